What follows belongs to an exercise in optimizing a design on an open flow for a short achievable clock period and few clock cycles; a production flow would make more cautious choices.
At most, simulation tests tie the RTL to the original design; equivalence was not proved.
Order is by start time. A run may have started before the one above it ended, and the first run may already hold edits.
Some runs may be left out. An edit can pass the tests and still lose a function that they never use.
No functional check of the RTL was part of runs 2 and 4.
Power figures rest on the tool's default switching activity, not on a simulated workload.

==> design/flow/design.v <==
module ALU (
    input [1:0] ctrl,
    input [7:0] in_1,
    input [7:0] in_2,
    output reg [7:0] out,
    output zero
);
    assign zero = (out == 0);
    always @(*) begin
        case (ctrl)
            0: out = in_1 & in_2;
            1: out = in_1 | in_2;
            2: out = in_1 + in_2;
            3: out = in_1 - in_2;
        endcase
    end
endmodule
module Mux2 (
    input select,
    input [7:0] in_1,
    input [7:0] in_2,
    output reg [7:0] out
);
    always @(*) begin
        case (select)
            0: out = in_1;
            1: out = in_2;
        endcase
    end
endmodule
module Mux4 (
    input [1:0] select,
    input [7:0] in_1,
    input [7:0] in_2,
    input [7:0] in_3,
    input [7:0] in_4,
    output reg [7:0] out
);
    always @(*) begin
        case (select)
            2'b00: out = in_1;
            2'b01: out = in_2;
            2'b10: out = in_3;
            2'b11: out = in_4;
        endcase
    end
endmodule
module Decoder (
    input [31:0] inst,
    output reg reg_write_enable,
    output reg [4:0] reg_read_addr_1,
    output reg [4:0] reg_read_addr_2,
    output reg [4:0] reg_write_addr,
    output reg data_write_enable,
    output reg [4:0] data_read_addr,
    output reg [4:0] data_write_addr,
    output reg [1:0] alu_ctrl,
    output reg reg_write_select,
    output reg branch,
    output reg [4:0] branch_offset
);
    always @(inst) begin
        casex ({inst[31:25], inst[14:12], inst[6:0]})
            17'bXXXXXXX_011_0000011: begin  
                reg_write_enable = 1'b1;
                reg_read_addr_1 = 5'b00000;
                reg_read_addr_2 = 5'b00000;
                reg_write_addr = inst[11:7];
                data_write_enable = 1'b0;
                data_read_addr = inst[19:15] + inst[24:20];
                data_write_addr = 5'b00000;
                alu_ctrl = 2'b00;
                reg_write_select = 1'b0;
                branch = 1'b0;
                branch_offset = 5'b00000;
            end
            17'bXXXXXXX_011_0100011: begin  
                reg_write_enable = 1'b0;
                reg_read_addr_1 = inst[24:20];
                reg_read_addr_2 = 5'b00000;  
                reg_write_addr = 5'b00000;
                data_write_enable = 1'b1;
                data_read_addr = 5'b00000;
                data_write_addr = inst[19:15] + inst[11:7];
                alu_ctrl = 2'b00;
                reg_write_select = 1'b0;
                branch = 1'b0;
                branch_offset = 5'b00000;
            end
            17'b0000000_111_0110011: begin  
                reg_write_enable = 1'b1;
                reg_read_addr_1 = inst[19:15];
                reg_read_addr_2 = inst[24:20];
                reg_write_addr = inst[11:7];
                data_write_enable = 1'b0;
                data_read_addr = 5'b00000;
                data_write_addr = 5'b00000;
                alu_ctrl = 2'b00;
                reg_write_select = 1'b1;
                branch = 1'b0;
                branch_offset = 5'b00000;
            end
            17'b0000000_110_0110011: begin  
                reg_write_enable = 1'b1;
                reg_read_addr_1 = inst[19:15];
                reg_read_addr_2 = inst[24:20];
                reg_write_addr = inst[11:7];
                data_write_enable = 1'b0;
                data_read_addr = 5'b00000;
                data_write_addr = 5'b00000;
                alu_ctrl = 2'b01;
                reg_write_select = 1'b1;
                branch = 1'b0;
                branch_offset = 5'b00000;
            end
            17'b0000000_000_0110011: begin  
                reg_write_enable = 1'b1;
                reg_read_addr_1 = inst[19:15];
                reg_read_addr_2 = inst[24:20];
                reg_write_addr = inst[11:7];
                data_write_enable = 1'b0;
                data_read_addr = 5'b00000;
                data_write_addr = 5'b00000;
                alu_ctrl = 2'b10;
                reg_write_select = 1'b1;
                branch = 1'b0;
                branch_offset = 5'b00000;
            end
            17'b0100000_000_0110011: begin  
                reg_write_enable = 1'b1;
                reg_read_addr_1 = inst[19:15];
                reg_read_addr_2 = inst[24:20];
                reg_write_addr = inst[11:7];
                data_write_enable = 1'b0;
                data_read_addr = 5'b00000;
                data_write_addr = 5'b00000;
                alu_ctrl = 2'b11;
                reg_write_select = 1'b1;
                branch = 1'b0;
                branch_offset = 5'b00000;
            end
            17'bXXXXXXX_000_1100011: begin  
                reg_write_enable = 1'b0;
                reg_read_addr_1 = inst[19:15];
                reg_read_addr_2 = inst[24:20];
                reg_write_addr = 5'b00000;
                data_write_enable = 1'b0;
                data_read_addr = 5'b00000;
                data_write_addr = 5'b00000;
                alu_ctrl = 2'b11;
                reg_write_select = 1'b0;
                branch = 1'b1;
                branch_offset = {inst[25], inst[11:8]} >> 1;
            end
            default: begin
                reg_write_enable = 1'b0;
                reg_read_addr_1 = 5'b00000;
                reg_read_addr_2 = 5'b00000;
                reg_write_addr = 5'b00000;
                data_write_enable = 1'b0;
                data_read_addr = 5'b00000;
                data_write_addr = 5'b00000;
                alu_ctrl = 2'b00;
                reg_write_select = 1'b0;
                branch = 1'b0;
                branch_offset = 5'b00000;
            end
        endcase
    end
endmodule
module DataHazardCtrl (
    input clk,
    input ex_mem_reg_write_enable,
    input [4:0] ex_mem_reg_write_addr,
    input mem_wb_reg_write_enable,
    input [4:0] mem_wb_reg_write_addr,
    input wb_reg_write_enable,
    input [4:0] wb_reg_write_addr,
    input [4:0] id_ex_reg_read_addr_1,
    input [4:0] id_ex_reg_read_addr_2,
    input id_ex_reg_write_enable,
    input id_ex_reg_write_select,
    input [4:0] id_ex_reg_write_addr,
    input [31:0] if_id_inst,
    output reg [1:0] forward_1,
    output reg [1:0] forward_2,
    output reg stall
);
    always @(*) begin
        if (ex_mem_reg_write_enable
            && (ex_mem_reg_write_addr != 0)
            && (ex_mem_reg_write_addr == id_ex_reg_read_addr_1)) begin
            forward_1 = 2'b01;
        end else if (mem_wb_reg_write_enable
            && (mem_wb_reg_write_addr != 0)
            && (mem_wb_reg_write_addr == id_ex_reg_read_addr_1)) begin
            forward_1 = 2'b10;
        end else if (wb_reg_write_enable
            && (wb_reg_write_addr != 0)
            && (wb_reg_write_addr == id_ex_reg_read_addr_1)) begin
            forward_1 = 2'b11;
        end else begin
            forward_1 = 2'b00;
        end
        if (ex_mem_reg_write_enable
            && (ex_mem_reg_write_addr != 0)
            && (ex_mem_reg_write_addr == id_ex_reg_read_addr_2)) begin
            forward_2 = 2'b01;
        end else if (mem_wb_reg_write_enable
            && (mem_wb_reg_write_addr != 0)
            && (mem_wb_reg_write_addr == id_ex_reg_read_addr_2)) begin
            forward_2 = 2'b10;
        end else if (wb_reg_write_enable
            && (wb_reg_write_addr != 0)
            && (wb_reg_write_addr == id_ex_reg_read_addr_2)) begin
            forward_2 = 2'b11;
        end else begin
            forward_2 = 2'b00;
        end
        if ((id_ex_reg_write_enable && !id_ex_reg_write_select)
            && ((id_ex_reg_write_addr == if_id_inst[19:15])
            || (id_ex_reg_write_addr == if_id_inst[24:20]))) begin
            stall = 1;
        end else begin
            stall = 0;
        end
    end
endmodule
module Register (
    input clk,
    input rst,
    input write_enable,
    input [4:0] read_addr_1,
    input [4:0] read_addr_2,
    input [4:0] write_addr,
    input [7:0] write_data,
    output [7:0] read_data_1,
    output [7:0] read_data_2
);
    reg [7:0] mem [0:31];
    integer i;
    assign read_data_1 = mem[read_addr_1];
    assign read_data_2 = mem[read_addr_2];
    always @(posedge clk) begin
        if (rst) begin
            for (i = 0; i < 32; i = i + 1) begin
                mem[i] <= 0;
            end
        end else if (write_enable && (write_addr != 0)) begin
            mem[write_addr] <= write_data;
        end
    end
endmodule
module PipelinedProcessor (
    input clk,
    input rst,
    output [4:0] imem_addr,
    input [31:0] imem_data,
    output [4:0] dmem_raddr,
    input [7:0] dmem_rdata,
    output dmem_we,
    output [4:0] dmem_waddr,
    output [7:0] dmem_wdata
);
    reg [4:0] pc;
    wire [31:0] inst;
    wire reg_write_enable;
    wire [4:0] reg_read_addr_1;
    wire [4:0] reg_read_addr_2;
    wire [4:0] reg_write_addr;
    wire data_write_enable;
    wire [4:0] data_read_addr;
    wire [4:0] data_write_addr;
    wire [1:0] alu_ctrl;
    wire reg_write_select;
    wire branch;
    wire [4:0] branch_offset;
    wire [7:0] reg_read_data_1;
    wire [7:0] reg_read_data_2;
    wire [7:0] data_read_data;
    wire [7:0] alu_out;
    wire [7:0] reg_write_mux_out;
    wire zero;
    reg [4:0] if_id_pc;
    reg [31:0] if_id_inst;
    reg [4:0] id_ex_pc;
    reg [4:0] id_ex_reg_read_addr_1;
    reg [4:0] id_ex_reg_read_addr_2;
    reg [7:0] id_ex_reg_read_data_1;
    reg [7:0] id_ex_reg_read_data_2;
    reg id_ex_reg_write_enable;
    reg [4:0] id_ex_reg_write_addr;
    reg id_ex_data_write_enable;
    reg [4:0] id_ex_data_read_addr;
    reg [4:0] id_ex_data_write_addr;
    reg [1:0] id_ex_alu_ctrl;
    reg id_ex_reg_write_select;
    reg id_ex_branch;
    reg [4:0] id_ex_branch_offset;
    reg [7:0] ex_mem_reg_read_data_1;
    reg ex_mem_reg_write_enable;
    reg [4:0] ex_mem_reg_write_addr;
    reg ex_mem_data_write_enable;
    reg [4:0] ex_mem_data_read_addr;
    reg [4:0] ex_mem_data_write_addr;
    reg ex_mem_reg_write_select;
    reg [7:0] ex_mem_alu_out;
    reg mem_wb_reg_write_enable;
    reg [4:0] mem_wb_reg_write_addr;
    reg mem_wb_reg_write_select;
    reg [7:0] mem_wb_alu_out;
    reg [7:0] mem_wb_data_read_data;
    reg [7:0] wb_reg_write_mux_out;
    reg wb_reg_write_enable;
    reg [4:0] wb_reg_write_addr;
    wire [1:0] forward_1;
    wire [1:0] forward_2;
    wire stall;
    wire [7:0] alu_in_1_mux_out;
    wire [7:0] alu_in_2_mux_out;
    Decoder decoder (
        .inst(if_id_inst),
        .reg_write_enable(reg_write_enable),
        .reg_read_addr_1(reg_read_addr_1),
        .reg_read_addr_2(reg_read_addr_2),
        .reg_write_addr(reg_write_addr),
        .data_write_enable(data_write_enable),
        .data_read_addr(data_read_addr),
        .data_write_addr(data_write_addr),
        .alu_ctrl(alu_ctrl),
        .reg_write_select(reg_write_select),
        .branch(branch),
        .branch_offset(branch_offset)
    );
    assign imem_addr = pc;
    assign inst = imem_data;
    Register register (
        .clk(clk),
        .rst(rst),
        .write_enable(mem_wb_reg_write_enable),
        .read_addr_1(reg_read_addr_1),
        .read_addr_2(reg_read_addr_2),
        .write_addr(mem_wb_reg_write_addr),
        .write_data(reg_write_mux_out),
        .read_data_1(reg_read_data_1),
        .read_data_2(reg_read_data_2)
    );
    assign dmem_we = ex_mem_data_write_enable;
    assign dmem_raddr = ex_mem_data_read_addr;
    assign dmem_waddr = ex_mem_data_write_addr;
    assign dmem_wdata = ex_mem_reg_read_data_1;
    assign data_read_data = dmem_rdata;
    Mux2 reg_write_mux (
        .select(mem_wb_reg_write_select),
        .in_1(mem_wb_data_read_data),
        .in_2(mem_wb_alu_out),
        .out(reg_write_mux_out)
    );
    Mux4 alu_in_1_mux (
        .select(forward_1),
        .in_1(id_ex_reg_read_data_1),
        .in_2(ex_mem_alu_out),
        .in_3(reg_write_mux_out),
        .in_4(wb_reg_write_mux_out),
        .out(alu_in_1_mux_out)
    );
    Mux4 alu_in_2_mux (
        .select(forward_2),
        .in_1(id_ex_reg_read_data_2),
        .in_2(ex_mem_alu_out),
        .in_3(reg_write_mux_out),
        .in_4(wb_reg_write_mux_out),
        .out(alu_in_2_mux_out)
    );
    ALU alu (
        .ctrl(id_ex_alu_ctrl),
        .in_1(alu_in_1_mux_out),
        .in_2(alu_in_2_mux_out),
        .out(alu_out),
        .zero(zero)
    );
    DataHazardCtrl data_hazard_ctrl (
        .clk(clk),
        .ex_mem_reg_write_enable(ex_mem_reg_write_enable),
        .ex_mem_reg_write_addr(ex_mem_reg_write_addr),
        .mem_wb_reg_write_enable(mem_wb_reg_write_enable),
        .mem_wb_reg_write_addr(mem_wb_reg_write_addr),
        .wb_reg_write_enable(wb_reg_write_enable),
        .wb_reg_write_addr(wb_reg_write_addr),
        .id_ex_reg_read_addr_1(id_ex_reg_read_addr_1),
        .id_ex_reg_read_addr_2(id_ex_reg_read_addr_2),
        .id_ex_reg_write_enable(id_ex_reg_write_enable),
        .id_ex_reg_write_select(id_ex_reg_write_select),
        .id_ex_reg_write_addr(id_ex_reg_write_addr),
        .if_id_inst(if_id_inst),
        .forward_1(forward_1),
        .forward_2(forward_2),
        .stall(stall)
    );
    always @(posedge clk) begin
        if (rst) begin
            pc <= 0;
            if_id_pc <= 0;
            if_id_inst <= 0;
            id_ex_pc <= 0;
            id_ex_reg_read_addr_1 <= 0;
            id_ex_reg_read_addr_2 <= 0;
            id_ex_reg_read_data_1 <= 0;
            id_ex_reg_read_data_2 <= 0;
            id_ex_reg_write_enable <= 0;
            id_ex_reg_write_addr <= 0;
            id_ex_data_write_enable <= 0;
            id_ex_data_read_addr <= 0;
            id_ex_data_write_addr <= 0;
            id_ex_alu_ctrl <= 0;
            id_ex_reg_write_select <= 0;
            id_ex_branch <= 0;
            id_ex_branch_offset <= 0;
            ex_mem_reg_read_data_1 <= 0;
            ex_mem_reg_write_enable <= 0;
            ex_mem_reg_write_addr <= 0;
            ex_mem_data_write_enable <= 0;
            ex_mem_data_read_addr <= 0;
            ex_mem_data_write_addr <= 0;
            ex_mem_reg_write_select <= 0;
            ex_mem_alu_out <= 0;
            mem_wb_reg_write_enable <= 0;
            mem_wb_reg_write_addr <= 0;
            mem_wb_reg_write_select <= 0;
            mem_wb_alu_out <= 0;
            mem_wb_data_read_data <= 0;
            wb_reg_write_mux_out <= 0;
            wb_reg_write_enable <= 0;
            wb_reg_write_addr <= 0;
        end else begin
            if (id_ex_branch & zero) begin
                pc <= id_ex_pc + id_ex_branch_offset * 2;
                if_id_pc <= 0;
                if_id_inst <= 0;
                id_ex_pc <= 0;
                id_ex_reg_read_addr_1 <= 0;
                id_ex_reg_read_addr_2 <= 0;
                id_ex_reg_read_data_1 <= 0;
                id_ex_reg_read_data_2 <= 0;
                id_ex_reg_write_enable <= 0;
                id_ex_reg_write_addr <= 0;
                id_ex_data_write_enable <= 0;
                id_ex_data_read_addr <= 0;
                id_ex_data_write_addr <= 0;
                id_ex_alu_ctrl <= 0;
                id_ex_reg_write_select <= 0;
                id_ex_branch <= 0;
                id_ex_branch_offset <= 0;
            end else if (stall) begin
                pc <= pc;
                if_id_pc <= if_id_pc;
                if_id_inst <= if_id_inst;
                id_ex_pc <= 0;
                id_ex_reg_read_addr_1 <= 0;
                id_ex_reg_read_addr_2 <= 0;
                id_ex_reg_read_data_1 <= 0;
                id_ex_reg_read_data_2 <= 0;
                id_ex_reg_write_enable <= 0;
                id_ex_reg_write_addr <= 0;
                id_ex_data_write_enable <= 0;
                id_ex_data_read_addr <= 0;
                id_ex_data_write_addr <= 0;
                id_ex_alu_ctrl <= 0;
                id_ex_reg_write_select <= 0;
                id_ex_branch <= 0;
                id_ex_branch_offset <= 0;
            end else begin
                pc <= pc + 1;
                if_id_pc <= pc;
                if_id_inst <= inst;
                id_ex_pc <= if_id_pc;
                id_ex_reg_read_addr_1 <= reg_read_addr_1;
                id_ex_reg_read_addr_2 <= reg_read_addr_2;
                id_ex_reg_read_data_1 <= reg_read_data_1;
                id_ex_reg_read_data_2 <= reg_read_data_2;
                id_ex_reg_write_enable <= reg_write_enable;
                id_ex_reg_write_addr <= reg_write_addr;
                id_ex_data_write_enable <= data_write_enable;
                id_ex_data_read_addr <= data_read_addr;
                id_ex_data_write_addr <= data_write_addr;
                id_ex_alu_ctrl <= alu_ctrl;
                id_ex_reg_write_select <= reg_write_select;
                id_ex_branch <= branch;
                id_ex_branch_offset <= branch_offset;
            end
            ex_mem_reg_read_data_1 <= alu_in_1_mux_out;  
            ex_mem_reg_write_enable <= id_ex_reg_write_enable;
            ex_mem_reg_write_addr <= id_ex_reg_write_addr;
            ex_mem_data_write_enable <= id_ex_data_write_enable;
            ex_mem_data_read_addr <= id_ex_data_read_addr;
            ex_mem_data_write_addr <= id_ex_data_write_addr;
            ex_mem_reg_write_select <= id_ex_reg_write_select;
            ex_mem_alu_out <= alu_out;
            mem_wb_reg_write_enable <= ex_mem_reg_write_enable;
            mem_wb_reg_write_addr <= ex_mem_reg_write_addr;
            mem_wb_reg_write_select <= ex_mem_reg_write_select;
            mem_wb_alu_out <= ex_mem_alu_out;
            mem_wb_data_read_data <= data_read_data;
            wb_reg_write_mux_out <= reg_write_mux_out;
            wb_reg_write_enable <= mem_wb_reg_write_enable;
            wb_reg_write_addr <= mem_wb_reg_write_addr;
        end
    end
endmodule
==> design/flow/run.sh <==
#!/bin/bash
# synth_recipe.tcl (not shown) runs the flow's synth.tcl, then flattens the netlist and writes it again
# the make line also repeats each setting of config.mk as NAME=value (left out here)
make -C /OpenROAD-flow-scripts/flow DESIGN_CONFIG=/design/flow/config.mk WORK_HOME=/design/flow/orfs CLKGATE_MAP_FILE= SYNTH_SCRIPT=/design/flow/synth_recipe.tcl finish
==> design/flow/config.mk <==
export PLATFORM = sky130hd
export DESIGN_NAME = PipelinedProcessor
export DESIGN_NICKNAME = PipelinedProcessor
export VERILOG_FILES = /design/flow/design.v
export SDC_FILE = /design/flow/constraint.sdc
export NUM_CORES = 4
export LEC_CHECK = 0
export CAP_MARGIN = 20
export CORE_MARGIN = 2
export CORE_UTILIZATION = 40
export SLEW_MARGIN = 20
==> design/flow/constraint.sdc <==
create_clock -name core_clock -period 5.5 [get_ports {clk}]
set_input_delay 1.1000 -clock core_clock [delete_from_list [all_inputs] [get_ports {clk}]]
set_output_delay 1.1000 -clock core_clock [all_outputs]
set_load 0.01 [all_outputs]
==> results of run 1 <==
## synthesized netlist by cell type (6+ instances only)
master                       n  area [µm²]
sky130_fd_sc_hd__a2111o_1    8        90.1
sky130_fd_sc_hd__and3_1     32         200
sky130_fd_sc_hd__nor3b_1     7        52.6
sky130_fd_sc_hd__o31a_1      8        70.1
sky130_fd_sc_hd__mux2_2     70         788
sky130_fd_sc_hd__a21o_1      7        52.6
sky130_fd_sc_hd__a31oi_1    45         282
sky130_fd_sc_hd__dfxtp_1   169        3380
sky130_fd_sc_hd__or3_1       6        37.5
sky130_fd_sc_hd__a221oi_1   17         149
sky130_fd_sc_hd__and2_1      6        37.5
sky130_fd_sc_hd__buf_2      18        90.1
sky130_fd_sc_hd__nor4b_1    10        87.6
sky130_fd_sc_hd__inv_1      26        97.6
sky130_fd_sc_hd__nor2_1    297        1110
sky130_fd_sc_hd__buf_1       8        30.0
sky130_fd_sc_hd__edfxtp_1  256        7690
sky130_fd_sc_hd__nor2b_1    67         419
sky130_fd_sc_hd__nand2b_1   36         225
sky130_fd_sc_hd__nor3_1     74         370
sky130_fd_sc_hd__mux4_2     16         360
sky130_fd_sc_hd__nand3_1    49         245
sky130_fd_sc_hd__a311oi_1   17         149
sky130_fd_sc_hd__nand4_1     9        56.3
sky130_fd_sc_hd__a22o_1     14         123
sky130_fd_sc_hd__a21oi_1    65         325
sky130_fd_sc_hd__xnor2_1    39         342
sky130_fd_sc_hd__xor2_1     25         219
sky130_fd_sc_hd__o31ai_1     9        67.6
sky130_fd_sc_hd__o221ai_1   10        87.6
sky130_fd_sc_hd__buf_4       9        67.6
sky130_fd_sc_hd__o21ai_0    67         335
sky130_fd_sc_hd__nand2_1   227         852
sky130_fd_sc_hd__nor4_1     48         300
sky130_fd_sc_hd__ha_1       22         275
sky130_fd_sc_hd__mux2i_1   155        1550
sky130_fd_sc_hd__clkbuf_1  134         503
## report_power, final
| group | switching, µW | internal, µW |
|---|---|---|
| Sequential | 87.7 | 3470 |
| Clock | 1290 | 1750 |
| Combinational | 329 | 226 |
## what timing repair did
| item | in CTS | in global routing |
|---|---|---|
| endpoints found under the setup margin | 0 | 98 |
| hold buffers | 0 | 0 |
| setup buffers | 0 | 0 |
| gates resized for setup | 0 | 10 |
## logic make-up (layout without fill, tap and decap cells)
| family | after synthesis | in the layout |
|---|---|---|
| and+or+nand+nor | 888 | 888 |
| DFF | 425 | 425 |
| AOI/OAI and AO/OA | 316 | 316 |
| muxes | 246 | 246 |
| buffers and inverters | 197 | 241 |
| xor gates and xnor gates | 64 | 64 |
| adders and majority gates | 29 | 29 |
| other | 1 | 8 |
## flip-flops by register name, summed over array words and instances (netlist names), 8 cells and up
name and count:
id_ex_reg_read_data_1 8, ex_mem_alu_out 8, mem_wb_alu_out 8, if_id_inst 32, ex_mem_reg_read_data_1 8, wb_reg_write_mux_out 8, id_ex_reg_read_data_2 8, register.mem 256
mem_wb_data_read_data 8
## per-layer routing
metal	routed length, µm	vias up	global-route usage [%]
met2	32100	683	39.6
li1	-	7875	-
met1	28100	8336	30.9
met5	15	-	0
met4	2830	2	10.0
met3	4790	152	3.51
## layout make-up
type / instances / area (µm²) / share of cell area [%]
flip-flops and latches: 425 / 11100 / 44.2
multi-input cells: 1551 / 10300 / 41.1
clock buffers: 65 / 1310 / 5.24
repair buffers: 133 / 1260 / 5.02
well taps: 696 / 871 / 3.48
clock inverters: 17 / 141 / 0.564
inverters: 26 / 97.6 / 0.390
## cell usage in the layout (no fill, tap or decap), types with 47 or more instances in the layout
master                            count
sky130_fd_sc_hd__clkbuf_16           47
sky130_fd_sc_hd__o21ai_0             66
sky130_fd_sc_hd__edfxtp_1           256
sky130_fd_sc_hd__nand3_1             49
sky130_fd_sc_hd__nor2b_1             67
sky130_fd_sc_hd__buf_4               61
sky130_fd_sc_hd__clkdlybuf4s50_1     64
sky130_fd_sc_hd__dfxtp_1            167
sky130_fd_sc_hd__nor2_1             296
sky130_fd_sc_hd__nor3_1              74
sky130_fd_sc_hd__nand2_1            225
sky130_fd_sc_hd__a21oi_1             64
sky130_fd_sc_hd__mux2i_1            147
sky130_fd_sc_hd__mux2_2              70
## worst max-delay path: stages, from the launching register on
cell and delay (ns):
sky130_fd_sc_hd__dfxtp_1 0.34, sky130_fd_sc_hd__or4_1 0.59, sky130_fd_sc_hd__o21a_1 0.24, sky130_fd_sc_hd__and3_1 0.27, sky130_fd_sc_hd__or3_1 0.39, sky130_fd_sc_hd__a31oi_4 0.23
sky130_fd_sc_hd__ha_1 0.20, sky130_fd_sc_hd__nand2_1 0.07, sky130_fd_sc_hd__o21ai_1 0.17, sky130_fd_sc_hd__xor2_1 0.16, sky130_fd_sc_hd__ha_1 0.30, sky130_fd_sc_hd__nand3_1 0.09
sky130_fd_sc_hd__a21oi_1 0.05, sky130_fd_sc_hd__a2111oi_2 0.34, sky130_fd_sc_hd__buf_4 0.17, sky130_fd_sc_hd__o21ai_0 0.07, sky130_fd_sc_hd__a21o_1 0.23, sky130_fd_sc_hd__o211ai_1 0.19
sky130_fd_sc_hd__o2bb2ai_1 0.20, sky130_fd_sc_hd__a21oi_4 0.10, sky130_fd_sc_hd__buf_12 0.17, sky130_fd_sc_hd__buf_12 0.16, sky130_fd_sc_hd__nor4_1 0.29
## worst paths after layout
kind / endpoint / depth (start not counted) / slack (ns) / start
min: ex_mem_data_write_enable / 1 / 0.44 / id_ex_data_write_enable
max: id_ex_reg_read_data_2[1] / 22 / 0.33 / wb_reg_write_addr[1]
max reg2reg: id_ex_reg_read_data_2[1] / 22 / 0.33 / wb_reg_write_addr[1]
min reg2reg: ex_mem_data_write_enable / 1 / 0.44 / id_ex_data_write_enable
## stage by stage
step / hold WS [ns] / cells / TNS, ns / area, µm²
6_report: 0.438 / 2913 / 0 / 25100
5_1_grt: 0.449 / 2913 / -0.0000893 / 25100
4_1_cts: 0.440 / 2912 / 0 / 25000
3_5_place_dp: 0.426 / 2830 / 0 / 23500
3_3_place_gp: 0.431 / 2830 / 0 / 23500
2_1_floorplan: 0.414 / 2173 / 0 / 21900
==> impl.org, run 1 <==
** Status
- The run finished with no timing, DRC or antenna violations.

** Route
- DR vias/cell :: 5.85
- Final routed DRC violation total :: 0
- For this block, the initial DRC count from the detailed router was 1,714.
- Number of search-and-repair iterations in the first detailed-routing pass :: 6
- Detailed Route WL :: 67,800 µm
- Remaining antenna violation count after routing :: 0
- After detailed routing, the average wire length per cell comes to 23.3 µm.
- The routed layout has 17.0k vias.

** Synthesis
- The most used flip-flop cell after synthesis is sky130_fd_sc_hd__edfxtp_1.
- The synthesized netlist occupies a cell area of 21,900 µm².
- Number of flops mapped to enable cells by yosys :: 256
- Number of warnings issued by yosys :: 7
- Gate Count Post-Synth :: 2,166
- By area, the combinational part of the netlist is dominated by simple AND/OR/NAND/NOR gates.
- The synthesized netlist devotes 1.76% of its cell area to adder and majority cells.
- The number of different library cells used by synthesis comes to 76.
- Flip-flop and latch count after synthesis :: 425
- Share of synthesized flip-flops with an asynchronous set or reset :: 0%
- Avg Cell Area, Syn :: 10.1 µm²
- Fraction of synthesized area in multiplexers :: 12.6%
- After Yosys synthesis, and, or, nand and nor cells account for 19.1% of the synthesized area.
- Of the total synthesized cell area, the portion taken by XOR and XNOR cells is 2.56%.
- Fraction of the mapped netlist area in compound gates :: 9.75%
- Sequential share of the synthesized area :: 50.5%

** Timing
- For the finished layout, the period the worst path requires is 5.17 ns.
- The worst path uses 94.0% of the clock period.
- The number of hold violations in the final report came to 0.
- Tightest Pin Transition :: 1.21 ns
- Setup Viol. Count Final :: 0
- Measured against its own limit, the worst slew margin works out to 19.2%.
- Post-route setup slack :: 0.330 ns
- The final max-slew violation count is 0.
- Derived from the worst setup path, the maximum achievable clock frequency is 193 MHz.
- Post-route clock skew :: 0.0161 ns

** GRT
- Global routing finished with a remaining overflow of 0.
- Vias in the first global route :: 16.9k
- First-pass GRT wire length :: 103,000 µm
- Gr usage total :: 23.7%
- Entering global routing, the biggest net connects 99 pins.
- The initial antenna violation count is 1.

** Final layout
- The net count of the finished layout is 2,250.
- Cells fill 46.4% of the core in the end.
- Cells with a size suffix above 1 make up 11.9% of the layout.
- Fill cells in the final layout number 5,024.
- Antenna diode instance count :: 0
- Area growth from synthesis to final layout :: 14.3%

** Clock network
- Number of clock buffers inserted by TritonCTS :: 45
- Maximum clock path buffer count :: 3
- CTS tree :: built
- Maximum level of the CTS H-tree :: 2
- Buffer cell driving the clock tree root :: sky130_fd_sc_hd__clkbuf_16
- Source-to-sink clock delay at the later pin of the worst-skew pair :: 0.59 ns
- Clock-pin slew reported for the worst setup and hold paths after clock tree synthesis :: 0.06 ns
- The tree built by TritonCTS fans out to 425 sinks.

** Place
- Estimated wirelength of the detail-placed design :: 45,500 µm
- Gp weighted congestion :: 0.905
- Input and output buffers added on the ports amount to 65.
- Worst setup timing slack at the placement stage :: 0.190 ns

** Floorplan
- The floorplan step set the die width to 238 µm.
- Die ar. :: 56,700 µm²
- The core region is 54,000 µm².
- Row generation in the floorplan step produced 85 rows.
- Initial cell density of the core :: 40.6%
- Number of primary I/O pins :: 66
- Chip height :: 238 µm

** Critical path
- The worst setup path is captured at a flip-flop.
- By startpoint and endpoint, the worst setup path is classified as flip-flop to flip-flop.
- Data required time at the worst endpoint :: 5.96 ns
- STA puts the critical path data arrival time at 5.63 ns.
- In this run the worst path has a maximum fanout of 28.
- STA classifies the critical path startpoint as a flip-flop.

** Run
- Max-capacitance violation count :: 0

** Power and ir drop
- P per Cell Area :: 286 nW/µm²
- Across the VDD grid, the largest voltage drop is 0.000235 V.
- Static leakage :: 0.00904 µW
- Power comes to 7160 µW.

** Min path
- The worst hold path belongs to the class flip-flop to flip-flop.
Testbench counts, summed over its fixed seeds: cycles 26,351.
==> inputs of run 2 (changes only) <==
==> design/flow/design.v (replaced) <==
module ALU (
    input [1:0] ctrl,
    input [7:0] in_1,
    input [7:0] in_2,
    output reg [7:0] out,
    output zero
);
    assign zero = (out == 0);
    always @(*) begin
        case (ctrl)
            0: out = in_1 & in_2;
            1: out = in_1 | in_2;
            2: out = in_1 + in_2;
            3: out = in_1 - in_2;
        endcase
    end
endmodule
module Mux2 (
    input select,
    input [7:0] in_1,
    input [7:0] in_2,
    output reg [7:0] out
);
    always @(*) begin
        case (select)
            0: out = in_1;
            1: out = in_2;
        endcase
    end
endmodule
module Mux4 (
    input [1:0] select,
    input [7:0] in_1,
    input [7:0] in_2,
    input [7:0] in_3,
    input [7:0] in_4,
    output reg [7:0] out
);
    always @(*) begin
        case (select)
            2'b00: out = in_1;
            2'b01: out = in_2;
            2'b10: out = in_3;
            2'b11: out = in_4;
        endcase
    end
endmodule
module Decoder (
    input [31:0] inst,
    output reg reg_write_enable,
    output reg [4:0] reg_read_addr_1,
    output reg [4:0] reg_read_addr_2,
    output reg [4:0] reg_write_addr,
    output reg data_write_enable,
    output reg [4:0] data_read_addr,
    output reg [4:0] data_write_addr,
    output reg [1:0] alu_ctrl,
    output reg reg_write_select,
    output reg branch,
    output reg [4:0] branch_offset
);
    always @(inst) begin
        casex ({inst[31:25], inst[14:12], inst[6:0]})
            17'bXXXXXXX_011_0000011: begin  
                reg_write_enable = 1'b1;
                reg_read_addr_1 = 5'b00000;
                reg_read_addr_2 = 5'b00000;
                reg_write_addr = inst[11:7];
                data_write_enable = 1'b0;
                data_read_addr = inst[19:15] + inst[24:20];
                data_write_addr = 5'b00000;
                alu_ctrl = 2'b00;
                reg_write_select = 1'b0;
                branch = 1'b0;
                branch_offset = 5'b00000;
            end
            17'bXXXXXXX_011_0100011: begin  
                reg_write_enable = 1'b0;
                reg_read_addr_1 = inst[24:20];
                reg_read_addr_2 = 5'b00000;  
                reg_write_addr = 5'b00000;
                data_write_enable = 1'b1;
                data_read_addr = 5'b00000;
                data_write_addr = inst[19:15] + inst[11:7];
                alu_ctrl = 2'b00;
                reg_write_select = 1'b0;
                branch = 1'b0;
                branch_offset = 5'b00000;
            end
            17'b0000000_111_0110011: begin  
                reg_write_enable = 1'b1;
                reg_read_addr_1 = inst[19:15];
                reg_read_addr_2 = inst[24:20];
                reg_write_addr = inst[11:7];
                data_write_enable = 1'b0;
                data_read_addr = 5'b00000;
                data_write_addr = 5'b00000;
                alu_ctrl = 2'b00;
                reg_write_select = 1'b1;
                branch = 1'b0;
                branch_offset = 5'b00000;
            end
            17'b0000000_110_0110011: begin  
                reg_write_enable = 1'b1;
                reg_read_addr_1 = inst[19:15];
                reg_read_addr_2 = inst[24:20];
                reg_write_addr = inst[11:7];
                data_write_enable = 1'b0;
                data_read_addr = 5'b00000;
                data_write_addr = 5'b00000;
                alu_ctrl = 2'b01;
                reg_write_select = 1'b1;
                branch = 1'b0;
                branch_offset = 5'b00000;
            end
            17'b0000000_000_0110011: begin  
                reg_write_enable = 1'b1;
                reg_read_addr_1 = inst[19:15];
                reg_read_addr_2 = inst[24:20];
                reg_write_addr = inst[11:7];
                data_write_enable = 1'b0;
                data_read_addr = 5'b00000;
                data_write_addr = 5'b00000;
                alu_ctrl = 2'b10;
                reg_write_select = 1'b1;
                branch = 1'b0;
                branch_offset = 5'b00000;
            end
            17'b0100000_000_0110011: begin  
                reg_write_enable = 1'b1;
                reg_read_addr_1 = inst[19:15];
                reg_read_addr_2 = inst[24:20];
                reg_write_addr = inst[11:7];
                data_write_enable = 1'b0;
                data_read_addr = 5'b00000;
                data_write_addr = 5'b00000;
                alu_ctrl = 2'b11;
                reg_write_select = 1'b1;
                branch = 1'b0;
                branch_offset = 5'b00000;
            end
            17'bXXXXXXX_000_1100011: begin  
                reg_write_enable = 1'b0;
                reg_read_addr_1 = inst[19:15];
                reg_read_addr_2 = inst[24:20];
                reg_write_addr = 5'b00000;
                data_write_enable = 1'b0;
                data_read_addr = 5'b00000;
                data_write_addr = 5'b00000;
                alu_ctrl = 2'b11;
                reg_write_select = 1'b0;
                branch = 1'b1;
                branch_offset = {inst[25], inst[11:8]} >> 1;
            end
            default: begin
                reg_write_enable = 1'b0;
                reg_read_addr_1 = 5'b00000;
                reg_read_addr_2 = 5'b00000;
                reg_write_addr = 5'b00000;
                data_write_enable = 1'b0;
                data_read_addr = 5'b00000;
                data_write_addr = 5'b00000;
                alu_ctrl = 2'b00;
                reg_write_select = 1'b0;
                branch = 1'b0;
                branch_offset = 5'b00000;
            end
        endcase
    end
endmodule
module DataHazardCtrl (
    input clk,
    input ex_mem_reg_write_enable,
    input [4:0] ex_mem_reg_write_addr,
    input mem_wb_reg_write_enable,
    input [4:0] mem_wb_reg_write_addr,
    input wb_reg_write_enable,
    input [4:0] wb_reg_write_addr,
    input [4:0] id_ex_reg_read_addr_1,
    input [4:0] id_ex_reg_read_addr_2,
    input id_ex_reg_write_enable,
    input id_ex_reg_write_select,
    input [4:0] id_ex_reg_write_addr,
    input [31:0] if_id_inst,
    output reg [1:0] forward_1,
    output reg [1:0] forward_2,
    output reg stall
);
    always @(*) begin
        if (ex_mem_reg_write_enable
            && (ex_mem_reg_write_addr != 0)
            && (ex_mem_reg_write_addr == id_ex_reg_read_addr_1)) begin
            forward_1 = 2'b01;
        end else if (mem_wb_reg_write_enable
            && (mem_wb_reg_write_addr != 0)
            && (mem_wb_reg_write_addr == id_ex_reg_read_addr_1)) begin
            forward_1 = 2'b10;
        end else if (wb_reg_write_enable
            && (wb_reg_write_addr != 0)
            && (wb_reg_write_addr == id_ex_reg_read_addr_1)) begin
            forward_1 = 2'b11;
        end else begin
            forward_1 = 2'b00;
        end
        if (ex_mem_reg_write_enable
            && (ex_mem_reg_write_addr != 0)
            && (ex_mem_reg_write_addr == id_ex_reg_read_addr_2)) begin
            forward_2 = 2'b01;
        end else if (mem_wb_reg_write_enable
            && (mem_wb_reg_write_addr != 0)
            && (mem_wb_reg_write_addr == id_ex_reg_read_addr_2)) begin
            forward_2 = 2'b10;
        end else if (wb_reg_write_enable
            && (wb_reg_write_addr != 0)
            && (wb_reg_write_addr == id_ex_reg_read_addr_2)) begin
            forward_2 = 2'b11;
        end else begin
            forward_2 = 2'b00;
        end
        if ((id_ex_reg_write_enable && !id_ex_reg_write_select)
            && ((id_ex_reg_write_addr == if_id_inst[19:15])
            || (id_ex_reg_write_addr == if_id_inst[24:20]))) begin
            stall = 1;
        end else begin
            stall = 0;
        end
    end
endmodule
module Register (
    input clk,
    input rst,
    input write_enable,
    input [4:0] read_addr_1,
    input [4:0] read_addr_2,
    input [4:0] write_addr,
    input [7:0] write_data,
    output [7:0] read_data_1,
    output [7:0] read_data_2
);
    reg [7:0] mem [0:31];
    integer i;
    assign read_data_1 = mem[read_addr_1];
    assign read_data_2 = mem[read_addr_2];
    always @(posedge clk) begin
        if (rst) begin
            for (i = 0; i < 32; i = i + 1) begin
                mem[i] <= 0;
            end
        end else if (write_enable && (write_addr != 0)) begin
            mem[write_addr] <= write_data;
        end
    end
endmodule
module PipelinedProcessor (
    input clk,
    input rst,
    output [4:0] imem_addr,
    input [31:0] imem_data,
    output [4:0] dmem_raddr,
    input [7:0] dmem_rdata,
    output dmem_we,
    output [4:0] dmem_waddr,
    output [7:0] dmem_wdata
);
    reg [4:0] pc;
    assign imem_addr = pc;
    reg        d_valid;
    reg [4:0]  d_pc;
    reg [31:0] d_inst;
    reg        e_valid;
    reg        e_wr;         
    reg [4:0]  e_rd;
    reg        e_ld;
    reg        e_sd;
    reg        e_beq;
    reg        e_pred;       
    reg [1:0]  e_op;         
    reg [7:0]  e_a, e_b;
    reg        e_fwd_a, e_fwd_b;
    reg        e_ld_fwd;     
    reg [4:0]  e_ld_addr;
    reg [4:0]  e_st_addr;
    reg [4:0]  e_target;
    reg        w_wr;
    reg [4:0]  w_rd;
    reg [7:0]  r;            
    reg        w_st;
    reg [4:0]  w_st_addr;
    reg [7:0]  w_st_data;
    reg [7:0] rf [1:31];
    wire [6:0] op  = d_inst[6:0];
    wire [2:0] f3  = d_inst[14:12];
    wire [6:0] f7  = d_inst[31:25];
    wire [4:0] rd  = d_inst[11:7];
    wire [4:0] rs1 = d_inst[19:15];
    wire [4:0] rs2 = d_inst[24:20];
    wire is_ld  = (f3 == 3'b011) && (op == 7'b0000011);
    wire is_sd  = (f3 == 3'b011) && (op == 7'b0100011);
    wire is_beq = (f3 == 3'b000) && (op == 7'b1100011);
    wire is_rr  = (op == 7'b0110011) &&
                  (((f7 == 7'b0000000) && ((f3 == 3'b111) || (f3 == 3'b110) || (f3 == 3'b000))) ||
                   ((f7 == 7'b0100000) && (f3 == 3'b000)));
    wire [1:0] alu_op = (f3 == 3'b111) ? 2'd0 :
                        (f3 == 3'b110) ? 2'd1 :
                        f7[5] ? 2'd3 : 2'd2;
    wire d_wr = (is_ld || is_rr) && (rd != 5'd0);
    wire [4:0] ld_addr = rs1 + rs2;
    wire [4:0] st_addr = rs1 + rd;
    wire [4:0] target = d_pc + {d_inst[25], d_inst[11:9], 1'b0};
    wire uncond = is_beq && (rs1 == rs2);
    wire d_redirect = d_valid && uncond;
    wire [7:0] rf_a = (rs1 == 5'd0) ? 8'd0 : rf[rs1];
    wire [7:0] rf_b = (rs2 == 5'd0) ? 8'd0 : rf[rs2];
    wire [7:0] rd_a = (w_wr && (w_rd == rs1)) ? r : rf_a;
    wire [7:0] rd_b = (w_wr && (w_rd == rs2)) ? r : rf_b;
    wire fwd_a = e_valid && e_wr && (e_rd == rs1);
    wire fwd_b = e_valid && e_wr && (e_rd == rs2);
    wire ld_fwd = e_valid && e_sd && (e_st_addr == ld_addr);
    wire [7:0] a = e_fwd_a ? r : e_a;
    wire [7:0] b = e_fwd_b ? r : e_b;
    reg [7:0] alu;
    always @(*) begin
        case (e_op)
            2'd0: alu = a & b;
            2'd1: alu = a | b;
            2'd2: alu = a + b;
            default: alu = a - b;
        endcase
    end
    wire [7:0] ld_data = e_ld_fwd ? w_st_data : dmem_rdata;
    wire eq = (a == b);
    wire e_redirect = e_valid && e_beq && !e_pred && eq;
    assign dmem_raddr = e_ld_addr;
    assign dmem_we = w_st;
    assign dmem_waddr = w_st_addr;
    assign dmem_wdata = w_st_data;
    integer i;
    always @(posedge clk) begin
        if (rst) begin
            pc <= 5'd0;
            d_valid <= 1'b0;
            e_valid <= 1'b0;
            w_wr <= 1'b0;
            w_st <= 1'b0;
            for (i = 1; i < 32; i = i + 1) rf[i] <= 8'd0;
        end else begin
            if (e_redirect) begin
                pc <= e_target;
                d_valid <= 1'b0;
                e_valid <= 1'b0;
            end else if (d_redirect) begin
                pc <= target;
                d_valid <= 1'b0;
                e_valid <= 1'b1;
            end else begin
                pc <= pc + 5'd1;
                d_valid <= 1'b1;
                e_valid <= d_valid;
            end
            w_wr <= e_valid && e_wr;
            w_st <= e_valid && e_sd;
            if (e_valid && e_wr) begin
                w_rd <= e_rd;
                r <= e_ld ? ld_data : alu;
            end
            if (e_valid && e_sd) begin
                w_st_addr <= e_st_addr;
                w_st_data <= b;
            end
            if (w_wr) rf[w_rd] <= r;
        end
        d_pc <= pc;
        d_inst <= imem_data;
        e_wr <= d_wr;
        e_rd <= rd;
        e_ld <= is_ld;
        e_sd <= is_sd;
        e_beq <= is_beq;
        e_pred <= uncond;
        e_op <= alu_op;
        e_a <= rd_a;
        e_b <= rd_b;
        e_fwd_a <= fwd_a;
        e_fwd_b <= fwd_b;
        e_ld_fwd <= ld_fwd;
        e_ld_addr <= ld_addr;
        e_st_addr <= st_addr;
        e_target <= target;
    end
endmodule
--- a/design/flow/config.mk
+++ b/design/flow/config.mk
@@ -7,2 +7,3 @@
 export LEC_CHECK = 0
+export ABC_CLOCK_PERIOD_IN_PS = 1500
 export CAP_MARGIN = 20
@@ -10,2 +11,4 @@
 export CORE_UTILIZATION = 40
+export SETUP_SLACK_MARGIN = 3.7
 export SLEW_MARGIN = 20
+export TNS_END_PERCENT = 100
==> run 2 against run 1 <==
Still clean on timing, DRC and antenna. Maximum frequency increased by 92%. Sequential share of layout area decreased by 3.5 points. Via count decreased by 23%. Synthesized cell count decreased by 35%. Register-to-register slack improved by 2.5 ns. Worst hold slack got worse by 0.071 ns. Total power decreased by 2.7%. Global-route usage increased by 0.19 points. Routed wire length decreased by 11%. Non-clock buffer count increased by 144. Largest cell class unchanged. Largest power group unchanged.
==> impl.org, run 2 <==
** Status
- Status :: finished clean

** Route
- Final routed DRC violation total :: 0
- Drt wl/cell :: 26.5 µm
- The first TritonRoute pass finished after 7 iterations.
- Number of vias after detailed routing :: 13.2k
- Wires add up to 60,400 µm.
- The count of nets left with antenna violations once routing finished came out at 0.
- DR vias/cell :: 5.77
- The first routing iteration left 1,276 violations.

** Critical path
- The worst register-to-register path has a setup slack of 2.81 ns.
- Arrival time at the worst endpoint :: 3.11 ns
- Capturing point of the worst reg2reg path :: r[6]
- Reg2reg start :: r[1]
- The worst setup path is captured at a flip-flop.
- Crit path launch :: r[1]
- At the worst endpoint, the required time is 5.92 ns.
- Measured in cells, the most critical reg-to-reg path has a length of 10.
- Category of the critical setup timing path :: flip-flop to flip-flop
- STA classifies the critical path startpoint as a flip-flop.
- Maximum fanout encountered on the critical timing path :: 4

** Timing
- Setup Viol. Count Final :: 0
- In this run the tightest slew margin relative to its limit is 38.9%.
- Post-route clock skew :: 0.0285 ns
- Achievable clock frequency :: 372 MHz
- At the pin with the least slew margin, the transition time is 0.917 ns.
- Hold Vio Cnt, Final :: 0
- After routing, the total negative slack on setup checks comes to 0 ns.
- Setup repair after global routing could not meet its margin everywhere.
- The final max-slew violation count was 0.
- Of the available clock period, the critical path in the final layout requires 48.9%.
- The worst path needs 2.69 ns of the cycle, external delays included.

** Power and ir drop
- The clock network accounts for 38.7% of the total power.
- IR drop worst, VDD :: 0.000199 V
- Switching portion of total power :: 25.4%
- P_int :: 5200 µW
- The design draws 6960 µW.
- Power share of the sequential group :: 46.4%
- Power spread over the standard cell area amounts to 273 nW/µm².
- Static leakage :: 0.00961 µW
- The share of total power dissipated in combinational logic is 14.9%.
- For this design the total switching power over the nets is 1770 µW.

** Clock network
- Clock tree synthesis found a total of 374 sinks.
- The clock passes through at most 3 buffers.
- Number of clock buffers inserted by TritonCTS :: 40
- Maximum level of the CTS H-tree :: 2
- The cell sitting at the root of the clock tree is a sky130_fd_sc_hd__clkbuf_16.
- The later pin in the worst-skew pair is clocked with a latency of 0.58 ns.
- CTS tree :: built
- After clock tree synthesis, the clock-pin slew on the worst setup and hold paths is 0.07 ns.

** Synthesis
- For this run, the number of Yosys warnings is 1.
- For this run, the leading register cell type out of synthesis is sky130_fd_sc_hd__edfxtp_1.
- Sequential share of the synthesized area :: 53.7%
- sky130_fd_sc_hd__edfxtp_1 is the most common cell in the netlist.
- Number of library cell types mapped by synthesis :: 64
- Counting instances in the post-synthesis netlist gives the leading cell types as 282 x sky130_fd_sc_hd__edfxtp_1, 251 x sky130_fd_sc_hd__and2_1, 115 x sky130_fd_sc_hd__mux4_2.
- In this run, synthesis inferred 282 flip-flops with an integrated enable.
- Of all flip-flops after synthesis, the portion carrying an async set or reset was 0%.
- Cell Area, Synth :: 19,200 µm²
- Ranked by total cell area, the synthesized netlist is headed by sky130_fd_sc_hd__edfxtp_1 44%, sky130_fd_sc_hd__mux4_2 14%, sky130_fd_sc_hd__dfxtp_1 9.6%.
- Avg Cell Area, Syn :: 13.6 µm²
- The synthesized design devotes to its leading area cell type 44.1% of total area.
- After synthesis the netlist holds a flip-flop and latch count of 374.
- Dominant cell type by area after synthesis :: sky130_fd_sc_hd__edfxtp_1
- After technology mapping, the gate count stands at 1,411.

** Floorplan
- The floorplan step defined a die boundary enclosing 49,700 µm².
- 66 I/O pins were placed.
- From bottom edge to top edge, the die measures 223 µm.
- Row Count :: 80
- The die is 223 µm wide.
- Initial cell density of the core :: 40.3%
- The core region is 47,500 µm².

** Run
- The tool flagged a number of max-cap violations equal to 0.

** GRT
- Sum of overflow across all layers after global routing :: 0
- First-pass GRT wire length :: 87,300 µm
- The initial antenna violation count was 0.
- Vias in the first global route :: 13.1k
- Gr usage total :: 23.9%
- Entering global routing, the biggest net connects 37 pins.

** Min path
- Hold wc startpoint :: d_pc[0]
- The worst hold path was traced through 0 stages.
- The path with the worst hold slack has its endpoint at e_target[0].
- In this run the worst hold path is classified as flip-flop to flip-flop.

** Place
- Gp weighted congestion :: 0.856
- During placement, the flow inserted port buffers numbering 65.
- Estimated wirelength of the detail-placed design :: 35,700 µm
- Post-Place Cells :: 2,015

** Final layout
- Once layout is complete, the cells apart from fillers number 2,282.
- Most used cells in the layout excluding fill and tap cells :: 282 x sky130_fd_sc_hd__edfxtp_1, 196 x sky130_fd_sc_hd__and2_1, 117 x sky130_fd_sc_hd__mux4_2
- Cells with a size suffix above 1 make up 43.3% of the layout.
- The net count of the finished layout is 1,718.
- Antenna diode instance count :: 0
- Max FFs per register :: 256
- Area growth from synthesis to final layout :: 32.8%
- Register containing the most flip-flops in the final layout :: rf
- Fill cells in the final layout number 3,765.
- Leading registers by flop count :: rf: 256 flops, d_inst: 32 flops
- Commonest non-fill, non-tap cell in the layout :: sky130_fd_sc_hd__edfxtp_1
[run 2: cells by family after synthesis]
logic type | after synthesis | synth area share, %
XOR/XNOR | 44 | 2.01
adder cells (fa/ha/maj) | 40 | 2.80
flip-flops | 374 | 53.7
AO/OA/AOI/OAI | 137 | 4.60
buffers and inverters | 130 | 3.42
AND/OR/NAND/NOR | 478 | 14.2
multiplexers | 208 | 19.2
[run 2: area by class of cell]
| cell class | count | area (µm²) | share of cell area [%] |
|---|---|---|---|
| sequential | 374 | 10400 | 40.7 |
| multi-input combinational | 911 | 9740 | 38.2 |
| timing repair buffer | 277 | 3170 | 12.5 |
| clock buffer | 49 | 1090 | 4.27 |
| tap | 615 | 769 | 3.02 |
| clock inverter | 24 | 213 | 0.835 |
| inverter | 32 | 125 | 0.491 |
[run 2: what timing repair did]
| action | CTS | global route |
|---|---|---|
| buffers inserted | 137 | 39 |
| pin swaps | 106 | 98 |
| endpoints found under the setup margin | 595 | 501 |
| hold buffers | 0 | 0 |
| gates cloned | 15 | 3 |
| hold endpoints to repair | 0 | 0 |
| gates resized for setup | 370 | 126 |
[run 2: worst max-delay path: stages, from the launching register on]
cell and delay (ns):
sky130_fd_sc_hd__edfxtp_1 0.51, sky130_fd_sc_hd__buf_6 0.18, sky130_fd_sc_hd__mux2i_4 0.20, sky130_fd_sc_hd__inv_2 0.11
sky130_fd_sc_hd__fa_2 0.43, sky130_fd_sc_hd__o21ba_4 0.21, sky130_fd_sc_hd__o21ai_2 0.13, sky130_fd_sc_hd__a21oi_1 0.10
sky130_fd_sc_hd__a21oi_2 0.18, sky130_fd_sc_hd__mux2_4 0.32, sky130_fd_sc_hd__a221oi_2 0.16
[run 2: layer usage]
| layer | GRT usage, % | wire length (µm) | vias up |
|---|---|---|---|
| li1 | - | - | 5705 |
| met1 | 32.1 | 24400 | 6764 |
| met2 | 39.2 | 29100 | 573 |
| met3 | 3.70 | 4500 | 134 |
| met4 | 9.46 | 2350 | 0 |
| met5 | 0 | 0 | - |
[run 2: stage by stage]
step                      area, µm²  hold slack, ns  worst slack [ns]  utilization [%]
after floorplan               19700           0.332              3.01                -
after global placement        20600           0.351              1.80             43.4
after detailed placement      20700           0.357              2.10             43.5
after CTS                     24600           0.364              2.85             51.8
after global routing          25500           0.374              2.76             53.6
final                         25500           0.367              2.81             53.6
[run 2: power groups by stage]
| stage | Clock [µW] | Sequential, µW | Combinational, µW |
|---|---|---|---|
| after detailed placement | 0 | 3310 | 709 |
| final | 2690 | 3230 | 1040 |
| after CTS | 2720 | 3230 | 955 |
| after global placement | 0 | 3310 | 703 |
| after floorplan | 0 | 3250 | 539 |
| after global routing | 2840 | 3240 | 1090 |
[run 2: worst max-delay path by stage]
stage           endpoint  slack [ns]  cells after the start
4_1_cts             r[6]        2.85                     11
3_3_place_gp       pc[4]        1.80                      7
2_1_floorplan       r[6]        3.01                     10
6_report            r[6]        2.81                     10
5_1_grt             r[6]        2.76                     10
3_5_place_dp   rf[28][4]        2.10                      5
==> inputs of run 3 (changes only) <==
--- a/design/flow/design.v
+++ b/design/flow/design.v
@@ -266,15 +266,9 @@
     assign imem_addr = pc;
-    reg        d_valid;
-    reg [4:0]  d_pc;
-    reg [31:0] d_inst;
-    reg        e_valid;
     reg        e_wr;         
     reg [4:0]  e_rd;
-    reg        e_ld;
-    reg        e_sd;
-    reg        e_beq;
-    reg        e_pred;       
-    reg [1:0]  e_op;         
+    reg        e_st;         
+    reg        e_br;         
+    reg        e_and, e_or, e_sub, e_arith, e_ld;    
     reg [7:0]  e_a, e_b;
-    reg        e_fwd_a, e_fwd_b;
+    reg        e_fa, e_fb;   
     reg        e_ld_fwd;     
@@ -290,8 +284,9 @@
     reg [7:0] rf [1:31];
-    wire [6:0] op  = d_inst[6:0];
-    wire [2:0] f3  = d_inst[14:12];
-    wire [6:0] f7  = d_inst[31:25];
-    wire [4:0] rd  = d_inst[11:7];
-    wire [4:0] rs1 = d_inst[19:15];
-    wire [4:0] rs2 = d_inst[24:20];
+    wire [31:0] inst = imem_data;
+    wire [6:0] op  = inst[6:0];
+    wire [2:0] f3  = inst[14:12];
+    wire [6:0] f7  = inst[31:25];
+    wire [4:0] rd  = inst[11:7];
+    wire [4:0] rs1 = inst[19:15];
+    wire [4:0] rs2 = inst[24:20];
     wire is_ld  = (f3 == 3'b011) && (op == 7'b0000011);
@@ -299,14 +294,12 @@
     wire is_beq = (f3 == 3'b000) && (op == 7'b1100011);
-    wire is_rr  = (op == 7'b0110011) &&
-                  (((f7 == 7'b0000000) && ((f3 == 3'b111) || (f3 == 3'b110) || (f3 == 3'b000))) ||
-                   ((f7 == 7'b0100000) && (f3 == 3'b000)));
-    wire [1:0] alu_op = (f3 == 3'b111) ? 2'd0 :
-                        (f3 == 3'b110) ? 2'd1 :
-                        f7[5] ? 2'd3 : 2'd2;
-    wire d_wr = (is_ld || is_rr) && (rd != 5'd0);
+    wire rr     = (op == 7'b0110011) && (f7[6] == 1'b0) && (f7[4:0] == 5'b00000);
+    wire is_and = rr && (f7[5] == 1'b0) && (f3 == 3'b111);
+    wire is_or  = rr && (f7[5] == 1'b0) && (f3 == 3'b110);
+    wire is_add = rr && (f7[5] == 1'b0) && (f3 == 3'b000);
+    wire is_sub = rr && (f7[5] == 1'b1) && (f3 == 3'b000);
+    wire f_wr = (is_ld || is_and || is_or || is_add || is_sub) && (rd != 5'd0);
     wire [4:0] ld_addr = rs1 + rs2;
     wire [4:0] st_addr = rs1 + rd;
-    wire [4:0] target = d_pc + {d_inst[25], d_inst[11:9], 1'b0};
+    wire [4:0] target = pc + {inst[25], inst[11:9], 1'b0};
     wire uncond = is_beq && (rs1 == rs2);
-    wire d_redirect = d_valid && uncond;
     wire [7:0] rf_a = (rs1 == 5'd0) ? 8'd0 : rf[rs1];
@@ -315,19 +308,58 @@
     wire [7:0] rd_b = (w_wr && (w_rd == rs2)) ? r : rf_b;
-    wire fwd_a = e_valid && e_wr && (e_rd == rs1);
-    wire fwd_b = e_valid && e_wr && (e_rd == rs2);
-    wire ld_fwd = e_valid && e_sd && (e_st_addr == ld_addr);
-    wire [7:0] a = e_fwd_a ? r : e_a;
-    wire [7:0] b = e_fwd_b ? r : e_b;
-    reg [7:0] alu;
-    always @(*) begin
-        case (e_op)
-            2'd0: alu = a & b;
-            2'd1: alu = a | b;
-            2'd2: alu = a + b;
-            default: alu = a - b;
-        endcase
-    end
+    wire fa = e_wr && (e_rd == rs1);
+    wire fb = e_wr && (e_rd == rs2);
+    wire ld_fwd = e_st && (e_st_addr == ld_addr);
+    wire [7:0] a = e_fa ? r : e_a;
+    wire [7:0] b = e_fb ? r : e_b;
+    wire [7:0] bx = b ^ {8{e_sub}};
+    wire [7:0] g0 = a & bx;
+    wire [7:0] p0 = a ^ bx;
+    wire [7:0] g1, p1, g2, p2, g3;
+    assign g1[0] = g0[0] | (p0[0] & e_sub);
+    assign p1[0] = 1'b0;
+    genvar k;
+    generate
+        for (k = 1; k < 8; k = k + 1) begin : pf1
+            assign g1[k] = g0[k] | (p0[k] & g0[k-1]);
+            assign p1[k] = p0[k] & p0[k-1];
+        end
+    endgenerate
+    wire [7:0] g1c;
+    assign g1c[0] = g1[0];
+    assign g1c[1] = g1[1] | (p1[1] & e_sub);
+    generate
+        for (k = 2; k < 8; k = k + 1) begin : pf1c
+            assign g1c[k] = g1[k];
+        end
+    endgenerate
+    wire [7:0] p1c = {p1[7:2], 2'b00};
+    generate
+        for (k = 0; k < 8; k = k + 1) begin : pf2
+            if (k < 2) begin : lo
+                assign g2[k] = g1c[k];
+                assign p2[k] = 1'b0;
+            end else begin : hi
+                assign g2[k] = g1c[k] | (p1c[k] & g1c[k-2]);
+                assign p2[k] = p1c[k] & p1c[k-2];
+            end
+        end
+        for (k = 0; k < 8; k = k + 1) begin : pf3
+            if (k < 4) begin : lo
+                assign g3[k] = g2[k];
+            end else begin : hi
+                assign g3[k] = g2[k] | (p2[k] & g2[k-4]);
+            end
+        end
+    endgenerate
+    wire [7:0] cin = {g3[6:0], e_sub};
+    wire [7:0] sum = p0 ^ cin;
     wire [7:0] ld_data = e_ld_fwd ? w_st_data : dmem_rdata;
-    wire eq = (a == b);
-    wire e_redirect = e_valid && e_beq && !e_pred && eq;
+    wire [7:0] res = ({8{e_and}} & (a & b)) | ({8{e_or}} & (a | b)) |
+                     ({8{e_arith}} & sum) | ({8{e_ld}} & ld_data);
+    reg        e_s0, e_s1, e_s2, e_s3;   
+    wire eq_ab = (e_a == e_b);
+    wire eq_rb = (r == e_b);
+    wire eq_ar = (e_a == r);
+    wire eq = (e_s0 & eq_ab) | (e_s1 & eq_rb) | (e_s2 & eq_ar) | e_s3;
+    wire e_redirect = e_br && eq;
     assign dmem_raddr = e_ld_addr;
@@ -340,4 +372,5 @@
             pc <= 5'd0;
-            d_valid <= 1'b0;
-            e_valid <= 1'b0;
+            e_wr <= 1'b0;
+            e_st <= 1'b0;
+            e_br <= 1'b0;
             w_wr <= 1'b0;
@@ -348,38 +381,26 @@
                 pc <= e_target;
-                d_valid <= 1'b0;
-                e_valid <= 1'b0;
-            end else if (d_redirect) begin
-                pc <= target;
-                d_valid <= 1'b0;
-                e_valid <= 1'b1;
             end else begin
-                pc <= pc + 5'd1;
-                d_valid <= 1'b1;
-                e_valid <= d_valid;
-            end
-            w_wr <= e_valid && e_wr;
-            w_st <= e_valid && e_sd;
-            if (e_valid && e_wr) begin
-                w_rd <= e_rd;
-                r <= e_ld ? ld_data : alu;
-            end
-            if (e_valid && e_sd) begin
-                w_st_addr <= e_st_addr;
-                w_st_data <= b;
+                pc <= uncond ? target : pc + 5'd1;
             end
+            e_wr <= !e_redirect && f_wr;
+            e_st <= !e_redirect && is_sd;
+            e_br <= !e_redirect && is_beq && !uncond;
+            w_wr <= e_wr;
+            w_st <= e_st;
             if (w_wr) rf[w_rd] <= r;
         end
-        d_pc <= pc;
-        d_inst <= imem_data;
-        e_wr <= d_wr;
         e_rd <= rd;
+        e_and <= is_and;
+        e_or <= is_or;
+        e_sub <= is_sub;
+        e_arith <= is_add || is_sub;
         e_ld <= is_ld;
-        e_sd <= is_sd;
-        e_beq <= is_beq;
-        e_pred <= uncond;
-        e_op <= alu_op;
         e_a <= rd_a;
         e_b <= rd_b;
-        e_fwd_a <= fwd_a;
-        e_fwd_b <= fwd_b;
+        e_fa <= fa;
+        e_fb <= fb;
+        e_s0 <= !fa && !fb;
+        e_s1 <= fa && !fb;
+        e_s2 <= !fa && fb;
+        e_s3 <= fa && fb;
         e_ld_fwd <= ld_fwd;
@@ -388,2 +409,8 @@
         e_target <= target;
+        w_rd <= e_rd;
+        r <= res;
+        if (e_st) begin
+            w_st_addr <= e_st_addr;
+            w_st_data <= b;
+        end
     end
==> run 3 against run 2 <==
Via count is 7.4% lower. Flip-flop and latch count is 34 lower. Non-clock buffer count is 32 lower. Clock skew is 0.0083 ns lower. Global-route usage is 1.4 points higher. Worst hold slack better by 0.033 ns. Clock power is 1% lower. Critical path depth stayed put. Final area is 5.4% lower. Utilization is 0.66 points higher. Cell count is 7.5% lower. Largest power group unchanged.
==> impl.org, run 3 <==
** Synthesis
- Avg Cell Area, Syn :: 14.0 µm²
- Area contributors post-synth :: sky130_fd_sc_hd__edfxtp_1 45%, sky130_fd_sc_hd__mux4_2 18%, sky130_fd_sc_hd__and2_1 8.7%
- Top cell type's share of synthesized area :: 44.6%
- The most used flip-flop cell after synthesis is sky130_fd_sc_hd__edfxtp_1.
- The cell count after synthesis came out at 1,297.
- The share of the Yosys chip area taken by registers is 52.4%.
- Number of warnings issued by yosys :: 1
- Synthesis inferred 340 register bits.
- Share of synthesized flip-flops with an asynchronous set or reset :: 0%
- In the synthesized netlist, the cells that appear most often are 269 x sky130_fd_sc_hd__edfxtp_1, 251 x sky130_fd_sc_hd__and2_1, 145 x sky130_fd_sc_hd__mux4_2.
- After synthesis, the netlist uses 55 different library cells.
- Cell Area, Synth :: 18,100 µm²
- Of all cell types, the one taking the most synthesized area is sky130_fd_sc_hd__edfxtp_1.
- Number of flops mapped to enable cells by yosys :: 269
- By instance count, the leading cell after synthesis is sky130_fd_sc_hd__edfxtp_1.

** Route
- In the final routed layout, each cell accounts on average for 27.7 µm.
- Final routed DRC violation total :: 0
- Remaining antenna violation count after routing :: 0
- Detailed Route WL :: 58,400 µm
- Number of search-and-repair iterations in the first detailed-routing pass :: 7
- Detailed routing inserted a total of 12.2k vias.
- DR vias/cell :: 5.78
- First-iteration detailed-routing DRC count :: 1,304

** Timing
- The number of hold violations in the final report came to 0.
- The clock arrives with 0.0202 ns of skew.
- Dividing the final minimum period by the clock period gives 45.7%.
- For this run, the top clock speed supported by timing is 398 MHz.
- For the pin with the worst max-slew slack, the measured transition is 0.653 ns.
- Setup repair after global routing could not meet its margin everywhere.
- Final period demand of the worst path :: 2.51 ns
- The final max-slew violation count came to 0.
- Worst rel slew slack :: 56.4%
- TNS Setup :: 0 ns
- Setup Viol. Count Final :: 0

** Critical path
- At the worst endpoint, the arrival time is 2.93 ns.
- Maximum fanout encountered on the critical timing path :: 3
- STA puts the critical path data required time at 5.92 ns.
- STA classifies the critical path startpoint as an input pin.
- CP endpoint kind :: flip-flop
- Category of the critical setup timing path :: input pin to flip-flop

** Floorplan
- In this run the horizontal extent of the chip is 217 µm.
- Row generation in the floorplan step produced 77 rows.
- Core Region :: 44,400 µm²
- Die ar. :: 47,000 µm²
- Number of primary I/O pins :: 66
- The die is 217 µm tall.
- Initial cell density of the core :: 40.8%

** Min path
- The min-delay analysis places its worst path in the category flip-flop to flip-flop.

** Place
- Gp weighted congestion :: 0.889
- Estimated wirelength of the detail-placed design :: 33,900 µm
- The count of buffers added on input and output ports is 65.
- In this run the cell area measured after placement is 19,700 µm².

** Final layout
- In the final design database the tool counted 1,554 nets.
- Compared with the post-synthesis result, the final layout area differs by 32.9%.
- Ranked by flip-flop count, first place goes to rf.
- Leaving out fill and tap cells, the most frequent cells in the layout are 269 x sky130_fd_sc_hd__edfxtp_1, 176 x sky130_fd_sc_hd__and2_1, 145 x sky130_fd_sc_hd__mux4_2.
- Commonest non-fill, non-tap cell in the layout :: sky130_fd_sc_hd__edfxtp_1
- Max FFs per register :: 256
- In the final layout, the share of cells above drive strength 1 is 48.5%.
- Once layout is complete, the utilization of the core stands at 54.2%.
- Final std cell area, no fill :: 24,100 µm²

** Clock network
- Hold bufs inserted after CTS :: 0
- Counting the buffers created by CTS gives 39.
- In this run the clock root is driven by a sky130_fd_sc_hd__clkbuf_16.
- Clock-pin slew reported for the worst setup and hold paths after clock tree synthesis :: 0.06 ns
- The clock net in this run drives a total of 340 sinks.
- CTS tree :: built
- At the later pin of the worst-skew pair, clock insertion delay measures 0.56 ns.
- The H-tree generated during clock tree synthesis spans 2 levels.
- No sink is reached through more buffers than the 3 on the longest clock path.

** GRT
- In the global route stage, overall resource usage came out at 25.3%.
- Vias in the first global route :: 12.5k
- The initial antenna violation count came to 1.
- Entering global routing, the biggest net connects 39 pins.
- After global routing the overflow that remains totals 0.
- The first global-routing pass estimated 86,400 µm of wire.

** Power and ir drop
- Static leakage :: 0.00914 µW
- P per Cell Area :: 269 nW/µm²
- Total power of the final layout :: 6480 µW
- IR analysis of the VDD net gives a maximum drop of 0.000191 V.

** Status
- Status :: finished clean

** Run
- Max-capacitance violation count :: 0
run 3: cell count changes after synthesis, moves of 16 or more:
cell,change
sky130_fd_sc_hd__or2_2,-17
sky130_fd_sc_hd__mux2_2,+38
sky130_fd_sc_hd__mux4_2,+30
sky130_fd_sc_hd__mux2i_1,-61
sky130_fd_sc_hd__a21oi_1,-41
sky130_fd_sc_hd__xor2_1,+34
sky130_fd_sc_hd__dfxtp_1,-21
sky130_fd_sc_hd__or2_1,+17
sky130_fd_sc_hd__nor2_1,-16
run 3: layout make-up:
| type | instances | area [µm²] |
|---|---|---|
| Fill cell | 3532 | 20300 |
| Sequential cell | 340 | 9550 |
| Multi-Input combinational cell | 847 | 9290 |
| Timing Repair Buffer | 245 | 3130 |
| Clock buffer | 49 | 1060 |
| Tap cell | 592 | 741 |
| Clock inverter | 20 | 236 |
| Inverter | 16 | 65.1 |
| Antenna cell | 1 | 2.50 |
run 3: final timing paths:
kind / from / end / slack, ns / depth (start not counted)
max: imem_data[23] / pc[0] / 2.99 / 10
min: e_rd[4] / w_rd[4] / 0.40 / 0
max reg2reg: r[1] / r[5] / 3.07 / 10
min reg2reg: e_rd[4] / w_rd[4] / 0.40 / 0
run 3: cell families after synthesis:
kind of cell / after synthesis / share of synthesized area, %
xor gates and xnor gates: 78 / 3.77
AOI/OAI and AO/OA: 84 / 3.16
adders and majority gates: 23 / 1.71
buffers and inverters: 111 / 2.73
DFF: 340 / 52.4
muxes: 205 / 21.7
and+or+nand+nor: 456 / 14.5
run 3: metal layers:
| metal | vias up | global-route usage [%] | share of wire (%) |
|---|---|---|---|
| li1 | 5274 | - | - |
| met1 | 6221 | 34.1 | 41 |
| met2 | 558 | 40.2 | 46 |
| met3 | 144 | 4.92 | 8.2 |
| met4 | 0 | 11.0 | 4.5 |
| met5 | - | 0 | 0 |
run 3: what timing repair did:
| action | in CTS | in global routing |
|---|---|---|
| buffers inserted | 119 | 21 |
| gates resized for setup | 407 | 124 |
| gates cloned | 22 | 2 |
| pin swaps | 113 | 52 |
| setup endpoints to repair | 584 | 528 |
run 3: worst max-delay path, stage by stage:
cell and delay, ns:
sky130_fd_sc_hd__buf_6 0.10, sky130_fd_sc_hd__buf_12 0.12, sky130_fd_sc_hd__ha_4 0.23, sky130_fd_sc_hd__or4_4 0.52, sky130_fd_sc_hd__nor2_4 0.11, sky130_fd_sc_hd__nand4_1 0.21
sky130_fd_sc_hd__buf_4 0.23, sky130_fd_sc_hd__xor2_1 0.14, sky130_fd_sc_hd__mux2i_1 0.13, sky130_fd_sc_hd__nor2_1 0.05
run 3: where the power goes:
part | internal [µW] | switching [µW] | leakage, µW
sequential | 2850 | 78.0 | 0.00343
combinational | 470 | 425 | 0.00507
clock | 1570 | 1080 | 0.000636
run 3: metrics by stage:
step	worst slack [ns]	hold slack [ns]	cells
2_1_floorplan	2.61	0.373	1297
3_3_place_gp	1.57	0.392	1876
3_5_place_dp	1.58	0.387	1876
4_1_cts	3.02	0.391	2086
5_1_grt	2.94	0.414	2109
6_report	2.99	0.401	2110
Testbench counts for the RTL of run 3, summed over its fixed seeds: cycles 21,947.
==> inputs of run 4 (changes only) <==
--- a/design/flow/design.v
+++ b/design/flow/design.v
@@ -264,4 +264,11 @@
 );
-    reg [4:0] pc;
-    assign imem_addr = pc;
+    reg [4:0] pc;                 
+    reg [4:0] pc_o;               
+    reg [31:0] bt_taken;          
+    reg [4:0] bt_target [0:31];   
+    assign imem_addr = pc_o;
+    wire f_pred = bt_taken[pc];
+    wire [4:0] f_tgt = bt_target[pc];
+    wire [4:0] f_next = f_pred ? f_tgt : pc + 5'd1;
+    wire [4:0] f_next_o = f_pred ? f_tgt : pc_o + 5'd1;
     reg        e_wr;         
@@ -270,9 +277,18 @@
     reg        e_br;         
-    reg        e_and, e_or, e_sub, e_arith, e_ld;    
+    reg        e_unc;        
+    reg        e_m_eq;       
+    reg        e_m_ne;       
+    reg        e_and, e_or, e_ld;            
+    reg        e_s0, e_s1, e_s2, e_s3;       
+    reg        e_c0, e_c1, e_c2, e_c3;       
     reg [7:0]  e_a, e_b;
+    reg [7:0]  e_bx;         
     reg        e_fa, e_fb;   
-    reg        e_ld_fwd;     
+    reg        e_q0, e_q1, e_q2, e_q3;       
     reg [4:0]  e_ld_addr;
+    reg [4:0]  e_ldx;        
     reg [4:0]  e_st_addr;
+    reg [4:0]  e_pc;
     reg [4:0]  e_target;
+    reg [4:0]  e_fix;        
     reg        w_wr;
@@ -283,2 +299,6 @@
     reg [7:0]  w_st_data;
+    reg        w_br;         
+    reg        w_taken;
+    reg [4:0]  w_pc;
+    reg [4:0]  w_target;
     reg [7:0] rf [1:31];
@@ -299,7 +319,9 @@
     wire is_sub = rr && (f7[5] == 1'b1) && (f3 == 3'b000);
-    wire f_wr = (is_ld || is_and || is_or || is_add || is_sub) && (rd != 5'd0);
+    wire is_ar  = is_add || is_sub;
+    wire f_wr = (is_ld || is_and || is_or || is_ar) && (rd != 5'd0);
     wire [4:0] ld_addr = rs1 + rs2;
     wire [4:0] st_addr = rs1 + rd;
-    wire [4:0] target = pc + {inst[25], inst[11:9], 1'b0};
-    wire uncond = is_beq && (rs1 == rs2);
+    wire [4:0] target = {pc[4:1] + {inst[25], inst[11:9]}, pc[0]};
+    wire [4:0] pc1 = pc + 5'd1;
+    wire same = (rs1 == rs2);
     wire [7:0] rf_a = (rs1 == 5'd0) ? 8'd0 : rf[rs1];
@@ -310,51 +332,47 @@
     wire fb = e_wr && (e_rd == rs2);
-    wire ld_fwd = e_st && (e_st_addr == ld_addr);
-    wire [7:0] a = e_fa ? r : e_a;
-    wire [7:0] b = e_fb ? r : e_b;
-    wire [7:0] bx = b ^ {8{e_sub}};
-    wire [7:0] g0 = a & bx;
-    wire [7:0] p0 = a ^ bx;
-    wire [7:0] g1, p1, g2, p2, g3;
-    assign g1[0] = g0[0] | (p0[0] & e_sub);
-    assign p1[0] = 1'b0;
-    genvar k;
-    generate
-        for (k = 1; k < 8; k = k + 1) begin : pf1
-            assign g1[k] = g0[k] | (p0[k] & g0[k-1]);
-            assign p1[k] = p0[k] & p0[k-1];
-        end
-    endgenerate
-    wire [7:0] g1c;
-    assign g1c[0] = g1[0];
-    assign g1c[1] = g1[1] | (p1[1] & e_sub);
-    generate
-        for (k = 2; k < 8; k = k + 1) begin : pf1c
-            assign g1c[k] = g1[k];
-        end
-    endgenerate
-    wire [7:0] p1c = {p1[7:2], 2'b00};
-    generate
-        for (k = 0; k < 8; k = k + 1) begin : pf2
-            if (k < 2) begin : lo
-                assign g2[k] = g1c[k];
-                assign p2[k] = 1'b0;
-            end else begin : hi
-                assign g2[k] = g1c[k] | (p1c[k] & g1c[k-2]);
-                assign p2[k] = p1c[k] & p1c[k-2];
+    function [7:0] add8;
+        input [7:0] x;
+        input [7:0] y;
+        input c;
+        reg [7:0] g, p, g1, p1, g2, p2, g3;
+        integer k;
+        begin
+            g = x & y;
+            p = x ^ y;
+            g1[0] = g[0] | (p[0] & c);
+            p1[0] = 1'b0;
+            for (k = 1; k < 8; k = k + 1) begin
+                g1[k] = g[k] | (p[k] & g[k-1]);
+                p1[k] = p[k] & p[k-1];
             end
-        end
-        for (k = 0; k < 8; k = k + 1) begin : pf3
-            if (k < 4) begin : lo
-                assign g3[k] = g2[k];
-            end else begin : hi
-                assign g3[k] = g2[k] | (p2[k] & g2[k-4]);
+            g1[1] = g1[1] | (p1[1] & c);
+            p1[1] = 1'b0;
+            for (k = 0; k < 8; k = k + 1) begin
+                if (k < 2) begin
+                    g2[k] = g1[k];
+                    p2[k] = 1'b0;
+                end else begin
+                    g2[k] = g1[k] | (p1[k] & g1[k-2]);
+                    p2[k] = p1[k] & p1[k-2];
+                end
             end
+            for (k = 0; k < 8; k = k + 1) begin
+                if (k < 4) g3[k] = g2[k];
+                else g3[k] = g2[k] | (p2[k] & g2[k-4]);
+            end
+            add8 = p ^ {g3[6:0], c};
         end
-    endgenerate
-    wire [7:0] cin = {g3[6:0], e_sub};
-    wire [7:0] sum = p0 ^ cin;
-    wire [7:0] ld_data = e_ld_fwd ? w_st_data : dmem_rdata;
+    endfunction
+    wire [7:0] sum0 = add8(e_a, e_bx, e_c0);
+    wire [7:0] sum1 = add8(r, e_bx, e_c1);
+    wire [7:0] sum2 = add8(e_a, r ^ {8{e_c2}}, e_c2);
+    wire [7:0] sum3 = add8(r, r ^ {8{e_c3}}, e_c3);
+    wire [7:0] a = e_fa ? r : e_a;
+    wire [7:0] b = e_fb ? r : e_b;
+    wire ld_fwd = w_st && (e_ldx == 5'd0);
+    wire [7:0] ld_data = ld_fwd ? w_st_data : dmem_rdata;
     wire [7:0] res = ({8{e_and}} & (a & b)) | ({8{e_or}} & (a | b)) |
-                     ({8{e_arith}} & sum) | ({8{e_ld}} & ld_data);
-    reg        e_s0, e_s1, e_s2, e_s3;   
+                     ({8{e_s0}} & sum0) | ({8{e_s1}} & sum1) |
+                     ({8{e_s2}} & sum2) | ({8{e_s3}} & sum3) |
+                     ({8{e_ld}} & ld_data);
     wire eq_ab = (e_a == e_b);
@@ -362,4 +380,4 @@
     wire eq_ar = (e_a == r);
-    wire eq = (e_s0 & eq_ab) | (e_s1 & eq_rb) | (e_s2 & eq_ar) | e_s3;
-    wire e_redirect = e_br && eq;
+    wire eq = (e_q0 & eq_ab) | (e_q1 & eq_rb) | (e_q2 & eq_ar) | e_q3;
+    wire e_miss = (e_m_eq & eq) | (e_m_ne & ~eq);
     assign dmem_raddr = e_ld_addr;
@@ -372,2 +390,3 @@
             pc <= 5'd0;
+            pc_o <= 5'd0;
             e_wr <= 1'b0;
@@ -375,42 +394,59 @@
             e_br <= 1'b0;
+            e_m_eq <= 1'b0;
+            e_m_ne <= 1'b0;
             w_wr <= 1'b0;
             w_st <= 1'b0;
+            w_br <= 1'b0;
+            bt_taken <= 32'd0;
             for (i = 1; i < 32; i = i + 1) rf[i] <= 8'd0;
         end else begin
-            if (e_redirect) begin
-                pc <= e_target;
-            end else begin
-                pc <= uncond ? target : pc + 5'd1;
-            end
-            e_wr <= !e_redirect && f_wr;
-            e_st <= !e_redirect && is_sd;
-            e_br <= !e_redirect && is_beq && !uncond;
+            pc <= e_miss ? e_fix : f_next;
+            pc_o <= e_miss ? e_fix : f_next_o;
+            e_wr <= !e_miss && f_wr;
+            e_st <= !e_miss && is_sd;
+            e_br <= !e_miss && is_beq;
+            e_m_eq <= !e_miss && is_beq && !f_pred;
+            e_m_ne <= !e_miss && is_beq && (same ? !f_pred : f_pred);
             w_wr <= e_wr;
             w_st <= e_st;
+            w_br <= e_br;
             if (w_wr) rf[w_rd] <= r;
+            if (w_br) bt_taken[w_pc] <= w_taken;
         end
+        if (w_br) bt_target[w_pc] <= w_target;
         e_rd <= rd;
+        e_unc <= same;
         e_and <= is_and;
         e_or <= is_or;
-        e_sub <= is_sub;
-        e_arith <= is_add || is_sub;
         e_ld <= is_ld;
+        e_s0 <= is_ar && !fa && !fb;
+        e_s1 <= is_ar && fa && !fb;
+        e_s2 <= is_ar && !fa && fb;
+        e_s3 <= is_ar && fa && fb;
+        e_c0 <= is_sub && !fa && !fb;
+        e_c1 <= is_sub && fa && !fb;
+        e_c2 <= is_sub && !fa && fb;
+        e_c3 <= is_sub && fa && fb;
         e_a <= rd_a;
         e_b <= rd_b;
+        e_bx <= rd_b ^ {8{is_sub}};
         e_fa <= fa;
         e_fb <= fb;
-        e_s0 <= !fa && !fb;
-        e_s1 <= fa && !fb;
-        e_s2 <= !fa && fb;
-        e_s3 <= fa && fb;
-        e_ld_fwd <= ld_fwd;
+        e_q0 <= !fa && !fb;
+        e_q1 <= fa && !fb;
+        e_q2 <= !fa && fb;
+        e_q3 <= fa && fb;
         e_ld_addr <= ld_addr;
+        e_ldx <= ld_addr ^ e_st_addr;
         e_st_addr <= st_addr;
+        e_pc <= pc;
         e_target <= target;
+        e_fix <= f_pred ? pc1 : target;
         w_rd <= e_rd;
         r <= res;
-        if (e_st) begin
-            w_st_addr <= e_st_addr;
-            w_st_data <= b;
-        end
+        w_st_addr <= e_st_addr;
+        w_st_data <= b;
+        w_taken <= e_unc || eq;
+        w_pc <= e_pc;
+        w_target <= e_target;
     end
==> design/flow/flow/run.sh (new file) <==
#!/bin/bash
# Own layout flow: the standard ORFS flow (standard.sh), unchanged except
# that ABC maps the logic with a delay-driven script (flow/abc_speed.script,
# classic "map -D" with buffering and sizing) and the resizer may swap a
# cell for one with another footprint. Registers are mapped exactly as in the
# standard synthesis (the ABC step only touches combinational logic).
set -euo pipefail
W=$PWD
rm -rf "$W/scripts_mod"
mkdir -p "$W/scripts_mod"
cp -r "$FLOW_HOME/scripts/." "$W/scripts_mod/"
cp "$W/flow/abc_speed.script" "$W/scripts_mod/abc_speed.script"
sed "s|CLKGATE_MAP_FILE= |CLKGATE_MAP_FILE= SCRIPTS_DIR=$W/scripts_mod MATCH_CELL_FOOTPRINT=0 |" "$W/standard.sh" > "$W/standard_mod.sh"
grep -q "SCRIPTS_DIR=$W/scripts_mod" "$W/standard_mod.sh"
bash "$W/standard_mod.sh" finish > "$W/flow_make.log" 2>&1
test -s "$W/out/final.def"
==> design/flow/flow/abc_speed.script (new file) <==
strash
dch
map -D 1500
buffer
upsize -D 1500
dnsize -D 1500
stime -p
==> design/flow/standard.sh (new file) <==
#!/bin/bash
# synth_recipe.tcl (not shown) runs the flow's synth.tcl, then flattens the netlist and writes it again
# the make line also repeats each setting of config.mk as NAME=value (left out here)
make -C /OpenROAD-flow-scripts/flow DESIGN_CONFIG=/design/flow/config.mk WORK_HOME=/design/flow/orfs CLKGATE_MAP_FILE= SYNTH_SCRIPT=/design/flow/synth_recipe.tcl "${@:-finish}"
removed: design/flow/run.sh
==> run 4 against run 3 <==
Maximum frequency grew 9.6%. Clock skew grew 0.0052 ns. First-iteration DRC count grew to 2.8 times the previous value. Combinational power grew to 5.2 times the previous value. Largest power group unchanged. Cell count grew 110%. Routed wire length grew 110%. Area after synthesis grew 54%. Total power grew 120%. Register-to-register slack gained 0.21 ns.
==> impl.org, run 4 <==
** Status
- The run finished with no timing, DRC or antenna violations.

** Place
- Estimated wirelength of the detail-placed design :: 63,800 µm
- Worst setup timing slack at the placement stage :: 1.83 ns
- Dpl cell area :: 29,800 µm²
- Post-Place Cells :: 3,875
- In this run the tool buffered the top-level ports with 65 buffer cells.
- The congestion estimate from routability-driven global placement came to 0.975.

** Synthesis
- Fraction of synthesized area in multiplexers :: 0%
- The synthesized netlist devotes 2.38% of its cell area to adder and majority cells.
- Sequential cells were found to cover 56.5% of the synthesized design area.
- The most used flip-flop cell after synthesis is sky130_fd_sc_hd__edfxtp_1.
- Simple-gate portion of the synthesized area :: 17.6%
- Avg Cell Area, Syn :: 9.17 µm²
- Leading cell types by count after synthesis :: 672 x sky130_fd_sc_hd__nor2_1, 416 x sky130_fd_sc_hd__edfxtp_1, 382 x sky130_fd_sc_hd__o21ai_0
- Share of synthesized flip-flops with an asynchronous set or reset :: 0%
- Fraction of the mapped netlist area in compound gates :: 16.6%
- Area contributors post-synth :: sky130_fd_sc_hd__edfxtp_1 45%, sky130_fd_sc_hd__dfxtp_1 12%, sky130_fd_sc_hd__nor2_1 9.1%
- XOR/XNOR Fraction of Synth Area :: 2.14%
- Most numerous cell in the Yosys netlist :: sky130_fd_sc_hd__nor2_1
- The mapped netlist covers 27,800 µm².
- Flip-flop and latch count after synthesis :: 578
- Gate Count Post-Synth :: 3,037
- The synthesized design contains 416 enable-type register cells.
- Number of warnings issued by yosys :: 1
- Summed over all instances, the cell type with the most area after synthesis is sky130_fd_sc_hd__edfxtp_1.
- Top cell type's share of synthesized area :: 44.9%
- The synthesized netlist contains 47 unique library cells.
- Combinational family with the most area after synthesis :: simple AND/OR/NAND/NOR gates

** Clock network
- Source-to-sink clock delay at the later pin of the worst-skew pair :: 0.63 ns
- The number of clock buffers added by TritonCTS is 66.
- Maximum clock path buffer count :: 3
- The tree is rooted in a sky130_fd_sc_hd__clkbuf_16.
- Clock-pin slew reported for the worst setup and hold paths after clock tree synthesis :: 0.06 ns
- Hold repair after CTS inserted 0 buffers.
- Clock sinks :: 578
- CTS tree :: built
- Maximum level of the CTS H-tree :: 3

** Timing
- Final number of max-transition violations :: 0
- Fraction of the cycle the final worst path needs :: 41.7%
- Worst rel slew slack :: 55.3%
- At the pin with the least slew margin, the transition time is 0.669 ns.
- TNS Setup :: 0 ns
- The number of hold violations in the final report was 0.
- Post-route setup slack :: 3.21 ns
- For this run, the top clock speed supported by timing is 436 MHz.
- Across the routed clock network, the largest skew measured is 0.0254 ns.
- The worst path in the final design needs a cycle of 2.29 ns, including I/O delays and setup.
- Unrepaired setup endpoints after global routing :: true
- Setup Viol. Count Final :: 0
- Worst Hold Margin :: 0.323 ns

** Final layout
- Final std cells w/o fill :: 4,378
- The top cell types in the final layout, fill and taps aside, are 512 x sky130_fd_sc_hd__nor2_1, 416 x sky130_fd_sc_hd__edfxtp_1, 282 x sky130_fd_sc_hd__o21ai_0.
- Area growth from synthesis to final layout :: 48.6%
- Leading registers by flop count :: rf: 256 flops, bt_target: 160 flops, bt_taken: 32 flops
- The register with the most flip-flops in the final layout is rf.
- The final layout contains 3,488 nets.
- Max FFs per register :: 256
- Summing all non-filler instances in the final layout gives an area of 41,400 µm².
- Leaving out fill and tap cells, the most frequent cell in the layout is sky130_fd_sc_hd__nor2_1.
- Fraction of final layout cells with drive strength greater than 1 :: 37.1%

** Floorplan
- Initial cell density of the core :: 40.5%
- After floorplanning, the core was divided into 96 placement rows.
- During I/O placement, the number of pins put on the boundary was 66.
- Die ar. :: 71,700 µm²
- Chip height :: 268 µm
- Core Region :: 68,700 µm²
- Die X-Extent :: 268 µm

** Route
- DR vias/cell :: 6.22
- Before antenna repair, the detailed router went through 6 iterations.
- Remaining antenna violation count after routing :: 0
- After detailed routing, the number of remaining DRC violations is 0.
- Detailed Route WL :: 122,000 µm
- Dividing the detail-routed wire length by the instance count gives 27.8 µm.
- The detailed router finished its first iteration with 3,693 violations.
- Number of vias after detailed routing :: 27.2k

** Critical path
- Maximum fanout encountered on the critical timing path :: 21
- For the worst setup path, the data required time is 6.00 ns.
- Arrival time at the worst endpoint :: 2.79 ns
- CP endpoint kind :: flip-flop
- Category of the critical setup timing path :: input pin to flip-flop
- Startpoint type of the worst setup path :: input pin

** GRT
- Gr usage total :: 32.1%
- Entering global routing, the biggest net connects 59 pins.
- Sum of overflow across all layers after global routing :: 0
- Antenna violations before repair :: 4
- The first global-routing pass estimated 169,000 µm of wire.
- The number of global-route vias before repair is 25.6k.

** Min path
- Min-Delay Path Class :: flip-flop to flip-flop

** Power and ir drop
- In this run the power density over the cells is 351 nW/µm².
- Static leakage :: 0.0147 µW
- VDD sags by at most 0.000340 V.

** Run
- Max-capacitance violation count :: 0
## run 4: path summary, 6_finish.rpt
| kind | start | end | slack, ns | cells past startpoint |
|---|---|---|---|---|
| hold / removal | e_target[0] | w_target[0] | 0.32 | 0 |
| setup / recovery | imem_data[21] | e_bx[2] | 3.21 | 11 |
| hold reg to reg | e_target[0] | w_target[0] | 0.32 | 0 |
| setup reg to reg | pc[1] | pc_o[3] | 3.28 | 14 |
## run 4: layout make-up
class	instances	area, µm²
diodes	1	2.50
clock buffers	87	1790
clock inverters	31	370
fillers	5406	27300
inverters	147	820
multi-input cells	2124	15300
flip-flops and latches	578	15900
well taps	931	1160
repair buffers	471	5950
repair inverters	8	70.1
## run 4: logic make-up (layout without fill, tap and decap cells)
kind of cell	after synthesis	in the layout
simple gates	1214	1224
xor+xnor	68	68
buf+inv	345	744
other cells	0	1
fa+ha+maj	50	50
compound gates	782	782
flops	578	578
## run 4: report_power, final
group | leakage (µW) | switching, µW | total [µW] | internal [µW]
sequential | 0.00538 | 322 | 5420 | 5090
combinational | 0.00823 | 2830 | 4660 | 1830
clock | 0.00106 | 1850 | 4450 | 2600
total | 0.0147 | 5000 | 14500 | 9530
## run 4: routing by layer
layer	up-vias	GRT usage, %	share of wire (%)
li1	11600	-	-
met2	1960	50.5	45
met1	13100	39.9	36
met3	575	7.93	11
met5	-	0	0.011
met4	2	19.7	7.6
## run 4: critical path: stages
cell and delay, ns:
sky130_fd_sc_hd__buf_12 0.11, sky130_fd_sc_hd__buf_12 0.16, sky130_fd_sc_hd__nor2_4 0.12, sky130_fd_sc_hd__buf_12 0.15, sky130_fd_sc_hd__buf_6 0.15, sky130_fd_sc_hd__o21ai_0 0.09, sky130_fd_sc_hd__o221ai_1 0.20, sky130_fd_sc_hd__nand3_1 0.26
sky130_fd_sc_hd__nand3_2 0.17, sky130_fd_sc_hd__o21ai_2 0.08, sky130_fd_sc_hd__xor2_1 0.16
## run 4: through the flow
stage          total power (µW)  utilization (%)
4_1_cts                   13800             55.0
6_report                  14500             60.2
2_1_floorplan              7200                -
3_5_place_dp               8130             43.3
3_3_place_gp               8090             43.3
5_1_grt                   15000             60.2
## run 4: what timing repair did
| item | in CTS | in global routing |
|---|---|---|
| buffers inserted | 211 | 100 |
| gates cloned | 57 | 16 |
| gates resized for setup | 909 | 557 |
| pin swaps | 209 | 222 |
| setup endpoints to repair | 810 | 612 |
==> inputs of run 5 (changes only) <==
--- a/design/flow/design.v
+++ b/design/flow/design.v
@@ -271,4 +271,5 @@
     wire [4:0] f_tgt = bt_target[pc];
-    wire [4:0] f_next = f_pred ? f_tgt : pc + 5'd1;
-    wire [4:0] f_next_o = f_pred ? f_tgt : pc_o + 5'd1;
+    wire [4:0] t_next = f_pred ? f_tgt : pc + 5'd1;
+    wire [4:0] t_next_o = f_pred ? f_tgt : pc_o + 5'd1;
+    reg        e_kill;
     reg        e_wr;         
@@ -276,4 +277,5 @@
     reg        e_st;         
+    reg        e_late;       
+    reg        e_ldf;        
     reg        e_br;         
-    reg        e_unc;        
     reg        e_m_eq;       
@@ -296,5 +298,5 @@
     reg [7:0]  r;            
-    reg        w_st;
-    reg [4:0]  w_st_addr;
-    reg [7:0]  w_st_data;
+    reg        o_we;
+    reg [4:0]  o_waddr;
+    reg [7:0]  o_wdata;
     reg        w_br;         
@@ -326,2 +328,5 @@
     wire same = (rs1 == rs2);
+    wire uncond = is_beq && same;
+    wire [4:0] f_next = uncond ? target : t_next;
+    wire [4:0] f_next_o = uncond ? target : t_next_o;
     wire [7:0] rf_a = (rs1 == 5'd0) ? 8'd0 : rf[rs1];
@@ -330,4 +335,7 @@
     wire [7:0] rd_b = (w_wr && (w_rd == rs2)) ? r : rf_b;
-    wire fa = e_wr && (e_rd == rs1);
-    wire fb = e_wr && (e_rd == rs2);
+    wire e_wr_v = e_wr && !e_kill;
+    wire fa = e_wr_v && (e_rd == rs1);
+    wire fb = e_wr_v && (e_rd == rs2);
+    wire prev_late = e_st && e_late && !e_kill;
+    wire f_late = fb || prev_late;
     function [7:0] add8;
@@ -371,4 +379,4 @@
     wire [7:0] b = e_fb ? r : e_b;
-    wire ld_fwd = w_st && (e_ldx == 5'd0);
-    wire [7:0] ld_data = ld_fwd ? w_st_data : dmem_rdata;
+    wire ld_fwd = e_ldf && (e_ldx == 5'd0);
+    wire [7:0] ld_data = ld_fwd ? o_wdata : dmem_rdata;
     wire [7:0] res = ({8{e_and}} & (a & b)) | ({8{e_or}} & (a | b)) |
@@ -381,7 +389,7 @@
     wire eq = (e_q0 & eq_ab) | (e_q1 & eq_rb) | (e_q2 & eq_ar) | e_q3;
-    wire e_miss = (e_m_eq & eq) | (e_m_ne & ~eq);
+    wire e_miss = !e_kill && ((e_m_eq & eq) | (e_m_ne & ~eq));
     assign dmem_raddr = e_ld_addr;
-    assign dmem_we = w_st;
-    assign dmem_waddr = w_st_addr;
-    assign dmem_wdata = w_st_data;
+    assign dmem_we = o_we;
+    assign dmem_waddr = o_waddr;
+    assign dmem_wdata = o_wdata;
     integer i;
@@ -391,9 +399,5 @@
             pc_o <= 5'd0;
-            e_wr <= 1'b0;
-            e_st <= 1'b0;
-            e_br <= 1'b0;
-            e_m_eq <= 1'b0;
-            e_m_ne <= 1'b0;
+            e_kill <= 1'b1;
             w_wr <= 1'b0;
-            w_st <= 1'b0;
+            o_we <= 1'b0;
             w_br <= 1'b0;
@@ -404,10 +408,6 @@
             pc_o <= e_miss ? e_fix : f_next_o;
-            e_wr <= !e_miss && f_wr;
-            e_st <= !e_miss && is_sd;
-            e_br <= !e_miss && is_beq;
-            e_m_eq <= !e_miss && is_beq && !f_pred;
-            e_m_ne <= !e_miss && is_beq && (same ? !f_pred : f_pred);
-            w_wr <= e_wr;
-            w_st <= e_st;
-            w_br <= e_br;
+            e_kill <= e_miss;
+            w_wr <= e_wr_v;
+            o_we <= prev_late || (is_sd && !f_late && !e_miss);
+            w_br <= e_br && !e_kill;
             if (w_wr) rf[w_rd] <= r;
@@ -416,4 +416,10 @@
         if (w_br) bt_target[w_pc] <= w_target;
+        e_wr <= f_wr;
+        e_st <= is_sd;
+        e_late <= f_late;
+        e_ldf <= prev_late;
+        e_br <= is_beq && !same;
+        e_m_eq <= is_beq && !same && !f_pred;
+        e_m_ne <= is_beq && !same && f_pred;
         e_rd <= rd;
-        e_unc <= same;
         e_and <= is_and;
@@ -446,5 +452,5 @@
         r <= res;
-        w_st_addr <= e_st_addr;
-        w_st_data <= b;
-        w_taken <= e_unc || eq;
+        o_waddr <= prev_late ? e_st_addr : st_addr;
+        o_wdata <= prev_late ? b : rd_b;
+        w_taken <= eq;
         w_pc <= e_pc;
==> design/flow/flow/run.sh (replaced) <==
#!/bin/bash
# Own layout flow: the standard ORFS flow (standard.sh), unchanged except
# that ABC maps the logic with a delay-driven script (flow/abc_speed.script,
# classic "map -D" with buffering and sizing). Registers are mapped exactly
# as in the standard synthesis (the ABC step only touches combinational logic).
set -euo pipefail
W=$PWD
rm -rf "$W/scripts_mod"
mkdir -p "$W/scripts_mod"
cp -r "$FLOW_HOME/scripts/." "$W/scripts_mod/"
cp "$W/flow/abc_speed.script" "$W/scripts_mod/abc_speed.script"
sed "s|CLKGATE_MAP_FILE= |CLKGATE_MAP_FILE= SCRIPTS_DIR=$W/scripts_mod |" "$W/standard.sh" > "$W/standard_mod.sh"
grep -q "SCRIPTS_DIR=$W/scripts_mod" "$W/standard_mod.sh"
bash "$W/standard_mod.sh" finish > "$W/flow_make.log" 2>&1
test -s "$W/out/final.def"
--- a/design/flow/config.mk
+++ b/design/flow/config.mk
@@ -10,3 +10,3 @@
 export CORE_MARGIN = 2
-export CORE_UTILIZATION = 40
+export CORE_UTILIZATION = 30
 export SETUP_SLACK_MARGIN = 3.7
==> run 5 against run 4 <==
Critical endpoint is now o_wdata[6]. Still clean on timing, DRC and antenna. Sequential power decreased by 2%. Die area increased by 33%. Global-route usage decreased by 9.5 points. Highest routed layer unchanged. Maximum frequency decreased by 5.2%. Critical path type unchanged. Worst hold slack improved by 0.0011 ns. Largest power group unchanged. Routed wire length decreased by 3.1%.
==> impl.org, run 5 <==
** GRT
- Antenna violations before repair :: 10
- The first global-routing pass estimated 161,000 µm of wire.
- Gr usage total :: 22.6%
- The number of global-route vias before repair is 24.6k.
- The total overflow left after global routing is 0.
- Entering global routing, the biggest net connects 64 pins.

** Critical path
- For the worst setup path, the data required time is 6.04 ns.
- Of all nets on the critical path, the largest fanout is 8.
- The critical path goes through buf_16 -> clkinvlp_4 -> buf_12 -> buf_12 -> o21ai_4 -> o22ai_4 -> o211ai_1 -> nand3_2 -> nand3_2 -> o21ai_2 -> nand2_1 -> o21ai_1.
- The worst setup path is of the input pin to flip-flop kind.
- For this design, the slowest cell found on the critical path is sky130_fd_sc_hd__o211ai_1.
- The largest single stage delay on the critical path is 0.34 ns.
- Tracing the worst setup path back leads to its startpoint at imem_data[21].
- CP endpoint kind :: flip-flop
- Data arrives at the worst endpoint at 2.96 ns.
- Reg2reg start :: e_a[4]
- Startpoint type of the worst setup path :: input pin

** Route
- Number of vias after detailed routing :: 27.0k
- Detailed Route WL :: 118,000 µm
- First-iteration detailed-routing DRC count :: 4,401
- The pre-antenna-repair detailed-routing pass consisted of 12 iterations.
- Dividing the detail-routed via count by the number of cells gives 5.82.
- After detailed routing, the average wire length per cell comes to 25.4 µm.
- The detail route stage leaves a number of antenna-violating nets equal to 0.
- For this run, design rule violations remaining after detail routing come to 0.

** Timing
- Post-route clock skew :: 0.0421 ns
- Setup Viol. Count Final :: 0
- Fraction of the cycle the final worst path needs :: 44.0%
- For the final routed database, the setup TNS stands at 0 ns.
- The number of hold violations in the final report came to 0.
- The routed design could run at a clock period as short as 2.42 ns.
- Tightest Pin Transition :: 0.958 ns
- Derived from the worst setup path, the maximum achievable clock frequency is 414 MHz.
- Worst rel slew slack :: 36.0%
- Final number of max-transition violations :: 0
- Setup repair after global routing could not meet its margin everywhere.
- Once routing completed, OpenROAD measured the worst setup slack at 3.08 ns.

** Final layout
- Register containing the most flip-flops in the final layout :: rf
- Final-layout fill cell count :: 8,334
- The library cells used most frequently in the layout, excluding fill and tap cells, are 574 x sky130_fd_sc_hd__nor2_1, 416 x sky130_fd_sc_hd__edfxtp_1, 254 x sky130_fd_sc_hd__o21ai_0.
- Post-layout nets :: 3,426
- Max FFs per register :: 256
- Leaving out fill and tap cells, the most frequent cell in the layout is sky130_fd_sc_hd__nor2_1.
- Area growth from synthesis to final layout :: 43.5%
- In the final layout, the share of cells above drive strength 1 is 33.1%.
- Leading registers by flop count :: rf: 256 flops, bt_target: 160 flops, bt_taken: 32 flops

** Synthesis
- The synthesized design spends more area on one cell type than any other, namely sky130_fd_sc_hd__edfxtp_1.
- Fraction of synthesized area in multiplexers :: 0%
- Leading cell types by count after synthesis :: 660 x sky130_fd_sc_hd__nor2_1, 416 x sky130_fd_sc_hd__edfxtp_1, 403 x sky130_fd_sc_hd__o21ai_0
- For this run, the number of Yosys warnings is 1.
- After synthesis, the share of flip-flops with an asynchronous set or reset is 0%.
- Yosys instantiated no cell more often than sky130_fd_sc_hd__nor2_1.
- Fraction of the mapped netlist area in compound gates :: 16.9%
- Number of library cell types mapped by synthesis :: 49
- Top cell type's share of synthesized area :: 44.7%
- In this run the mean area of a mapped cell was 9.17 µm².
- In this run, synthesis inferred 416 flip-flops with an integrated enable.
- By area the synthesized netlist is led by sky130_fd_sc_hd__edfxtp_1 45%, sky130_fd_sc_hd__dfxtp_1 12%, sky130_fd_sc_hd__nor2_1 8.9%.
- After synthesis, the largest family of logic cells by area is simple AND/OR/NAND/NOR gates.
- The synthesized netlist occupies a cell area of 28,000 µm².
- In this run, synthesis produced a sequential element count of 580.
- Simple-gate portion of the synthesized area :: 17.6%
- Synth Flop Type :: sky130_fd_sc_hd__edfxtp_1
- The synthesized netlist devotes 2.37% of its cell area to adder and majority cells.
- XOR/XNOR Fraction of Synth Area :: 1.97%
- Sequential share of the synthesized area :: 56.4%
- After technology mapping, the gate count stands at 3,052.

** Clock network
- CTS placed an instance of sky130_fd_sc_hd__clkbuf_16 at the clock tree root.
- Maximum level of the CTS H-tree :: 2
- TritonCTS built the clock tree.
- For this design, the sink count on the clock tree is 580.
- For the worst-skew pair, the clock arrives at the later sink with an insertion delay of 0.70 ns.
- Maximum clock path buffer count :: 3
- Clock-pin slew reported for the worst setup and hold paths after clock tree synthesis :: 0.06 ns
- After clock tree synthesis, the flow added hold-fix buffers numbering 0.
- Number of clock buffers inserted by TritonCTS :: 59

** Floorplan
- Die ar. :: 95,700 µm²
- Initial cell density of the core :: 30.1%
- Core Region :: 92,900 µm²
- Row Count :: 112
- Chip height :: 309 µm
- 66 I/O pins were placed.
- Die X-Extent :: 309 µm

** Power and ir drop
- P per Cell Area :: 326 nW/µm²
- Summed over all cells, the static leakage comes to 0.0143 µW.
- The worst-case IR drop observed on VDD is 0.000245 V.

** Run
- Across the run, the number of max-cap violations was 0.

** Min path
- The worst hold path begins at e_target[0].
- Min-Delay Path Class :: flip-flop to flip-flop

** Place
- Port buffering added 65 buffers.
- Gp weighted congestion :: 0.957
- Estimated wirelength of the detail-placed design :: 62,200 µm
- Worst setup timing slack at the placement stage :: 1.47 ns

** Status
- The flow ran to the end and the layout has no timing, DRC or antenna violations.
-- run 5: worst paths after layout --
check | endpoint | slack [ns] | depth (start not counted)
setup reg to reg | pc_o[4] | 3.16 | 11
setup / recovery | o_wdata[6] | 3.08 | 12
hold / removal | w_target[0] | 0.32 | 0
hold reg to reg | w_target[0] | 0.32 | 0
-- run 5: kinds of logic (layout without fill, tap and decap cells) --
logic type,Yosys count,in the layout
simple gates,1216,1216
flops,580,580
compound gates,796,797
fa+ha+maj,50,50
xor+xnor,63,63
other cells,0,3
buf+inv,347,679
-- run 5: area by class of cell --
cell class              instances  area, µm²  share of cell area (%)
flip-flops and latches        580      15900                    39.6
multi-input cells            2126      14500                    36.2
repair buffers                394       4940                    12.3
clock buffers                  73       1620                    4.04
well taps                    1254       1570                    3.91
inverters                     154        848                    2.11
clock inverters                39        370                   0.922
repair inverters               19        349                   0.869
diodes                          3       7.51                  0.0187
-- run 5: where the power goes --
part           leakage (µW)  switching, µW  total, µW  internal [µW]
sequential          0.00553            266       5320           5050
clock              0.000987           1860       4200           2340
combinational       0.00780           2220       3570           1350
-- run 5: stage by stage --
| stage | area [µm²] | hold slack [ns] | std cells | total power, µW | util (%) |
|---|---|---|---|---|---|
| finish | 40200 | 0.324 | 4642 | 13100 | 43.2 |
| global route | 40200 | 0.321 | 4641 | 13500 | 43.2 |
| CTS | 37400 | 0.325 | 4543 | 12500 | 40.2 |
| detailed placement | 30300 | 0.312 | 4215 | 7570 | 32.6 |
| global placement | 30300 | 0.311 | 4215 | 7560 | 32.6 |
| floorplan | 28900 | 0.309 | 3052 | 6790 | - |
-- run 5: metal layers --
layer | vias up | global-route usage [%] | share of wire, %
met3 | 666 | 7.59 | 14
met2 | 2087 | 34.2 | 43
met1 | 12800 | 28.5 | 36
met4 | 12 | 11.7 | 7.1
li1 | 11500 | - | -
met5 | - | 0 | 0.066
-- run 5: what timing repair did --
item | 4_1_cts | 5_1_grt
buffers inserted | 176 | 87
pin swaps | 169 | 200
cloned | 40 | 9
gates resized for setup | 792 | 473
endpoints found under the setup margin | 819 | 466
-- run 5: critical path: cells and delay by family --
family	cells	cell delay (ns)
compound gates	5	0.70
simple gates	3	0.56
buf+inv	4	0.55
Testbench counts for the RTL of run 5, summed over its fixed seeds: cycles 21,025.
==> inputs of run 6 (changes only) <==
--- a/design/flow/config.mk
+++ b/design/flow/config.mk
@@ -10,3 +10,3 @@
 export CORE_MARGIN = 2
-export CORE_UTILIZATION = 30
+export CORE_UTILIZATION = 40
 export SETUP_SLACK_MARGIN = 3.7
==> run 6 against run 5 <==
Clock-buffer cell count is 6 higher. Sequential power hardly changed. Register-to-register slack hardly changed. Global-route usage is 9.6 points higher. Non-clock buffer count is 65 higher. Largest cell class unchanged. Total power is 3.7% higher. Final area is 3.7% higher. Highest routed layer unchanged. First-iteration DRC count is 0.59% higher. Synthesized cell count stayed put. Worst hold slack hardly changed. Sequential share of layout area is 1.4 points lower.
==> impl.org, run 6 <==
** Status
- The run finished with no timing, DRC or antenna violations.

** Place
- Gp weighted congestion :: 0.975
- The count of buffers added on input and output ports is 65.
- Summed over all nets, the half-perimeter wirelength after detailed placement is 64,100 µm.
- The placed instances occupy a cell area of 29,900 µm².

** Timing
- Final hold analysis gives a worst-case slack of 0.324 ns.
- Setup Viol. Count Final :: 0
- At the pin with the least slew margin, the transition time is 0.823 ns.
- After routing, the total negative slack on setup checks comes to 0 ns.
- Hold Vio Cnt, Final :: 0
- Setup repair after global routing could not meet its margin everywhere.
- The worst path in the final design needs a cycle of 2.33 ns, including I/O delays and setup.
- Achievable clock frequency :: 429 MHz
- Fraction of the cycle the final worst path needs :: 42.4%
- Final number of max-transition violations :: 0
- Worst rel slew slack :: 45.0%
- Post-route clock skew :: 0.0465 ns

** Synthesis
- Cell Area, Synth :: 28,000 µm²
- Avg Cell Area, Syn :: 9.17 µm²
- Leading cell types by count after synthesis :: 660 x sky130_fd_sc_hd__nor2_1, 416 x sky130_fd_sc_hd__edfxtp_1, 403 x sky130_fd_sc_hd__o21ai_0
- Top cell type's share of synthesized area :: 44.7%
- Most numerous cell in the Yosys netlist :: sky130_fd_sc_hd__nor2_1
- Synthesis handed over a netlist of 3,052 instances.
- The most used flip-flop cell after synthesis is sky130_fd_sc_hd__edfxtp_1.
- For this run, the number of Yosys warnings is 1.
- Sorting the synthesized cells by area gives the leading types as sky130_fd_sc_hd__edfxtp_1 45%, sky130_fd_sc_hd__dfxtp_1 12%, sky130_fd_sc_hd__nor2_1 8.9%.
- Number of flops mapped to enable cells by yosys :: 416
- Number of library cell types mapped by synthesis :: 49
- Sequential share of the synthesized area :: 56.4%
- sky130_fd_sc_hd__edfxtp_1 takes more of the synthesized area than any other cell.
- Of all flip-flops after synthesis, the portion carrying an async set or reset was 0%.
- In this run, synthesis produced a sequential element count of 580.

** Final layout
- The register with the most flip-flops in the layout has 256 of them.
- From synthesis to final layout, the design area changed by 48.8%.
- In the layout the commonest cells are 542 x sky130_fd_sc_hd__nor2_1, 416 x sky130_fd_sc_hd__edfxtp_1, 239 x sky130_fd_sc_hd__o21ai_0.
- Commonest non-fill, non-tap cell in the layout :: sky130_fd_sc_hd__nor2_1
- Fraction of final layout cells with drive strength greater than 1 :: 36.6%
- Cells fill 60.4% of the core in the end.
- Register containing the most flip-flops in the final layout :: rf
- Leading registers by flop count :: rf: 256 flops, bt_target: 160 flops, bt_taken: 32 flops
- Once layout is done, the placed cells without fillers occupy 41,600 µm².
- Post-layout nets :: 3,509

** Min path
- Worst Hold Depth :: 0
- Destination of the worst hold path :: w_pc[1]
- The worst hold path begins at e_pc[1].
- Min-Delay Path Class :: flip-flop to flip-flop

** Floorplan
- In this run the vertical extent of the chip is 268 µm.
- Row Count :: 96
- 66 I/O pins were placed.
- Die ar. :: 72,100 µm²
- From left edge to right edge, the die measures 268 µm.
- In this run the standard cell core region covers 68,900 µm².
- Initial cell density of the core :: 40.6%

** Clock network
- In this run the deepest clock path goes through 3 buffers.
- Clock-pin slew reported for the worst setup and hold paths after clock tree synthesis :: 0.06 ns
- Number of clock buffers inserted by TritonCTS :: 66
- The number of hold buffers added after CTS was 0.
- TritonCTS built the clock tree.
- Maximum level of the CTS H-tree :: 3
- In this run the clock root is driven by a sky130_fd_sc_hd__clkbuf_16.
- Clock sinks :: 580
- Source-to-sink clock delay at the later pin of the worst-skew pair :: 0.64 ns

** Critical path
- The worst setup path is captured at a flip-flop.
- Data required time at the worst endpoint :: 6.03 ns
- The worst register-to-register path begins at pc[0].
- Arrival time at the worst endpoint :: 2.86 ns
- Crit path launch :: pc[0]
- Startpoint type of the worst setup path :: flip-flop
- Capturing point of the worst reg2reg path :: pc_o[0]
- Across all register-to-register paths, the minimum setup slack is 3.17 ns.
- For the worst flop-to-flop path, the logic depth is 12.
- Category of the critical setup timing path :: flip-flop to flip-flop
- In this run the worst path has a maximum fanout of 12.

** Route
- Final routed DRC violation total :: 0
- Once detail routing completed, the nets flagged for antenna violations numbered 0.
- In the routed layout, each cell is associated on average with a via count of 6.27.
- The routed design has 123,000 µm of wire.
- Dividing the detail-routed wire length by the instance count gives 28.1 µm.
- First-iteration detailed-routing DRC count :: 4,427
- The pre-antenna-repair detailed-routing pass consisted of 7 iterations.
- Number of vias after detailed routing :: 27.6k

** Power and ir drop
- Across the VDD grid, the largest voltage drop is 0.000354 V.
- Static leakage :: 0.0148 µW
- Total power of the final layout :: 13,600 µW
- In this run the power density over the cells is 326 nW/µm².

** GRT
- The total overflow left after global routing is 0.
- First-pass GRT wire length :: 170,000 µm
- Antenna violations before repair :: 5
- The number of global-route vias before repair was 25.9k.
- Gr usage total :: 32.2%
- Pin count of the biggest net entering global routing :: 77

** Run
- Max-capacitance violation count :: 0
## run 6: cell type report
cell class                      instances  area, µm²
Clock buffer                           79       1760
Multi-Input combinational cell       2133      15200
Tap cell                              931       1160
Sequential cell                       580      15900
Timing Repair Buffer                  459       5820
Timing Repair inverter                 23        374
Clock inverter                         38        478
Inverter                              154        853
Fill cell                            5406      27300
Antenna cell                            2       5.00
## run 6: metrics by stage
step                instances  worst slack [ns]
floorplan                3052              3.03
global placement         3887              1.44
detailed placement       3887              1.41
CTS                      4276              3.20
global route             4398              3.08
finish                   4399              3.17
## run 6: cell families after synthesis
| group | count (synthesis) | synth area share, % |
|---|---|---|
| flops | 580 | 56.4 |
| simple gates | 1216 | 17.6 |
| fa+ha+maj | 50 | 2.37 |
| compound gates | 796 | 16.9 |
| buf+inv | 347 | 4.80 |
| xor+xnor | 63 | 1.97 |
## run 6: worst max-delay path by stage
stage	endpoint	slack (ns)	cells past startpoint
4_1_cts	r[5]	3.20	10
5_1_grt	pc[0]	3.08	12
2_1_floorplan	rf[9][0]	3.03	6
3_3_place_gp	o_wdata[1]	1.44	11
3_5_place_dp	o_wdata[0]	1.41	10
6_report	pc_o[0]	3.17	12
## run 6: where the power goes
part | internal, µW | switching (µW) | total (µW) | leakage, µW
Clock | 2660 | 1940 | 4600 | 0.00108
Sequential | 5060 | 294 | 5350 | 0.00553
Combinational | 1370 | 2250 | 3620 | 0.00818
## run 6: per-layer routing
| layer | GRT usage (%) | part of all wire [%] | up-vias | wire length [µm] |
|---|---|---|---|---|
| met2 | 50.6 | 45 | 2069 | 55100 |
| met3 | 8.46 | 12 | 637 | 14900 |
| met5 | 0 | 0.0065 | - | 8 |
| met1 | 39.9 | 36 | 13200 | 44200 |
| met4 | 19.0 | 7.5 | 2 | 9200 |
| li1 | - | - | 11700 | - |
## run 6: critical path, stage by stage, from the launching register on
cell and delay [ns]:
sky130_fd_sc_hd__dfxtp_4 0.45, sky130_fd_sc_hd__buf_6 0.14, sky130_fd_sc_hd__o21ai_0 0.10, sky130_fd_sc_hd__o221ai_1 0.33, sky130_fd_sc_hd__nand3_1 0.19, sky130_fd_sc_hd__nand3_1 0.16
sky130_fd_sc_hd__nand2_4 0.09, sky130_fd_sc_hd__clkinvlp_4 0.08, sky130_fd_sc_hd__buf_4 0.18, sky130_fd_sc_hd__nand3_1 0.15, sky130_fd_sc_hd__o21ai_0 0.12, sky130_fd_sc_hd__nand2_1 0.07
sky130_fd_sc_hd__a31oi_1 0.18
## run 6: what timing repair did
item,in CTS,in global routing
setup buffers,221,103
setup endpoints to repair,820,504
cloned,51,18
resized for setup,1052,465
pin swaps,238,213
==> inputs of run 7 (changes only) <==
==> design/flow/flow/run.sh (replaced) <==
#!/bin/bash
# Own layout flow: the standard ORFS flow (standard.sh), unchanged except
# that ABC maps the logic with a delay-driven script (flow/abc_speed.script,
# classic "map -D" with buffering and sizing) and the resizer may swap a
# cell for one with another footprint. Registers are mapped exactly as in the
# standard synthesis (the ABC step only touches combinational logic).
set -euo pipefail
W=$PWD
rm -rf "$W/scripts_mod"
mkdir -p "$W/scripts_mod"
cp -r "$FLOW_HOME/scripts/." "$W/scripts_mod/"
cp "$W/flow/abc_speed.script" "$W/scripts_mod/abc_speed.script"
sed "s|CLKGATE_MAP_FILE= |CLKGATE_MAP_FILE= SCRIPTS_DIR=$W/scripts_mod MATCH_CELL_FOOTPRINT=0 |" "$W/standard.sh" > "$W/standard_mod.sh"
grep -q "SCRIPTS_DIR=$W/scripts_mod" "$W/standard_mod.sh"
bash "$W/standard_mod.sh" finish > "$W/flow_make.log" 2>&1
test -s "$W/out/final.def"
==> run 7 against run 6 <==
Critical path depth unchanged. Die area unchanged. Setup slack about the same. Clock power down 6.5%. Final area down 2.1%. Non-clock buffer count down 13. Total power down 1.7%. Maximum frequency about the same.
==> impl.org, run 7 <==
** Status
- Status :: finished clean

** Critical path
- Maximum fanout encountered on the critical timing path :: 7
- STA classifies the critical path startpoint as a flip-flop.
- Delay contributed by the slowest stage of the critical path :: 0.49 ns
- The critical path is of the flip-flop to flip-flop type.
- Walking the worst path, the cells encountered are inv_1 -> o22ai_1 -> a21oi_1 -> nand4_1 -> nand4_4 -> or2_1 -> nand3_2 -> clkinv_4 -> nor4_4 -> buf_6 -> a22oi_2 -> a21oi_2.
- Slowest cell on the critical path :: sky130_fd_sc_hd__dfxtp_1
- Data arrives at the worst endpoint at 2.95 ns.
- In this design, the largest share of critical-path delay is due to simple AND/OR/NAND/NOR gates.
- CP endpoint kind :: flip-flop
- At the worst endpoint, the required time is 6.12 ns.
- Critical path buffer and inverter count :: 3

** Timing
- Across the routed clock network, the largest skew measured is 0.0763 ns.
- Worst rel slew slack :: 51.9%
- Unrepaired setup endpoints after global routing :: true
- For the final routed database, the setup TNS stands at 0 ns.
- Setup Viol. Count Final :: 0
- The final max-slew violation count is 0.
- Tightest Pin Transition :: 0.722 ns
- Fraction of the cycle the final worst path needs :: 42.4%
- Achievable clock frequency :: 429 MHz
- The clock period could shrink to 2.33 ns.
- The number of hold violations in the final report came to 0.

** Power and ir drop
- Combinational logic is responsible for 28.3% of the overall power.
- Static leakage :: 0.0144 µW
- In this run, flip-flops and latches consume 39.5% of the power.
- P per Cell Area :: 327 nW/µm²
- Switching portion of total power :: 33.0%
- Clock network fraction of total power :: 32.2%
- P_int :: 8940 µW
- Total net switching power :: 4400 µW
- IR drop worst, VDD :: 0.000359 V

** Clock network
- Source-to-sink clock delay at the later pin of the worst-skew pair :: 0.69 ns
- Hold bufs inserted after CTS :: 0
- Maximum level of the CTS H-tree :: 2
- Clock sinks :: 580
- Clock-pin slew reported for the worst setup and hold paths after clock tree synthesis :: 0.07 ns
- TritonCTS created 61 clock buffers.
- Maximum clock path buffer count :: 3
- TritonCTS built the clock tree.
- The cell sitting at the root of the clock tree is a sky130_fd_sc_hd__clkbuf_16.

** Place
- The number of placed instances, taps included, is 3,887.
- Port buffer count :: 65
- Estimated wirelength of the detail-placed design :: 64,400 µm
- The congestion estimate from routability-driven global placement came to 0.953.
- Once placement finished, the instance area stood at 30,000 µm².

** Route
- The routed layout has 27.1k vias.
- Detailed Route WL :: 119,000 µm
- For this run, the detailed router's first-pass iteration total came to 6.
- Remaining antenna violation count after routing :: 0
- After detailed routing, the number of vias per cell comes to 6.19.
- First-iteration detailed-routing DRC count :: 3,707
- Drt wl/cell :: 27.2 µm
- Final routed DRC violation total :: 0

** Synthesis
- Synth Flop Type :: sky130_fd_sc_hd__edfxtp_1
- Each instance of the synthesized netlist takes up on average 9.17 µm².
- Number of flops mapped to enable cells by yosys :: 416
- Share of synthesized flip-flops with an asynchronous set or reset :: 0%
- Most numerous cell in the Yosys netlist :: sky130_fd_sc_hd__nor2_1
- The cell count after synthesis came out at 3,052.
- In the synthesized netlist, the cells that appear most often are 660 x sky130_fd_sc_hd__nor2_1, 416 x sky130_fd_sc_hd__edfxtp_1, 403 x sky130_fd_sc_hd__o21ai_0.
- For this run, the number of Yosys warnings is 1.
- Sequential elements use 56.4% of the synthesized area.
- Flip-flop and latch count after synthesis :: 580
- Number of library cell types mapped by synthesis :: 49
- After synthesis, the largest area contributor takes up 44.7% of total cell area.
- The largest total area in the synthesized netlist belongs to sky130_fd_sc_hd__edfxtp_1.
- Area contributors post-synth :: sky130_fd_sc_hd__edfxtp_1 45%, sky130_fd_sc_hd__dfxtp_1 12%, sky130_fd_sc_hd__nor2_1 8.9%
- Summing every instance area after synthesis gives 28,000 µm².

** Floorplan
- Number of primary I/O pins :: 66
- Initial cell density of the core :: 40.6%
- Row Count :: 96
- The die is 268 µm tall.
- The die covers 72,100 µm².
- Measured along the x axis, the die boundary spans 268 µm.
- The floorplan step defined a core boundary enclosing 68,900 µm².

** Min path
- Min-Delay Path Class :: flip-flop to flip-flop

** Final layout
- Area growth from synthesis to final layout :: 45.7%
- Commonest non-fill, non-tap cell in the layout :: sky130_fd_sc_hd__nor2_1
- Fraction of final layout cells with drive strength greater than 1 :: 35.5%
- Final std cells w/o fill :: 4,373
- The finished cells cover 40,700 µm².
- The layout has 5,516 filler cells.
- In the layout the commonest cells are 532 x sky130_fd_sc_hd__nor2_1, 416 x sky130_fd_sc_hd__edfxtp_1, 286 x sky130_fd_sc_hd__o21ai_0.
- The register with the most flip-flops in the layout has 256 of them.
- The largest registers in the layout are rf: 256 flops, bt_target: 160 flops, bt_taken: 32 flops.
- Register containing the most flip-flops in the final layout :: rf
- Post-layout nets :: 3,481

** GRT
- Antenna violations before repair :: 5
- Gr usage total :: 31.4%
- The number of global-route vias before repair was 25.5k.
- Entering global routing, the biggest net connects 64 pins.
- The total overflow left after global routing is 0.
- The first global-routing pass estimated 166,000 µm of wire.

** Run
- Max-cap violations in this run came to 0.
-- run 7: cell types whose count changed in the layout (fill, tap and decap cells not counted), sizes merged, moves of 7 or more --
cell / change
dlymetal6s2s: +13
clkbuf: +24
clkinvlp: +7
buf: -30
inv: -11
bufbuf: -13
-- run 7: metrics by stage --
step | worst slack (ns) | hold slack [ns] | util (%) | total power [µW]
after floorplan | 3.11 | 0.309 | - | 6800
after global placement | 1.14 | 0.311 | 43.5 | 7580
after detailed placement | 1.11 | 0.314 | 43.5 | 7610
after CTS | 3.20 | 0.327 | 54.9 | 12800
after global routing | 3.12 | 0.333 | 59.1 | 13700
final | 3.17 | 0.325 | 59.1 | 13300
-- run 7: layer usage --
metal | track usage (%) | routed length [µm]
met1 | 39.3 | 43900
met3 | 6.73 | 12700
met5 | 0 | 39
met4 | 18.3 | 7880
met2 | 50.4 | 54500
-- run 7: power groups by stage --
stage,combinational (µW),sequential (µW),clock (µW)
2_1_floorplan,1480,5320,0
3_5_place_dp,2260,5350,0
6_report,3770,5270,4300
5_1_grt,3960,5280,4500
4_1_cts,3280,5250,4310
3_3_place_gp,2230,5340,0
-- run 7: worst paths after layout --
| path | startpoint | end | slack (ns) | depth (start not counted) |
|---|---|---|---|---|
| max | e_a[3] | pc_o[4] | 3.17 | 12 |
| min | e_pc[2] | w_pc[2] | 0.32 | 0 |
| max reg2reg | e_a[3] | pc_o[4] | 3.17 | 12 |
| min reg2reg | e_pc[2] | w_pc[2] | 0.32 | 0 |
-- run 7: cell type report --
class                      count  area [µm²]  area share [%]
sequential                   580       15900            39.0
multi-input combinational   2129       15100            37.0
timing repair buffer         446        5450            13.4
clock buffer                  77        1690            4.15
tap                          931        1160            2.86
inverter                     154         863            2.12
clock inverter                37         412            1.01
timing repair inverter        17         180           0.442
antenna                        2        5.00          0.0123
-- run 7: what timing repair did --
item,4_1_cts,5_1_grt
pin swaps,202,183
endpoints found under the setup margin,819,630
gates resized for setup,888,461
gates cloned,57,5
buffers inserted,208,100
-- run 7: logic make-up after synthesis --
logic type,after synthesis,share of synthesized area [%]
and+or+nand+nor,1216,17.6
xor gates and xnor gates,63,1.97
DFF,580,56.4
adders and majority gates,50,2.37
buffers and inverters,347,4.80
AOI/OAI and AO/OA,796,16.9
==> inputs of run 8 (changes only) <==
--- a/design/flow/config.mk
+++ b/design/flow/config.mk
@@ -10,3 +10,4 @@
 export CORE_MARGIN = 2
-export CORE_UTILIZATION = 40
+export CORE_UTILIZATION = 45
+export PLACE_DENSITY = 0.7
 export SETUP_SLACK_MARGIN = 3.7
==> run 8 against run 7 <==
Largest cell class unchanged. Maximum frequency fell by 12%. Clock-buffer cell count down 11. Area after synthesis did not move. Critical endpoint is now e_a[4].
==> impl.org, run 8 <==
** Status
- The run finished with no timing, DRC or antenna violations.

** Critical path
- Of all nets on the critical path, the largest fanout is 10.
- STA classifies the critical path startpoint as an input pin.
- Slowest cell on the critical path :: sky130_fd_sc_hd__nand3_1
- Delay contributed by the slowest stage of the critical path :: 0.50 ns
- Setup slack on the worst reg-to-reg path comes out at 3.09 ns.
- CP endpoint kind :: flip-flop
- In this run the worst setup path begins at imem_data[15].
- Category of the critical setup timing path :: input pin to flip-flop
- The critical path goes through buf_16 -> buf_4 -> buf_12 -> clkinv_16 -> clkbuf_16 -> o21ai_1 -> o22ai_2 -> o211ai_1 -> nand3_1 -> nand3_2 -> o21ai_1.
- Data on the critical path arrives at its endpoint at 3.22 ns.
- Counting stages on the worst path, the most repeated cell is sky130_fd_sc_hd__o21ai_1.
- Data required time at the worst endpoint :: 6.07 ns
- Reg2reg start :: r[1]
- Capturing point of the worst reg2reg path :: pc_o[0]
- The worst register-to-register path has a depth of 13.

** Power and ir drop
- Static leakage :: 0.0139 µW
- Summing internal, switching and leakage power gives 13,000 µW.
- IR drop worst, VDD :: 0.000316 V
- P per Cell Area :: 336 nW/µm²

** Min path
- The startpoint identified for the worst hold timing path is e_pc[1].
- Worst Hold Depth :: 0
- The path with the worst hold slack has its endpoint at w_pc[1].
- The worst hold path belongs to the class flip-flop to flip-flop.

** Synthesis
- Flip-flop and latch count after synthesis :: 580
- Counting distinct cell types in the post-synthesis netlist gives 49.
- Gate Count Post-Synth :: 3,052
- Cell Area, Synth :: 28,000 µm²
- For this run, the number of Yosys warnings is 1.
- In the post-synthesis netlist, the cell with the most instances is sky130_fd_sc_hd__nor2_1.
- In this run, synthesis inferred 416 flip-flops with an integrated enable.
- Area contributors post-synth :: sky130_fd_sc_hd__edfxtp_1 45%, sky130_fd_sc_hd__dfxtp_1 12%, sky130_fd_sc_hd__nor2_1 8.9%
- Dominant cell type by area after synthesis :: sky130_fd_sc_hd__edfxtp_1
- Averaged over all synthesized cells, the footprint is 9.17 µm².
- Top cell type's share of synthesized area :: 44.7%
- Leading cell types by count after synthesis :: 660 x sky130_fd_sc_hd__nor2_1, 416 x sky130_fd_sc_hd__edfxtp_1, 403 x sky130_fd_sc_hd__o21ai_0
- Sequential share of the synthesized area :: 56.4%
- Share of synthesized flip-flops with an asynchronous set or reset :: 0%
- The most used flip-flop cell after synthesis is sky130_fd_sc_hd__edfxtp_1.

** GRT
- Antenna violations before repair :: 7
- Global routing used 52.5% of the available met2 tracks.
- met2 is the most crowded layer.
- Vias in the first global route :: 25.2k
- Sum of overflow across all layers after global routing :: 0
- Global routing consumed, on the met1 layer, 40.6% of the routing resources.
- Entering global routing, the biggest net connects 64 pins.
- Gr usage total :: 33.4%
- First-pass GRT wire length :: 159,000 µm
- Met3 layer usage reported by global route :: 10.2%

** Clock network
- Source-to-sink clock delay at the later pin of the worst-skew pair :: 0.69 ns
- Clock-pin slew reported for the worst setup and hold paths after clock tree synthesis :: 0.07 ns
- Clock tree synthesis found a total of 580 sinks.
- Buffer cell driving the clock tree root :: sky130_fd_sc_hd__clkbuf_16
- Maximum level of the CTS H-tree :: 2
- Buffers inserted during clock tree synthesis total 60.
- Maximum clock path buffer count :: 3
- CTS tree :: built

** Timing
- Setup violations remaining at the end of the flow were counted as 0.
- The final max-slew violation count is 0.
- Tightest Pin Transition :: 1.06 ns
- Setup repair after global routing could not meet its margin everywhere.
- Post-route setup slack :: 2.85 ns
- Worst rel slew slack :: 28.8%
- The number of hold violations in the final report is 0.
- Between clock sinks in the finished design, the worst skew comes to 0.0474 ns.
- The worst path needs 2.65 ns of the cycle, external delays included.
- Fraction of the cycle the final worst path needs :: 48.2%
- For this run, the top clock speed supported by timing is 377 MHz.
- TNS Setup :: 0 ns

** Final layout
- For this run, the number of standard cells in the final layout without fillers is 4,197.
- Register containing the most flip-flops in the final layout :: rf
- The area growth from synthesis to layout is 38.0%.
- The largest registers in the layout are rf: 256 flops, bt_target: 160 flops, bt_taken: 32 flops.
- Commonest non-fill, non-tap cell in the layout :: sky130_fd_sc_hd__nor2_1
- Most used cells in the layout excluding fill and tap cells :: 583 x sky130_fd_sc_hd__nor2_1, 416 x sky130_fd_sc_hd__edfxtp_1, 279 x sky130_fd_sc_hd__o21ai_0
- Fill cells in the final layout number 4,536.
- Max FFs per register :: 256
- Fraction of final layout cells with drive strength greater than 1 :: 30.7%
- In the final design database the tool counted 3,399 nets.

** Route
- Dividing the detail-routed wire length by the instance count gives 28.1 µm.
- Number of vias after detailed routing :: 27.4k
- The final layout contains routed wiring with a total length of 118,000 µm.
- Remaining antenna violation count after routing :: 0
- After detailed routing, the number of remaining DRC violations is 0.
- For this block, the initial DRC count from the detailed router was 4,431.
- After detailed routing, the number of vias per cell comes to 6.53.
- Number of search-and-repair iterations in the first detailed-routing pass :: 7

** Place
- The congestion estimate from routability-driven global placement came to 0.990.
- Counting tap cells, the placed design contains a total of 3,793 instances.
- Worst setup timing slack at the placement stage :: 1.45 ns
- Buffers placed on the I/O ports in this run total 65.
- After legalization and detailed placement, the total HPWL measured 60,800 µm.

** Floorplan
- Row Count :: 91
- Initial cell density of the core :: 45.4%
- In this run the count of I/O pins placed on the die edge is 66.
- Chip height :: 253 µm
- Die ar. :: 64,200 µm²
- The die is 253 µm wide.
- Core Region :: 61,600 µm²

** Run
- Max-capacitance violation count :: 0
[run 8: cell count changes in the layout (fill, tap and decap cells not counted), moves of 11 or more]
cell,before,now
sky130_fd_sc_hd__nor2_2,73,45
sky130_fd_sc_hd__buf_6,110,78
sky130_fd_sc_hd__buf_4,182,164
sky130_fd_sc_hd__nor2_4,56,33
sky130_fd_sc_hd__nand2_1,220,241
sky130_fd_sc_hd__a21oi_2,35,19
sky130_fd_sc_hd__a21oi_1,67,85
sky130_fd_sc_hd__nor2_1,532,583
sky130_fd_sc_hd__nand2_4,31,42
sky130_fd_sc_hd__buf_8,22,9
sky130_fd_sc_hd__nand2_8,58,29
[run 8: final cells by class]
| class | count | area (µm²) | share of cell area [%] |
|---|---|---|---|
| well taps | 837 | 1050 | 2.71 |
| repair buffers | 365 | 4320 | 11.2 |
| clock buffers | 66 | 1540 | 4.00 |
| inverters | 154 | 875 | 2.27 |
| multi-input cells | 2128 | 14200 | 36.9 |
| flip-flops and latches | 580 | 15900 | 41.2 |
| repair inverters | 18 | 236 | 0.613 |
| clock inverters | 47 | 409 | 1.06 |
| diodes | 2 | 5.00 | 0.0130 |
[run 8: cell families after synthesis]
kind of cell / after synthesis / synth area share [%]
XOR/XNOR: 63 / 1.97
AND/OR/NAND/NOR: 1216 / 17.6
AO/OA/AOI/OAI: 796 / 16.9
buffers and inverters: 347 / 4.80
adder cells (fa/ha/maj): 50 / 2.37
flip-flops: 580 / 56.4
[run 8: how the worst max path moves through the flow]
stage               depth (start not counted)  slack [ns]          to
floorplan                                   6        3.11   rf[12][0]
global placement                           10        1.50  o_wdata[0]
detailed placement                         10        1.45  o_wdata[3]
CTS                                        13        3.18       pc[0]
global route                               11        2.93      e_a[4]
finish                                     11        2.85      e_a[4]
[run 8: metal layers]
layer | up-vias | wire, µm
met1 | 13000 | 39900
li1 | 11400 | -
met4 | 10 | 9710
met2 | 2235 | 51900
met5 | - | 178
met3 | 720 | 16200
[run 8: timing repair]
action,4_1_cts,5_1_grt
hold buffers,0,0
pin swaps,172,166
endpoints found under the setup margin,816,540
gates cloned,40,12
resized for setup,740,380
buffers inserted,148,89
[run 8: per-stage QoR]
stage                     hold slack [ns]  cell area (µm²)  util, %
after floorplan                     0.309            28900        -
after global placement              0.310            29900     48.5
after detailed placement            0.312            29900     48.5
after CTS                           0.322            36000     58.4
after global routing                0.336            38600     62.6
final                               0.323            38600     62.7
[run 8: power breakdown]
part / internal [µW] / switching [µW] / leakage [µW]
combinational: 1290 / 2270 / 0.00745
clock: 2230 / 1880 / 0.000950
sequential: 5050 / 237 / 0.00553
[run 8: critical path, delay by kind of cell]
family	cells	cell delay, ns
simple gates	2	0.71
compound gates	4	0.67
buf+inv	5	0.72
==> inputs of run 9 (changes only) <==
--- a/design/flow/flow/run.sh
+++ b/design/flow/flow/run.sh
@@ -3,3 +3,3 @@
 # that ABC maps the logic with a delay-driven script (flow/abc_speed.script,
-# classic "map -D" with buffering and sizing) and the resizer may swap a
+# classic "map -D 600" with buffering and sizing) and the resizer may swap a
 # cell for one with another footprint. Registers are mapped exactly as in the
==> design/flow/flow/abc_speed.script (replaced) <==
strash
dch
map -D 600
buffer
upsize -D 600
dnsize -D 600
stime -p
--- a/design/flow/config.mk
+++ b/design/flow/config.mk
@@ -10,4 +10,3 @@
 export CORE_MARGIN = 2
-export CORE_UTILIZATION = 45
-export PLACE_DENSITY = 0.7
+export CORE_UTILIZATION = 40
 export SETUP_SLACK_MARGIN = 3.7
==> run 9 against run 8 <==
Still clean. Setup slack improved by 0.17 ns. Cell count increased by 7.7%. Sequential share of layout area decreased by 3.0 points. Final area increased by 7.9%. Register-to-register slack improved by 0.20 ns. Worst hold slack got worse by 0.0035 ns. Maximum frequency increased by 7.0%.
==> impl.org, run 9 <==
** Critical path
- Category of the critical setup timing path :: input pin to flip-flop
- Data required time at the worst endpoint :: 6.02 ns
- Walking the worst path, the cells encountered are buf_16 -> buf_12 -> clkbuf_16 -> o21ai_0 -> o21ai_2 -> o211ai_1 -> nand3_1 -> nand3_1 -> o21ai_1.
- Setup slack on the worst reg-to-reg path comes out at 3.29 ns.
- Startpoint type of the worst setup path :: input pin
- Reg2reg start :: pc[0]
- Delay contributed by the slowest stage of the critical path :: 0.60 ns
- Maximum fanout encountered on the critical timing path :: 17
- The largest individual stage delay along the critical path comes from the cell sky130_fd_sc_hd__o211ai_1.
- STA puts the critical path data arrival time at 3.00 ns.
- The number of cells on the worst reg-to-reg path is 11.
- Most frequent CP cell :: sky130_fd_sc_hd__nand3_1
- The worst setup path is captured at a flip-flop.
- The endpoint identified for the worst register-to-register timing path is pc[4].

** Synthesis
- Cell Area, Synth :: 28,800 µm²
- Gate Count Post-Synth :: 3,211
- Number of warnings issued by yosys :: 1
- Synth Flop Type :: sky130_fd_sc_hd__edfxtp_1
- Number of library cell types mapped by synthesis :: 66
- Leading cell types by count after synthesis :: 659 x sky130_fd_sc_hd__nor2_1, 451 x sky130_fd_sc_hd__nand2_1, 416 x sky130_fd_sc_hd__edfxtp_1
- Area contributors post-synth :: sky130_fd_sc_hd__edfxtp_1 43%, sky130_fd_sc_hd__dfxtp_1 11%, sky130_fd_sc_hd__nor2_1 8.6%
- Fraction of synthesized area in multiplexers :: 0%
- The biggest area contributor in the post-synthesis netlist is sky130_fd_sc_hd__edfxtp_1.
- Summing the areas of all xor and xnor instances in the mapped netlist gives 1.55% of the synthesized area.
- sky130_fd_sc_hd__nor2_1 is the most common cell in the netlist.
- Share of synthesized flip-flops with an asynchronous set or reset :: 0%
- Number of flops mapped to enable cells by yosys :: 416
- Avg Cell Area, Syn :: 8.98 µm²
- Fraction of the mapped netlist area in compound gates :: 16.0%
- Flip-flop and latch count after synthesis :: 580
- Of the synthesized area, sequential elements account for 54.7%.
- Combinational family with the most area after synthesis :: simple AND/OR/NAND/NOR gates
- Top cell type's share of synthesized area :: 43.3%
- The synthesized netlist devotes 20.4% of its cell area to simple gates.
- After Yosys synthesis, full adders, half adders and majority gates account for 2.30% of the synthesized area.

** Clock network
- Hold bufs inserted after CTS :: 0
- Number of clock buffers inserted by TritonCTS :: 60
- Maximum level of the CTS H-tree :: 2
- The clock reaches the later pin of the worst-skew pair after 0.68 ns.
- TritonCTS built the clock tree.
- Clock sinks :: 580
- Buffer cell driving the clock tree root :: sky130_fd_sc_hd__clkbuf_16
- Clock-pin slew was measured on the worst setup and hold paths at 0.07 ns.
- Maximum clock path buffer count :: 3

** Final layout
- Final std cells w/o fill :: 4,521
- Post-layout nets :: 3,609
- Commonest non-fill, non-tap cell in the layout :: sky130_fd_sc_hd__nor2_1
- Max FFs per register :: 256
- Area growth from synthesis to final layout :: 44.4%
- Register containing the most flip-flops in the final layout :: rf
- Final-layout fill cell count :: 5,709
- The largest registers in the layout are rf: 256 flops, bt_target: 160 flops, bt_taken: 32 flops.
- The post-route netlist has 34.8% of its cells at a drive strength greater than 1.
- Most used cells in the layout excluding fill and tap cells :: 574 x sky130_fd_sc_hd__nor2_1, 416 x sky130_fd_sc_hd__edfxtp_1, 314 x sky130_fd_sc_hd__nand2_1

** Route
- DR vias/cell :: 6.39
- Number of search-and-repair iterations in the first detailed-routing pass :: 12
- Remaining antenna violation count after routing :: 0
- Number of vias after detailed routing :: 28.9k
- The final layout contains routed wiring with a total length of 130,000 µm.
- After detailed routing, the average wire length per cell comes to 28.8 µm.
- After detailed routing, the number of remaining DRC violations is 0.
- For this block, the initial DRC count from the detailed router was 4,653.

** Floorplan
- Measured along the x axis, the die boundary spans 273 µm.
- The floorplan step defined a die boundary enclosing 74,300 µm².
- Row generation in the floorplan step produced 98 rows.
- Initial cell density of the core :: 40.4%
- Pin placement for this block handled 66 I/O pins.
- Core Region :: 71,500 µm²
- Chip height :: 273 µm

** Timing
- Final period demand of the worst path :: 2.48 ns
- TNS Setup :: 0 ns
- Unrepaired setup endpoints after global routing :: true
- Setup violations remaining at the end of the flow were counted as 0.
- Fraction of the cycle the final worst path needs :: 45.0%
- In the post-route analysis, the smallest setup slack over all paths is 3.02 ns.
- The final max-slew violation count was 0.
- Across all hold checks on the routed design, the worst slack comes to 0.319 ns.
- Post-route clock skew :: 0.0409 ns
- Measured against its own limit, the worst slew margin works out to 40.0%.
- The number of hold violations in the final report came to 0.
- At the pin with the least slew margin, the transition time is 0.897 ns.
- Achievable clock frequency :: 404 MHz

** GRT
- The initial antenna violation count is 6.
- Sum of overflow across all layers after global routing :: 0
- Gr usage total :: 32.9%
- The number of global-route vias before repair came to 26.6k.
- First-pass GRT wire length :: 180,000 µm
- Entering global routing, the biggest net connects 60 pins.

** Min path
- Worst Hold Depth :: 0
- For hold timing, the worst endpoint is w_target[3].
- Hold wc startpoint :: e_target[3]
- The tightest min-delay check is of the flip-flop to flip-flop type.

** Place
- Estimated wirelength of the detail-placed design :: 66,200 µm
- Post-Place Cells :: 4,066
- Port buffering added 65 buffers.
- Worst setup timing slack at the placement stage :: 1.54 ns
- Gp weighted congestion :: 0.962

** Run
- Max-capacitance violation count :: 0

** Power and ir drop
- P per Cell Area :: 342 nW/µm²
- The share of total power dissipated in the clock network is 29.1%.
- Total net switching power :: 5110 µW
- Static leakage :: 0.0150 µW
- Switching portion of total power :: 35.9%
- Combinational logic is responsible for 32.9% of the overall power.
- Internal power comes to 9130 µW.
- Sequential cells account for 38.0% of the total power.
- VDD sags by at most 0.000317 V.

** Status
- The flow ran to the end and the layout has no timing, DRC or antenna violations.
run 9: final cells by class:
cell class	instances	area (µm²)	area share [%]
Clock buffer	78	1630	3.92
Timing Repair Buffer	406	5290	12.7
Timing Repair inverter	32	538	1.29
Antenna cell	4	10.0	0.0240
Sequential cell	580	15900	38.2
Clock inverter	34	325	0.781
Multi-Input combinational cell	2277	15800	38.0
Inverter	160	907	2.18
Tap cell	950	1190	2.85
run 9: what timing repair did:
item / in CTS / in global routing
endpoints found under the hold margin: 0 / 0
resized for setup: 1012 / 451
endpoints found under the setup margin: 810 / 527
pin swaps: 199 / 233
cloned: 67 / 12
setup buffers: 170 / 90
run 9: through the flow:
step | power [µW] | area [µm²] | utilization, %
floorplan | 7370 | 29600 | -
global placement | 8340 | 30700 | 43.0
detailed placement | 8370 | 30800 | 43.0
CTS | 13400 | 38600 | 54.0
global route | 14600 | 41600 | 58.2
finish | 14200 | 41600 | 58.3
run 9: how the worst max path moves through the flow:
stage / slack, ns / startpoint / endpoint / depth (start not counted)
2_1_floorplan: 3.04 / rst / rf[9][0] / 6
3_3_place_gp: 1.64 / imem_data[22] / o_wdata[4] / 11
3_5_place_dp: 1.54 / imem_data[22] / o_wdata[0] / 11
4_1_cts: 3.24 / pc_o[3] / imem_addr[3] / 1
5_1_grt: 3.04 / imem_data[15] / e_a[5] / 9
6_report: 3.02 / imem_data[15] / e_a[5] / 9
run 9: per-layer routing:
layer / vias up / global-route usage (%) / part of all wire, %
met5: - / 0.706 / 0.028
met4: 6 / 19.7 / 8.4
met3: 742 / 9.24 / 13
met2: 2382 / 50.8 / 44
met1: 13700 / 41.1 / 35
li1: 12000 / - / -
run 9: logic make-up (layout without fill, tap and decap cells):
family	count (synthesis)	in the layout
simple gates	1404	1406
compound gates	770	770
flops	580	580
buf+inv	356	710
xor+xnor	51	51
fa+ha+maj	50	50
other cells	0	4
run 9: power by group through the flow:
stage	clock (µW)	sequential [µW]	combinational [µW]
after global routing	4310	5410	4910
after global placement	0	5510	2830
final	4140	5400	4690
after detailed placement	0	5510	2860
after floorplan	0	5380	1990
after CTS	4130	5400	3910
run 9: critical path, delay by kind of cell:
kind                   cells  cell delay, ns
buffers and inverters      3            0.45
and+or+nand+nor            2            0.41
AOI/OAI and AO/OA          4            1.02

-- port drivers added, routing unchanged --
In the flow no input, the clock included, has a driving cell. The finished layouts below were timed again as built, in two steps. Step 1: set_driving_cell puts a clkbuf_16 on clk and a buf_2 on each other input, an assumption about the parent block. Step 2 moves the port delays by t, midway between the first and last clock arrival at a register: inputs arrive t later, outputs are due t later. That takes back most of the time a late clock gives input paths. a / b / c = ideal / step 1 / step 2; a / b = the first two.
| run | t (ns) | setup WS [ns] | worst setup path at the end | latest minus earliest clock arrival (ns) | cell pins on the clock port's net |
|---|---|---|---|---|---|
| run 1 | 0.639 | 0.330 / 0.330 / 0.330 | register to register | 0.017 / 0.017 | 1 |
| run 2 | 0.623 | 2.812 / 2.812 / 2.812 | register to register | 0.030 / 0.029 | 1 |
| run 3 | 0.607 | 2.988 / 2.900 / 2.293 | input to register | 0.021 / 0.021 | 1 |
| run 4 | 0.680 | 3.207 / 3.071 / 2.391 | input to register | 0.027 / 0.026 | 1 |
| run 5 | 0.746 | 3.082 / 2.928 / 2.182 | input to register | 0.048 / 0.049 | 1 |
| run 6 | 0.679 | 3.170 / 3.005 / 2.325 | input to register | 0.050 / 0.049 | 1 |
| run 7 | 0.717 | 3.170 / 3.058 / 2.341 | input to register | 0.077 / 0.076 | 1 |
| run 8 | 0.734 | 2.850 / 2.828 / 2.094 | input to register | 0.050 / 0.050 | 1 |
| run 9 | 0.728 | 3.023 / 2.945 / 2.216 | input to register | 0.041 / 0.041 | 1 |
After both steps every run listed still meets setup and hold. The setup slack of run 5, which loses most, moves by -0.154 ns with the drivers and by -0.900 ns with both steps.
